This design comes from an exercise in tuning for a short achievable clock period and few clock cycles on the open sky130 flow, not from production work.
Function was checked by simulation only, so behaviour that the tests miss may differ from the original.
Runs are listed by start time; runs that overlapped did not see each other's results, and the first one shown may already differ from the original design.
The series may have gaps, and a smaller design here may also do less where the tests do not look.

## run.sh

```bash
#!/bin/bash
# synth_recipe.tcl (not shown) runs the flow's synth.tcl, then flattens the netlist and writes it again
# the make line also repeats each setting of config.mk as NAME=value (left out here)
make -C /OpenROAD-flow-scripts/flow DESIGN_CONFIG=/design/flow/config.mk WORK_HOME=/design/flow/orfs CLKGATE_MAP_FILE= SYNTH_SCRIPT=/design/flow/synth_recipe.tcl finish
```

## config.mk

```make
export PLATFORM = sky130hd
export DESIGN_NAME = RV32I
export DESIGN_NICKNAME = RV32I
export VERILOG_FILES = /design/flow/design.v
export SDC_FILE = /design/flow/constraint.sdc
export NUM_CORES = 4
export LEC_CHECK = 0
export CAP_MARGIN = 20
export CORE_MARGIN = 2
export CORE_UTILIZATION = 40
export SLEW_MARGIN = 20
```

## constraint.sdc

```tcl
create_clock -name core_clock -period 8.0 [get_ports {CLK}]
set_input_delay 1.6000 -clock core_clock [delete_from_list [all_inputs] [get_ports {CLK}]]
set_output_delay 1.6000 -clock core_clock [all_outputs]
set_load 0.01 [all_outputs]
```

## design.v

```verilog
module m_regfile (CLK, w_rs1, w_rs2, w_rdata1, w_rdata2, w_we, rd, w_wdata);
    input  wire        CLK;
    input  wire [ 4:0] w_rs1, w_rs2;
    output wire [31:0] w_rdata1, w_rdata2;
    input  wire        w_we;
    input  wire [ 4:0] rd;
    input  wire [31:0] w_wdata;
    reg [31:0] mem [0:31];
    assign w_rdata1 = (w_rs1 == 0) ? 0 : mem[w_rs1];
    assign w_rdata2 = (w_rs2 == 0) ? 0 : mem[w_rs2];
    always @(posedge CLK) begin
        if(w_we) begin
            if(rd!=0) mem[rd] <= w_wdata;
        end
    end
endmodule
module m_imm_gen(w_inst, r_imm);
    input  wire [31:0]  w_inst;
    output reg  [31:0]  r_imm;
    wire [6:0] opcode = w_inst[6:0];
    wire [31:0] imm_I = { {21{w_inst[31]}}, w_inst[30:25], w_inst[24:20] };
    wire [31:0] imm_S = { {21{w_inst[31]}}, w_inst[30:25], w_inst[11:8], w_inst[7] };
    wire [31:0] imm_B = { {20{w_inst[31]}}, w_inst[7],w_inst[30:25] ,w_inst[11:8], 1'b0 };
    wire [31:0] imm_U = { w_inst[31:12], 12'b0 };
    wire [31:0] imm_J = { {12{w_inst[31]}}, w_inst[19:12], w_inst[20], w_inst[30:25], w_inst[24:21], 1'b0 };
    wire [31:0] imm_C = { 27'b0, w_inst[19:15] };
    always @(*) begin
        case (opcode)
            7'h13 : r_imm = imm_I;
            7'h23 : r_imm = imm_S;
            7'h03 : r_imm = imm_I;
            7'h37 : r_imm = imm_U;
            7'h63 : r_imm = imm_B;
            7'h17 : r_imm = imm_U;
            7'h6F : r_imm = imm_J;
            7'h67 : r_imm = imm_I;
            7'h73 : r_imm = imm_C;
            default          : r_imm = 0;
        endcase
    end
endmodule
module m_alu_i (w_in1, w_in2, w_funct3, w_funct7, r_rslt);
    input wire [31:0]   w_in1, w_in2;
    input wire  [2:0]   w_funct3;
    input wire  [6:0]   w_funct7;
    output reg [31:0]   r_rslt;
    wire signed [31:0] w_sin1 = w_in1;
    wire signed [31:0] w_sin2 = w_in2;
    wire [4:0] w_shamt = w_in2[4:0];
    always@(*) begin
        case (w_funct3)
            3'h0 : r_rslt = (w_funct7) ? w_in1 - w_in2 : w_in1 + w_in2;
            3'h1 : r_rslt = w_in1 << w_shamt;
            3'h2 : r_rslt = {31'b0, w_sin1 < w_sin2};
            3'h3 : r_rslt = {31'b0, w_in1 < w_in2};
            3'h4 : r_rslt = w_in1 ^ w_in2;
            3'h5 : begin
                                if(w_funct7[5]) r_rslt = w_sin1 >>> w_shamt;
                                else            r_rslt = w_in1   >> w_shamt;
                            end
            3'h6 : r_rslt = w_in1 | w_in2;
            3'h7 : r_rslt = w_in1 & w_in2;
            default        : begin
                r_rslt = 0;
            end
        endcase
    end
endmodule
module m_alu_b(w_in1, w_in2, w_funct3, r_rslt);
    input wire [31:0]  w_in1, w_in2;
    input wire  [2:0]  w_funct3;
    output reg         r_rslt;
    wire signed [31:0] w_sin1 = w_in1;
    wire signed [31:0] w_sin2 = w_in2;
    always@(*) begin
        case(w_funct3)
            3'h0 : r_rslt = w_in1 == w_in2;
            3'h1 : r_rslt = w_in1 != w_in2;
            3'h4 : r_rslt = w_sin1 < w_sin2;
            3'h5 : r_rslt = w_sin1 >= w_sin2;
            3'h6 : r_rslt = w_in1 < w_in2;
            3'h7 : r_rslt = w_in1 >= w_in2;
            default        : r_rslt = 0;
        endcase
    end
endmodule
module RV32I (
    input  wire         CLK,           
    input  wire         RST_X,         
    output wire [11:0]  imem_addr,
    input  wire [31:0]  imem_rdata,
    output wire [11:0]  dmem_addr,
    output wire  [3:0]  dmem_we,
    output wire [31:0]  dmem_wdata,
    input  wire [31:0]  dmem_rdata,
    output wire [31:0]  io_addr,
    output wire         io_we,
    output wire [31:0]  io_wdata,
    input  wire [31:0]  io_rdata
  );
    wire        w_stall = 1'b0;        
    wire [31:0] w_data = io_rdata;
    wire [31:0] w_mic_addr, w_mic_wdata;
    wire  [2:0] w_mic_ctrl;
    wire  [1:0] w_mic_req;
    wire        w_mic_mmuwe;
    reg  [31:0] r_pc;  
    reg   [1:0] r_state;  
    reg  [31:0] r_ir;  
    reg   [6:0] r_opcode;  
    reg   [2:0] r_funct3;  
    reg   [6:0] r_funct7;  
    reg   [4:0] r_rd;  
    reg  [31:0] r_imm;  
    reg  [31:0] r_rrs1;  
    reg  [31:0] r_rrs2;  
    reg  [31:0] r_rslt;  
    reg  [31:0] r_dram_data;
    always @(posedge CLK) begin
        r_state <= (!RST_X) ? 0 : (w_stall) ? r_state : (r_state==3) ? 0 : r_state+1;
    end
    wire [31:0] w_mem_rdata;
    wire        w_we = (r_opcode==7'h23 && r_state==2);
    wire [31:0] w_reg_d  = (r_opcode==7'h03) ? w_mem_rdata : r_rslt;
    wire        w_reg_we = (r_opcode==7'h03) ? 1 :
                           (r_opcode==7'h37) ? 1 :
                           (r_opcode==7'h17) ? 1 :
                           (r_opcode==7'h6F) ? 1 :
                           (r_opcode==7'h67) ? 1 :
                           (r_opcode==7'h33) ? 1 :
                           (r_opcode==7'h13) ? 1 : 0;
    assign w_mic_req = (r_state==0)                                ? 2  :
                       (r_state==2 && w_we)                        ? 1 :
                       (r_state==2 && r_opcode==7'h03)  ? 0  : 3;
    wire [31:0] w_ir;
    wire  [6:0] w_op      = w_ir[ 6: 0];
    wire  [4:0] w_rd      = w_ir[11: 7];
    wire  [4:0] w_rs1     = w_ir[19:15];
    wire  [4:0] w_rs2     = w_ir[24:20];
    wire  [2:0] w_funct3  = w_ir[14:12];
    wire  [6:0] w_funct7  = w_ir[31:25];
    wire [11:0] w_funct12 = w_ir[31:20];
    wire [31:0] w_imm;
    wire [31:0] w_rrs1, w_rrs2;
    m_imm_gen imm_gen0(w_ir, w_imm);
    wire w_reg_w = (w_reg_we && r_state==0 && !w_stall);  
    m_regfile regs(CLK, w_rs1, w_rs2, w_rrs1, w_rrs2, w_reg_w, r_rd, w_reg_d);
    reg  [31:0] r_mic_addr;
    always @(posedge CLK) begin
        if(r_state == 1) begin
            r_ir       <= w_ir;
            r_opcode   <= w_op;
            r_rd       <= w_rd;
            r_funct3   <= w_funct3;
            r_funct7   <= w_funct7;
            r_imm      <= w_imm;
            r_rrs1     <= w_rrs1;
            r_rrs2     <= w_rrs2;
        end
    end
    always @(posedge CLK) begin
        if(!RST_X)
            r_mic_addr <= 0;
        else if(r_state == 1)
            r_mic_addr <= w_rrs1 + w_imm;
    end
    wire [31:0] w_alu_i_rslt;  
    wire        w_alu_b_rslt;  
    wire  [6:0] w_alu_fn7 = (r_opcode==7'h13) ? 
                            ((r_funct3==3'h0) ? 0 : r_funct7 & 7'h20) : r_funct7;
    wire [31:0] w_in2 = (r_opcode==7'h13) ? r_imm : r_rrs2;
    m_alu_i ALU_I (r_rrs1, w_in2, r_funct3, w_alu_fn7, w_alu_i_rslt);
    m_alu_b ALU_B (r_rrs1, w_in2, r_funct3, w_alu_b_rslt);
    reg  [31:0] r_jmp_pc;
    reg         r_tkn;
    always @(posedge CLK) begin
        if(r_state == 2) begin
           case(r_opcode)  
               7'h37 : r_rslt <= r_imm;
               7'h17 : r_rslt <= r_pc + r_imm;
               7'h6F : r_rslt <= r_pc + 4;
               7'h67 : r_rslt <= r_pc + 4;
               7'h33 : r_rslt <= w_alu_i_rslt;
               7'h13 : r_rslt <= w_alu_i_rslt;
               7'h63 : r_rslt <= 0;
               7'h03 : r_rslt <= 0;
               7'h23 : r_rslt <= 0;
               7'h0F : r_rslt <= 0;
               default : begin
                   r_rslt <= 0;
               end
           endcase
            r_jmp_pc <= (r_opcode==7'h67) ? r_rrs1+r_imm : r_pc+r_imm;
            r_tkn    <= (r_opcode==7'h6F || r_opcode==7'h67) ? 1 :
                        (r_opcode==7'h63) ? w_alu_b_rslt : 0;
        end
    end
    always@(posedge CLK) begin
        r_dram_data <= w_data;
    end
    assign  w_mic_addr  = r_mic_addr;
    assign  w_mic_wdata = r_rrs2;
    assign  w_mic_ctrl  = r_funct3;
    wire [31:0] w_lcm_data;  
    wire [31:0] w_mic_insn_addr = r_pc;
    wire [31:0] w_mic_insn_data;
    assign  w_ir = w_mic_insn_data;
    reg  [2:0] r_ctrl;
    reg  [1:0] r_addr2;
    wire [31:0] w_wdata_t, w_odata1, w_odata2;
    always@(posedge CLK) begin
        r_addr2 <= w_mic_addr;
        r_ctrl  <= w_mic_ctrl;
    end
    assign w_wdata_t =  (w_mic_ctrl[1:0]==0) ? {4{w_mic_wdata[ 7:0]}} :
                        (w_mic_ctrl[1:0]==1) ? {2{w_mic_wdata[15:0]}} :
                        w_mic_wdata;
    assign w_mic_insn_data  = w_odata1;
    wire [31:0] w_odata2_t   = w_odata2;
    wire [31:0] w_odata2_t2  = w_odata2_t >> {r_addr2[1:0], 3'b0};
    wire [31:0] w_odata2_lb  = {{24{w_odata2_t2[7]}}, w_odata2_t2[7:0]};
    wire [31:0] w_odata2_lbu = {24'h0, w_odata2_t2[7:0]};
    wire [31:0] w_odata2_lh  = {{16{w_odata2_t2[15]}}, w_odata2_t2[15:0]};
    wire [31:0] w_odata2_lhu = {16'h0, w_odata2_t2[15:0]};
    assign w_lcm_data = (r_ctrl[2:0]==3'b000) ? w_odata2_lb :
                        (r_ctrl[2:0]==3'b100) ? w_odata2_lbu:
                        (r_ctrl[2:0]==3'b001) ? w_odata2_lh :
                        (r_ctrl[2:0]==3'b101) ? w_odata2_lhu: w_odata2_t2;
    wire  [3:0] w_we_sb = (4'b0001 << w_mic_addr[1:0]);
    wire  [3:0] w_we_sh = (4'b0011 << {w_mic_addr[1], 1'b0});
    wire  [3:0] w_we_sw = 4'b1111;
    wire  [3:0] w_mic_lcmwe =   (!(w_we && w_mic_addr[31:28]==4'h1 && !w_stall))   ? 0 :
                                (w_mic_ctrl[1:0]==2)                            ? w_we_sw :
                                (w_mic_ctrl[1:0]==1)                            ? w_we_sh : w_we_sb;
    assign imem_addr  = w_mic_insn_addr[14-1:2];
    assign w_odata1   = imem_rdata;
    assign dmem_addr  = w_mic_addr[14-1:2];
    assign dmem_we    = w_mic_lcmwe;
    assign dmem_wdata = w_wdata_t;
    assign w_odata2   = dmem_rdata;
    assign io_addr  = w_mic_addr;
    assign io_we    = w_mic_mmuwe;
    assign io_wdata = w_mic_wdata;
    assign w_mic_mmuwe  = w_we && (w_mic_addr[31:28]!=4'h1);
    assign w_mem_rdata  = (w_mic_addr[31:28]==4'h1) ? w_lcm_data : r_dram_data;
    always @(posedge CLK) begin
        r_pc <= (!RST_X) ? {4'h1, 28'h0000000}
                         : (r_state!=3 || w_stall) ? r_pc : (r_tkn) ? r_jmp_pc : r_pc+4;
    end
endmodule
```

==> results of run 1 <==
## metrics by stage
step | cells | hold slack (ns)
finish | 8297 | 0.5062
global placement | 8039 | 0.4873
detailed placement | 8042 | 0.4898
floorplan | 5558 | 0.3462
global route | 8296 | 0.5117
CTS | 8293 | 0.5013
## worst paths after layout
kind,depth (start not counted),end,slack (ns),start
hold reg to reg,2,r_mic_addr[26],0.51,r_mic_addr[26]
setup / recovery,17,r_rslt[29],1.58,r_opcode[6]
setup reg to reg,17,r_rslt[29],1.58,r_opcode[6]
hold / removal,2,r_mic_addr[26],0.51,r_mic_addr[26]
## cells by family after synthesis
| group | after synthesis | share of synthesized area (%) |
|---|---|---|
| flip-flops | 1310 | 51.88 |
| multiplexers | 877 | 21.51 |
| other | 1 | 0.005079 |
| buffers and inverters | 552 | 3.067 |
| AO/OA/AOI/OAI | 1311 | 11.41 |
| XOR/XNOR | 140 | 1.661 |
| AND/OR/NAND/NOR | 1144 | 7.171 |
| adder cells (fa/ha/maj) | 192 | 3.294 |
## worst min-delay path, stage by stage (launching register included)
cell     delay, ns
dfxtp_1       0.32
nand3_1       0.08
o31ai_1       0.06
## registers in the layout, summed over array words and instances (netlist names)
signal and flops:
r_state 2, r_addr2 2, r_mic_addr 32, r_imm 32, r_dram_data 32, r_jmp_pc 32
r_tkn 1, r_funct3 3, r_opcode 7, r_rd 5, r_rrs1 32, r_funct7 7
r_rrs2 32, r_pc 32, r_ctrl 3, regs.mem 1024, r_rslt 32
## per-layer routing
| metal | up-vias | part of all wire (%) | global-route usage (%) |
|---|---|---|---|
| li1 | 22410 | - | - |
| met1 | 27460 | 38 | 39.03 |
| met2 | 3183 | 46 | 47.66 |
| met3 | 717 | 9.0 | 5.885 |
| met4 | 4 | 7.5 | 19.56 |
| met5 | - | 0.0079 | 0 |
## cell usage in the layout (no fill, tap or decap), types with 68 or more instances in the layout
cell	instances
clkbuf_16	142
edfxtp_1	1207
nor3_1	85
nand3_1	101
ha_1	185
nand2_1	312
a21oi_1	345
mux2i_1	257
nor2_1	350
dfxtp_1	103
inv_1	128
clkdlybuf4s50_1	212
buf_4	206
nor2b_1	83
xnor2_1	87
o21ai_0	294
mux4_2	561
a21o_1	68
o221ai_1	86
## cell type report
class	count	area, um2
Fill cell	16270	98810
Sequential cell	1310	38310
Multi-Input combinational cell	3696	33960
Timing Repair Buffer	436	3970
Clock buffer	171	3672
Tap cell	2464	3083
Clock inverter	80	953.4
Inverter	137	518.0
Antenna cell	3	7.507
==> run notes, run 1 <==
outcome no timing/DRC/antenna violations; vias per cell 6.480; first-pass GRT wire length 402.1 mm; Mapped Area 73840 um2; Final WS setup 1.579 ns; Max Clk Rate 155.7 MHz; biggest area consumer among synthesized cells edfxtp_1; Layout area overhead 14.40%; Synth Flop Type edfxtp_1; area share of the largest cell type after synthesis 49.09%; total number of vias 53.77k; final net count 6011; setup tns final 0 ns; dominant cell by count in the synthesized netlist edfxtp_1; Die X 433.7 um; DIE HEIGHT 433.7 um; pre-CTS setup slack 0.9888 ns; Worst setup SP type flip-flop; postcts setup bufs 0; CTS Buffer Depth 3; post-synthesis sequential area ratio 51.88%; CP cell instances and3b_1 -> nand2_4 -> mux2_2 -> inv_1 -> ha_1 -> inv_1 -> o31ai_1 -> a21oi_1 -> a2111oi_0 -> or2_2 -> a211oi_1 -> o41ai_1 -> o211ai_1 -> xnor2_1 -> o221ai_1 -> buf_4 -> nand3_1; Core Area 183300 um2; CTS buffer count 140; CTS H-tree depth 4; Worst EP required 8.50 ns; Final Hold Viols 0; CTS resizes 0; cell count after synthesis 5527; DRC viols 0; die footprint 188100 um2; worst path arrival time 6.93 ns; crit path max fanout 26; Post-synth EDFFs 1207; worst slew pin tran 1.280 ns; RSZ-0062 raised after global routing no; Final Cell Area 84470 um2; Final Cycle Share 80.27%; Avg Cell Area, Syn 13.36 um2; Final Wtd Congestion 1.012; top post-synthesis cells by count 1207 x edfxtp_1, 561 x mux4_2, 386 x nor2_1; antenna violations before repair 6; Slew headroom 13.80%; CTS tree built; count of cell types in the netlist 100; crit-path max cell delay 1.09 ns; vias in the first global route 51.60k; # clock sinks 1310; Bufs and invs on worst path 3; dpl hpwl 199.8 mm; Crit path top cell by count inv_1; FP Rows 157; Critical Path End Type flip-flop; maxcap violations 0; post-synthesis register bit count 1310; Root Buffer Master clkbuf_16; drt first pass iters 7; fin util 46.09%; GRT Overall Usage 30.52%; grt ovf 0; Hold Path Class flip-flop to flip-flop; Antenna Nets Post-Route 0; CP Class flip-flop to flip-flop; port buffer count 222; WL final 290.4 mm; Final Setup Violations 0; Tmin final 6.421 ns; largest net degree at the start of global routing 97; Pins Over Slew Limit 0; Worst path slowest cell a2111oi_0; Post-synth ARST share 0%; Area contributors post-synth edfxtp_1 49%, mux4_2 17%, mux2i_1 3.5%; layout cells sized above 1 20.10%; DRT iter0 DRCs 7554; yosys warns 5; Clk Latency, worst-skew pair 0.81 ns; Starting Density 40.29%; Reg clk slew, reported paths 0.06 ns; placed cell areas 79730 um2; CP delay by family, top compound AO/OA/AOI/OAI gates; hold buffers post-CTS 0; Routed WL per cell 34.99 um; IO Pins 223; clock skew 0.04477 ns
Testbench counts, summed over its fixed seeds: cycles 3,415,692.
Power of run 1 is not shown: the default activity estimate is doubtful for this run.
==> run 2: changes to the inputs <==
==> design.v (replaced) <==
module RV32I (
    input  wire         CLK,
    input  wire         RST_X,
    output wire [11:0]  imem_addr,
    input  wire [31:0]  imem_rdata,
    output wire [11:0]  dmem_addr,
    output wire  [3:0]  dmem_we,
    output wire [31:0]  dmem_wdata,
    input  wire [31:0]  dmem_rdata,
    output wire [31:0]  io_addr,
    output wire         io_we,
    output wire [31:0]  io_wdata,
    input  wire [31:0]  io_rdata
  );
    localparam NB = 8;
    wire        mp;           
    wire [31:0] redirect;
    wire        stall_d;      
    reg         bv   [0:NB-1];
    reg  [31:0] btag [0:NB-1];
    reg  [31:0] btgt [0:NB-1];
    reg   [1:0] bctr [0:NB-1];
    reg   [2:0] brr;
    reg  [31:0] pc_f;
    reg  [NB-1:0] bh;
    reg  [31:0] b_tgt;
    reg   [1:0] b_ctr;
    reg   [2:0] b_idx;
    integer i;
    always @(*) begin
        b_tgt = 32'h0; b_ctr = 2'b0; b_idx = 3'd0;
        for (i = 0; i < NB; i = i + 1) begin
            bh[i] = bv[i] && (btag[i] == pc_f);
            if (bh[i]) begin
                b_tgt = b_tgt | btgt[i];
                b_ctr = b_ctr | bctr[i];
                b_idx = b_idx | i[2:0];
            end
        end
    end
    wire        b_hit = |bh;
    wire        pt_f  = b_hit && b_ctr[1];
    wire [31:0] pc4_f = pc_f + 32'd4;
    wire [31:0] pn_f  = pt_f ? b_tgt : pc4_f;
    assign imem_addr = pc_f[13:2];
    reg         v_i;
    reg  [31:0] pc_i, pn_i;
    reg         pt_i, hit_i;
    reg   [2:0] idx_i;
    reg   [1:0] q;
    reg  [31:0] q0_ins, q0_pc, q0_pn, q1_ins, q1_pc, q1_pn;
    reg         q0_pt, q0_hit, q1_pt, q1_hit;
    reg   [2:0] q0_idx, q1_idx;
    reg         v_d;
    reg  [31:0] ir_d, pc_d, pn_d;
    reg         pt_d, hit_d;
    reg   [2:0] idx_d;
    wire        dacc  = !v_d || !stall_d;
    wire        q_ne  = (q != 2'd0);
    wire        pop   = dacc && q_ne;
    wire        push  = v_i && !(dacc && !q_ne);
    wire  [1:0] q_nx  = q - {1'b0, pop} + {1'b0, push};
    wire        iss   = !q_nx[1];
    always @(posedge CLK) begin
        if (!RST_X) begin
            pc_f <= 32'h10000000;
            v_i  <= 1'b0;
            q    <= 2'd0;
            v_d  <= 1'b0;
        end else if (mp) begin
            pc_f <= redirect;
            v_i  <= 1'b0;
            q    <= 2'd0;
            v_d  <= 1'b0;
        end else begin
            if (iss) pc_f <= pn_f;
            v_i <= iss;
            q   <= q_nx;
            if (dacc) v_d <= q_ne || v_i;
        end
    end
    always @(posedge CLK) begin
        pc_i  <= pc_f;
        pn_i  <= pn_f;
        pt_i  <= pt_f;
        hit_i <= b_hit;
        idx_i <= b_idx;
        if (pop) begin
            q0_ins <= q1_ins; q0_pc <= q1_pc; q0_pn <= q1_pn;
            q0_pt  <= q1_pt;  q0_hit <= q1_hit; q0_idx <= q1_idx;
        end
        if (push) begin
            if ((q == 2'd0) || (q == 2'd1 && pop)) begin
                q0_ins <= imem_rdata; q0_pc <= pc_i; q0_pn <= pn_i;
                q0_pt  <= pt_i; q0_hit <= hit_i; q0_idx <= idx_i;
            end else begin
                q1_ins <= imem_rdata; q1_pc <= pc_i; q1_pn <= pn_i;
                q1_pt  <= pt_i; q1_hit <= hit_i; q1_idx <= idx_i;
            end
        end
        if (dacc) begin
            if (q_ne) begin
                ir_d <= q0_ins; pc_d <= q0_pc; pn_d <= q0_pn;
                pt_d <= q0_pt; hit_d <= q0_hit; idx_d <= q0_idx;
            end else begin
                ir_d <= imem_rdata; pc_d <= pc_i; pn_d <= pn_i;
                pt_d <= pt_i; hit_d <= hit_i; idx_d <= idx_i;
            end
        end
    end
    wire  [6:0] op  = ir_d[6:0];
    wire  [4:0] rd  = ir_d[11:7];
    wire  [2:0] f3  = ir_d[14:12];
    wire  [4:0] rs1 = ir_d[19:15];
    wire  [4:0] rs2 = ir_d[24:20];
    wire  [6:0] f7  = ir_d[31:25];
    wire is_lui   = (op == 7'h37);
    wire is_auipc = (op == 7'h17);
    wire is_jal   = (op == 7'h6F);
    wire is_jalr  = (op == 7'h67);
    wire is_br    = (op == 7'h63);
    wire is_ld    = (op == 7'h03);
    wire is_st    = (op == 7'h23);
    wire is_opi   = (op == 7'h13);
    wire is_op    = (op == 7'h33);
    wire [31:0] imm_I = {{21{ir_d[31]}}, ir_d[30:20]};
    wire [31:0] imm_S = {{21{ir_d[31]}}, ir_d[30:25], ir_d[11:7]};
    wire [31:0] imm_B = {{20{ir_d[31]}}, ir_d[7], ir_d[30:25], ir_d[11:8], 1'b0};
    wire [31:0] imm_U = {ir_d[31:12], 12'b0};
    wire [31:0] imm_J = {{12{ir_d[31]}}, ir_d[19:12], ir_d[20], ir_d[30:21], 1'b0};
    wire [31:0] imm   = is_st ? imm_S : is_br ? imm_B : is_jal ? imm_J :
                        (is_lui || is_auipc) ? imm_U : imm_I;
    wire use1 = is_jalr || is_br || is_ld || is_st || is_opi || is_op;
    wire use2 = is_br || is_st || is_op;
    wire wen  = (is_lui || is_auipc || is_jal || is_jalr || is_op || is_opi || is_ld) && (rd != 5'd0);
    wire sp   = is_lui || is_auipc || is_jal;       
    wire uimm = is_opi || is_ld || is_st || is_jalr;
    wire [31:0] pc4_d = pc_d + 32'd4;
    wire [31:0] tgt_d = pc_d + imm;
    wire [31:0] spv   = is_lui ? imm_U : is_auipc ? tgt_d : pc4_d;
    wire        tok_d = (pn_d == tgt_d);
    wire [6:0] fn7   = is_opi ? ((f3 == 3'd0) ? 7'd0 : (f7 & 7'h20)) : f7;
    wire       alu_r = is_op || is_opi;
    wire c_add  = !alu_r || (f3 == 3'd0 && fn7 == 7'd0);
    wire c_sub  = alu_r && f3 == 3'd0 && fn7 != 7'd0;
    wire c_sll  = alu_r && f3 == 3'd1;
    wire c_slt  = alu_r && f3 == 3'd2;
    wire c_sltu = alu_r && f3 == 3'd3;
    wire c_xor  = alu_r && f3 == 3'd4;
    wire c_srl  = alu_r && f3 == 3'd5 && !fn7[5];
    wire c_sra  = alu_r && f3 == 3'd5 && fn7[5];
    wire c_or   = alu_r && f3 == 3'd6;
    wire c_and  = alu_r && f3 == 3'd7;
    reg  [31:0] rf [1:31];
    reg         v_e, wen_e, ld_e, st_e, br_e, jal_e, jalr_e, pt_e, tok_e, hit_e;
    reg   [4:0] rd_e;
    reg   [2:0] f3_e, idx_e;
    reg  [31:0] opA, opB, opS, tgt_e, pc4_e, pc_e;
    reg         e_add, e_sub, e_sll, e_slt, e_sltu, e_xor, e_srl, e_sra, e_or, e_and;
    reg         wen_m, ld_m;
    reg   [4:0] rd_m;
    reg   [2:0] f3_m;
    reg  [31:0] val_m;
    reg         wen_m2, ld_m2, io_m2;
    reg   [4:0] rd_m2;
    reg   [2:0] f3_m2;
    reg   [1:0] a_m2;
    reg  [31:0] val_m2, iod_m2;
    reg         wen_w;
    reg   [4:0] rd_w;
    reg  [31:0] val_w;
    wire [31:0] res_e;
    wire hE1 = wen_e  && rd_e  == rs1;
    wire hM1 = wen_m  && rd_m  == rs1;
    wire h21 = wen_m2 && rd_m2 == rs1;
    wire hW1 = wen_w  && rd_w  == rs1;
    wire hE2 = wen_e  && rd_e  == rs2;
    wire hM2 = wen_m  && rd_m  == rs2;
    wire h22 = wen_m2 && rd_m2 == rs2;
    wire hW2 = wen_w  && rd_w  == rs2;
    wire st1 = use1 && (hE1 ? ld_e : hM1 ? ld_m : h21 ? ld_m2 : 1'b0);
    wire st2 = use2 && (hE2 ? ld_e : hM2 ? ld_m : h22 ? ld_m2 : 1'b0);
    assign stall_d = st1 || st2;
    wire [31:0] rf1 = (rs1 == 5'd0) ? 32'h0 : rf[rs1];
    wire [31:0] rf2 = (rs2 == 5'd0) ? 32'h0 : rf[rs2];
    wire [31:0] e1  = hM1 ? val_m : h21 ? val_m2 : hW1 ? val_w : rf1;
    wire [31:0] e2  = hM2 ? val_m : h22 ? val_m2 : hW2 ? val_w : rf2;
    wire [31:0] a_early = sp ? spv : e1;
    wire        a_fe    = !sp && hE1;
    wire [31:0] b_early = uimm ? imm : sp ? 32'h0 : e2;
    wire        b_fe    = !uimm && !sp && hE2;
    wire go_e = v_d && !stall_d && !mp;
    always @(posedge CLK) begin
        if (!RST_X) begin
            v_e <= 1'b0; wen_e <= 1'b0; ld_e <= 1'b0; st_e <= 1'b0;
            br_e <= 1'b0; jal_e <= 1'b0; jalr_e <= 1'b0;
        end else begin
            v_e    <= go_e;
            wen_e  <= go_e && wen;
            ld_e   <= go_e && is_ld;
            st_e   <= go_e && is_st;
            br_e   <= go_e && is_br;
            jal_e  <= go_e && is_jal;
            jalr_e <= go_e && is_jalr;
        end
    end
    always @(posedge CLK) begin
        rd_e  <= rd;
        f3_e  <= f3;
        pt_e  <= pt_d;
        tok_e <= tok_d;
        hit_e <= hit_d;
        idx_e <= idx_d;
        tgt_e <= tgt_d;
        pc4_e <= pc4_d;
        pc_e  <= pc_d;
        opA   <= a_fe ? res_e : a_early;
        opB   <= b_fe ? res_e : b_early;
        opS   <= hE2 ? res_e : e2;
        e_add <= c_add; e_sub <= c_sub; e_sll <= c_sll; e_slt <= c_slt; e_sltu <= c_sltu;
        e_xor <= c_xor; e_srl <= c_srl; e_sra <= c_sra; e_or <= c_or; e_and <= c_and;
    end
    wire [31:0] sum  = opA + opB;
    wire [32:0] dif  = {1'b0, opA} - {1'b0, opB};
    wire        ltu  = dif[32];
    wire        lts  = (opA[31] ^ opB[31]) ? opA[31] : dif[31];
    wire        eq   = (opA == opB);
    wire [31:0] sll  = opA << opB[4:0];
    wire [31:0] srl  = opA >> opB[4:0];
    wire signed [31:0] sopA = opA;
    wire [31:0] sra  = sopA >>> opB[4:0];
    assign res_e = ({32{e_add}}  & sum)
                 | ({32{e_sub}}  & dif[31:0])
                 | ({32{e_sll}}  & sll)
                 | ({32{e_slt}}  & {31'b0, lts})
                 | ({32{e_sltu}} & {31'b0, ltu})
                 | ({32{e_xor}}  & (opA ^ opB))
                 | ({32{e_srl}}  & srl)
                 | ({32{e_sra}}  & sra)
                 | ({32{e_or}}   & (opA | opB))
                 | ({32{e_and}}  & (opA & opB));
    reg cond;
    always @(*) begin
        case (f3_e)
            3'd0: cond = eq;
            3'd1: cond = !eq;
            3'd4: cond = lts;
            3'd5: cond = !lts;
            3'd6: cond = ltu;
            3'd7: cond = !ltu;
            default: cond = 1'b0;
        endcase
    end
    wire ok_tk = pt_e && tok_e;
    assign mp = v_e && (jalr_e || (br_e ? (cond ? !ok_tk : pt_e) : jal_e ? !ok_tk : pt_e));
    assign redirect = jalr_e ? sum : ((br_e && cond) || jal_e) ? tgt_e : pc4_e;
    reg         u_v, u_tk, u_hit;
    reg   [2:0] u_idx;
    reg  [31:0] u_pc, u_tgt;
    always @(posedge CLK) begin
        if (!RST_X) u_v <= 1'b0;
        else        u_v <= br_e || jal_e;
        u_tk  <= (br_e && cond) || jal_e;
        u_hit <= hit_e;
        u_idx <= idx_e;
        u_pc  <= pc_e;
        u_tgt <= tgt_e;
    end
    wire u_match = u_hit && bv[u_idx] && (btag[u_idx] == u_pc);
    integer j;
    always @(posedge CLK) begin
        if (!RST_X) begin
            for (j = 0; j < NB; j = j + 1) bv[j] <= 1'b0;
            brr <= 3'd0;
        end else if (u_v) begin
            if (u_match) begin
                if (u_tk) begin
                    if (bctr[u_idx] != 2'd3) bctr[u_idx] <= bctr[u_idx] + 2'd1;
                end else begin
                    if (bctr[u_idx] != 2'd0) bctr[u_idx] <= bctr[u_idx] - 2'd1;
                end
            end else if (u_tk) begin
                bv[brr]   <= 1'b1;
                btag[brr] <= u_pc;
                btgt[brr] <= u_tgt;
                bctr[brr] <= 2'd2;
                brr       <= brr + 3'd1;
            end
        end
    end
    wire        loc_e = (sum[31:28] == 4'h1);
    wire  [3:0] we_sb = 4'b0001 << sum[1:0];
    wire  [3:0] we_sh = 4'b0011 << {sum[1], 1'b0};
    wire  [3:0] we_b  = (f3_e[1:0] == 2'd2) ? 4'b1111 : (f3_e[1:0] == 2'd1) ? we_sh : we_sb;
    reg   [3:0] m_we;
    reg         m_iowe;
    reg  [31:0] m_wd, m_iowd;
    always @(posedge CLK) begin
        if (!RST_X) begin
            wen_m <= 1'b0; ld_m <= 1'b0; m_we <= 4'b0; m_iowe <= 1'b0;
        end else begin
            wen_m  <= wen_e;
            ld_m   <= ld_e;
            m_we   <= (st_e && loc_e) ? we_b : 4'b0;
            m_iowe <= st_e && !loc_e;
        end
        rd_m   <= rd_e;
        f3_m   <= f3_e;
        val_m  <= jalr_e ? pc4_e : res_e;
        m_wd   <= (f3_e[1:0] == 2'd0) ? {4{opS[7:0]}} : (f3_e[1:0] == 2'd1) ? {2{opS[15:0]}} : opS;
        m_iowd <= opS;
    end
    assign dmem_addr  = val_m[13:2];
    assign dmem_we    = m_we;
    assign dmem_wdata = m_wd;
    assign io_addr    = val_m;
    assign io_we      = m_iowe;
    assign io_wdata   = m_iowd;
    always @(posedge CLK) begin
        if (!RST_X) begin
            wen_m2 <= 1'b0; ld_m2 <= 1'b0;
        end else begin
            wen_m2 <= wen_m;
            ld_m2  <= ld_m;
        end
        rd_m2  <= rd_m;
        f3_m2  <= f3_m;
        a_m2   <= val_m[1:0];
        io_m2  <= (val_m[31:28] != 4'h1);
        val_m2 <= val_m;
        iod_m2 <= io_rdata;
    end
    wire [31:0] t2  = dmem_rdata >> {a_m2, 3'b0};
    wire [31:0] lcm = (f3_m2 == 3'b000) ? {{24{t2[7]}}, t2[7:0]} :
                      (f3_m2 == 3'b100) ? {24'h0, t2[7:0]} :
                      (f3_m2 == 3'b001) ? {{16{t2[15]}}, t2[15:0]} :
                      (f3_m2 == 3'b101) ? {16'h0, t2[15:0]} : t2;
    wire [31:0] ldv = io_m2 ? iod_m2 : lcm;
    always @(posedge CLK) begin
        if (!RST_X) wen_w <= 1'b0;
        else        wen_w <= wen_m2;
        rd_w  <= rd_m2;
        val_w <= ld_m2 ? ldv : val_m2;
    end
    always @(posedge CLK) begin
        if (wen_w) rf[rd_w] <= val_w;
    end
endmodule
--- a/config.mk
+++ b/config.mk
@@ -5,7 +5,9 @@
 export SDC_FILE = /design/flow/constraint.sdc
 export NUM_CORES = 4
 export LEC_CHECK = 0
+export ABC_CLOCK_PERIOD_IN_PS = 2500
 export CAP_MARGIN = 20
 export CORE_MARGIN = 2
 export CORE_UTILIZATION = 40
+export SETUP_SLACK_MARGIN = 5
 export SLEW_MARGIN = 20
==> run 2 against run 1 <==
  * Core utilization up 7.2 points
  * Count of clock-buffer cells in the layout rose by 189
  * Die area is 54% higher
  * Sequential cell count increased by 1146
  * Wire length rose by 74%
  * Worst setup slack gained 1.7 ns
  * Highest routed layer unchanged
==> run notes, run 2 <==
grt ovf 0 (unchanged); drt first pass iters 8 (was 7); crit-path max cell delay 0.60 ns (was 1.09 ns); CP Class flip-flop to flip-flop (unchanged); commonest non-fill, non-tap cell in the layout edfxtp_1 (unchanged); DIE HEIGHT 538.0 um (was 433.7 um); largest reg by FF count rf (was regs.mem); cell count after synthesis 8235 (was 5527); Final WS setup 3.282 ns (was 1.579 ns); first-pass GRT wire length 677.3 mm (was 402.1 mm); layout cells sized above 1 39.09% (was 20.10%); Core Area 284500 um2 (was 183300 um2); Reg2Reg Depth 20 (was 17); area share of the largest cell type after synthesis 45.34% (was 49.09%); Final Wtd Congestion 0.9971 (was 1.012); WL final 505.6 mm (was 290.4 mm); maxcap violations 0 (unchanged); setup tns final 0 ns (unchanged); die footprint 289400 um2 (was 188100 um2); Tmin final 4.718 ns (was 6.421 ns); largest net degree at the start of global routing 73 (was 97); CTS tree built (unchanged); crit path max fanout 10 (was 26); GRT Overall Usage 33.61% (was 30.52%); post-synthesis sequential area ratio 58.22% (was 51.88%); port buffer count 222 (unchanged); # clock sinks 2456 (was 1310); CTS buffer count 273 (was 140); vias in the first global route 82.29k (was 51.60k); Antenna Nets Post-Route 0 (unchanged); hold buffers post-CTS 0 (unchanged); yosys warns 1 (was 5); Final Cell Area 151600 um2 (was 84470 um2); worst slew pin tran 1.319 ns (was 1.280 ns); R2R Setup Slk 3.28 ns (was 1.58 ns); Worst EP required 8.81 ns (was 8.50 ns); Fill cells 22.64k (was 16.27k); Slew headroom 11.28% (was 13.80%); Final Hold Viols 0 (unchanged); worst path arrival time 5.52 ns (was 6.93 ns); vias per cell 6.486 (was 6.480); Synth Flop Type edfxtp_1 (unchanged); CP Launch Point opA[2] (was r_opcode[6]); total number of vias 86.66k (was 53.77k); Max Clk Rate 211.9 MHz (was 155.7 MHz); post-synthesis register bit count 2456 (was 1310); FF-to-FF Start opA[2] (was r_opcode[6]); dominant cell by count in the synthesized netlist edfxtp_1 (unchanged); Worst path slowest cell or4_4 (was a2111oi_0); top post-synthesis cells by count 1722 x edfxtp_1, 734 x dfxtp_1, 651 x mux4_2 (was 1207 x edfxtp_1, 561 x mux4_2, 386 x nor2_1); Mapped Area 114100 um2 (was 73840 um2); CTS H-tree depth 5 (was 4); Layout area overhead 32.95% (was 14.40%); biggest area consumer among synthesized cells edfxtp_1 (unchanged); largest registers rf: 992 flops, btag: 256 flops, btgt: 256 flops; Clk Latency, worst-skew pair 0.94 ns (was 0.81 ns); Area contributors post-synth edfxtp_1 45%, dfxtp_1 13%, mux4_2 13% (was edfxtp_1 49%, mux4_2 17%, mux2i_1 3.5%); CP cell instances inv_1 -> ha_4 -> nand2b_4 -> o311ai_4 -> a211o_1 -> a21oi_2 -> a311o_2 -> a211oi_4 -> a2111oi_4 -> nor2_2 -> o31ai_2 -> fa_2 -> inv_4 -> o2bb2ai_4 -> nand3_2 -> o31ai_4 -> or3_4 -> o211a_4 -> or4_4 -> nor3_4 (was and3b_1 -> nand2_4 -> mux2_2 -> inv_1 -> ha_1 -> inv_1 -> o31ai_1 -> a21oi_1 -> a2111oi_0 -> or2_2 -> a211oi_1 -> o41ai_1 -> o211ai_1 -> xnor2_1 -> o221ai_1 -> buf_4 -> nand3_1); IO Pins 223 (unchanged); Post-synth ARST share 0% (unchanged); count of cell types in the netlist 93 (was 100); Worst setup SP type flip-flop (unchanged); Post-synth EDFFs 1722 (was 1207); Reg clk slew, reported paths 0.06 ns (about the same); clock skew 0.08723 ns (was 0.04477 ns); pre-CTS setup slack 1.917 ns (was 0.9888 ns); DRC viols 0 (unchanged); max reg flops 992 (was 1024); Reg-to-Reg End jalr_e (was r_rslt[29]); CTS Buffer Depth 4 (was 3); Routed WL per cell 37.84 um (was 34.99 um); Root Buffer Master clkbuf_16 (unchanged); antenna violations before repair 60 (was 6); Final Setup Violations 0 (unchanged); Worst Setup EP jalr_e (was r_rslt[29]); fin util 53.31% (was 46.09%); Pins Over Slew Limit 0 (unchanged); Avg Cell Area, Syn 13.85 um2 (was 13.36 um2); FP Rows 196 (was 157); Hold Path Class flip-flop to flip-flop (unchanged); outcome no timing/DRC/antenna violations (unchanged); Starting Density 40.10% (was 40.29%); dpl hpwl 290.4 mm (was 199.8 mm); placed cell areas 121100 um2 (was 79730 um2); Final Cycle Share 58.98% (was 80.27%); Die X 538.0 um (was 433.7 um); RSZ-0062 raised after global routing yes (was no); Critical Path End Type flip-flop (unchanged); most frequent cells in the layout 1722 x edfxtp_1, 651 x mux4_2, 602 x dfxtp_1 (was 1207 x edfxtp_1, 561 x mux4_2, 350 x nor2_1); DRT iter0 DRCs 13.84k (was 7554); final net count 9587 (was 6011)
==> run 2: changes by cell type after synthesis, moves of 90 or more <==
cell / change
a211oi_1: +162
a21oi_1: +178
a22oi_1: +115
buf_2: +141
dfxtp_1: +631
edfxtp_1: +515
mux2_2: +105
mux2i_1: +129
mux4_2: +90
nor2_1: +253
xor2_1: +237
==> run 2: what timing repair did <==
action                     in CTS  in global routing
setup buffers                 599                220
pin swaps                     264                251
gates resized for setup      2198                570
setup endpoints to repair    1259               1349
cloned                        183                 21
==> run 2: worst min path at each step <==
stage               endpoint  depth (start not counted)     start  slack [ns]
finish              u_pc[19]                          0  pc_e[19]        0.32
global route        u_pc[20]                          0  pc_e[20]        0.32
CTS                 u_pc[19]                          0  pc_e[19]        0.32
detailed placement  u_idx[2]                          0  idx_e[2]        0.31
global placement    u_idx[2]                          0  idx_e[2]        0.31
floorplan           u_idx[0]                          0  idx_e[0]        0.31
==> run 2: logic make-up after synthesis <==
family,after synthesis,share of synthesized area [%]
fa+ha+maj,137,1.529
mux,1199,17.84
buf+inv,784,2.916
xor+xnor,473,3.755
compound gates,1671,9.563
flops,2456,58.22
simple gates,1515,6.177
==> run 2: area by class of cell <==
class                           instances  area [um2]  share of cell area, %
Multi-Input combinational cell       5039       52360                  34.53
Timing Repair inverter                  1       8.758               0.005776
Timing Repair Buffer                 1409       17950                  11.83
Sequential cell                      2456       66760                  44.03
Clock inverter                        135        1490                 0.9827
Antenna cell                           28       70.07                0.04621
Clock buffer                          360        7607                  5.017
Inverter                              172       688.2                 0.4538
Tap cell                             3762        4707                  3.104
==> run 2: layer usage <==
metal | wire length, um | global-route usage, %
met1 | 178500 | 42.48
met2 | 223300 | 51.23
met3 | 59030 | 8.469
met4 | 44630 | 22.28
met5 | 109 | 0
==> run 2: critical path: cells and delay by family, from the launching register on <==
kind | cells | cell delay, ns
adder cells (fa/ha/maj) | 2 | 0.59
buffers and inverters | 2 | 0.16
flip-flops | 1 | 0.39
AND/OR/NAND/NOR | 6 | 1.44
AO/OA/AOI/OAI | 10 | 2.03
==> run 2: metrics by stage <==
| step | std cells | hold WS (ns) |
|---|---|---|
| finish | 13360 | 0.3159 |
| global route | 13340 | 0.3243 |
| CTS | 13090 | 0.3175 |
| detailed placement | 11820 | 0.3120 |
| global placement | 11820 | 0.3110 |
| floorplan | 8235 | 0.3095 |
Testbench counts for the RTL of run 2, summed over its fixed seeds: cycles 995,852.
Power of run 2 is not shown: the default activity estimate is doubtful for this run.
==> run 3: changes to the inputs <==
==> design.v (replaced) <==
module RV32I (
    input  wire         CLK,
    input  wire         RST_X,
    output wire [11:0]  imem_addr,
    input  wire [31:0]  imem_rdata,
    output wire [11:0]  dmem_addr,
    output wire  [3:0]  dmem_we,
    output wire [31:0]  dmem_wdata,
    input  wire [31:0]  dmem_rdata,
    output wire [31:0]  io_addr,
    output wire         io_we,
    output wire [31:0]  io_wdata,
    input  wire [31:0]  io_rdata
  );
    localparam NB = 8;
    wire        mp;           
    reg         mp_q;         
    wire [31:0] redirect;
    wire        stall_d;      
    reg         bv   [0:NB-1];
    reg  [11:0] btag [0:NB-1];
    reg  [11:0] btgt [0:NB-1];
    reg   [1:0] bctr [0:NB-1];
    reg   [2:0] brr;
    reg  [31:0] pc_f;
    reg  [NB-1:0] bh;
    reg  [11:0] b_tgt;
    reg   [1:0] b_ctr;
    reg   [2:0] b_idx;
    integer i;
    always @(*) begin
        b_tgt = 12'h0; b_ctr = 2'b0; b_idx = 3'd0;
        for (i = 0; i < NB; i = i + 1) begin
            bh[i] = bv[i] && (btag[i] == pc_f[13:2]);
            if (bh[i]) begin
                b_tgt = b_tgt | btgt[i];
                b_ctr = b_ctr | bctr[i];
                b_idx = b_idx | i[2:0];
            end
        end
    end
    wire        b_hit = |bh;
    wire        pt_f  = b_hit && b_ctr[1];
    wire [31:0] pn_f  = pt_f ? {pc_f[31:14], b_tgt, 2'b00} : pc_f + 32'd4;
    assign imem_addr = pc_f[13:2];
    reg         v_i;
    reg  [31:0] pc_i;
    reg  [11:0] pn_i;
    reg         pt_i, hit_i;
    reg   [2:0] idx_i;
    reg   [1:0] q;
    reg  [31:0] q0_ins, q0_pc, q1_ins, q1_pc;
    reg  [11:0] q0_pn, q1_pn;
    reg         q0_pt, q0_hit, q1_pt, q1_hit;
    reg   [2:0] q0_idx, q1_idx;
    reg         v_d;
    reg  [31:0] ir_d, pc_d;
    reg  [11:0] pn_d;
    reg         pt_d, hit_d;
    reg   [2:0] idx_d;
    wire        vi    = v_i && !mp_q;
    wire        vd    = v_d && !mp_q;
    wire  [1:0] qe    = mp_q ? 2'd0 : q;
    wire        dacc  = !vd || !stall_d;
    wire        q_ne  = (qe != 2'd0);
    wire        pop   = dacc && q_ne;
    wire        push  = vi && !(dacc && !q_ne);
    wire  [1:0] q_nx  = qe - {1'b0, pop} + {1'b0, push};
    wire        iss   = (qe == 2'd0) || (qe == 2'd1 && !vi);
    always @(posedge CLK) begin
        if (!RST_X) begin
            pc_f <= 32'h10000000;
            v_i  <= 1'b0;
            q    <= 2'd0;
            v_d  <= 1'b0;
            mp_q <= 1'b0;
        end else begin
            if (mp)       pc_f <= redirect;
            else if (iss) pc_f <= pn_f;
            v_i  <= iss;
            q    <= q_nx;
            if (dacc) v_d <= q_ne || vi;
            mp_q <= mp;
        end
    end
    always @(posedge CLK) begin
        pc_i  <= pc_f;
        pn_i  <= b_tgt;
        pt_i  <= pt_f;
        hit_i <= b_hit;
        idx_i <= b_idx;
        if (pop) begin
            q0_ins <= q1_ins; q0_pc <= q1_pc; q0_pn <= q1_pn;
            q0_pt  <= q1_pt;  q0_hit <= q1_hit; q0_idx <= q1_idx;
        end
        if (push) begin
            if (!q_ne || (qe == 2'd1 && pop)) begin
                q0_ins <= imem_rdata; q0_pc <= pc_i; q0_pn <= pn_i;
                q0_pt  <= pt_i; q0_hit <= hit_i; q0_idx <= idx_i;
            end else begin
                q1_ins <= imem_rdata; q1_pc <= pc_i; q1_pn <= pn_i;
                q1_pt  <= pt_i; q1_hit <= hit_i; q1_idx <= idx_i;
            end
        end
        if (dacc) begin
            if (q_ne) begin
                ir_d <= q0_ins; pc_d <= q0_pc; pn_d <= q0_pn;
                pt_d <= q0_pt; hit_d <= q0_hit; idx_d <= q0_idx;
            end else begin
                ir_d <= imem_rdata; pc_d <= pc_i; pn_d <= pn_i;
                pt_d <= pt_i; hit_d <= hit_i; idx_d <= idx_i;
            end
        end
    end
    wire  [6:0] op  = ir_d[6:0];
    wire  [4:0] rd  = ir_d[11:7];
    wire  [2:0] f3  = ir_d[14:12];
    wire  [4:0] rs1 = ir_d[19:15];
    wire  [4:0] rs2 = ir_d[24:20];
    wire  [6:0] f7  = ir_d[31:25];
    wire is_lui   = (op == 7'h37);
    wire is_auipc = (op == 7'h17);
    wire is_jal   = (op == 7'h6F);
    wire is_jalr  = (op == 7'h67);
    wire is_br    = (op == 7'h63);
    wire is_ld    = (op == 7'h03);
    wire is_st    = (op == 7'h23);
    wire is_opi   = (op == 7'h13);
    wire is_op    = (op == 7'h33);
    wire [31:0] imm_I = {{21{ir_d[31]}}, ir_d[30:20]};
    wire [31:0] imm_S = {{21{ir_d[31]}}, ir_d[30:25], ir_d[11:7]};
    wire [31:0] imm_B = {{20{ir_d[31]}}, ir_d[7], ir_d[30:25], ir_d[11:8], 1'b0};
    wire [31:0] imm_U = {ir_d[31:12], 12'b0};
    wire [31:0] imm_J = {{12{ir_d[31]}}, ir_d[19:12], ir_d[20], ir_d[30:21], 1'b0};
    wire [31:0] imm   = is_st ? imm_S : is_br ? imm_B : is_jal ? imm_J :
                        (is_lui || is_auipc) ? imm_U : imm_I;
    wire use1 = is_jalr || is_br || is_ld || is_st || is_opi || is_op;
    wire use2 = is_br || is_st || is_op;
    wire wen  = (is_lui || is_auipc || is_jal || is_jalr || is_op || is_opi || is_ld) && (rd != 5'd0);
    wire sp   = is_lui || is_auipc || is_jal;       
    wire uimm = is_opi || is_ld || is_st || is_jalr || is_lui || is_auipc;
    wire [31:0] pc4_d = pc_d + 32'd4;
    wire [31:0] spv   = is_lui ? 32'h0 : is_auipc ? pc_d : pc4_d;
    wire [31:0] timm  = ir_d[2] ? imm_J : imm_B;
    wire [14:0] tlo_d = {1'b0, pc_d[13:0]} + {1'b0, timm[13:0]};
    wire        skp   = is_br && (imm_B == 32'd8);
    wire [6:0] fn7   = is_opi ? ((f3 == 3'd0) ? 7'd0 : (f7 & 7'h20)) : f7;
    wire       alu_r = is_op || is_opi;
    wire c_add  = !alu_r || (f3 == 3'd0 && fn7 == 7'd0);
    wire c_sub  = alu_r && f3 == 3'd0 && fn7 != 7'd0;
    wire c_sll  = alu_r && f3 == 3'd1;
    wire c_slt  = alu_r && f3 == 3'd2;
    wire c_sltu = alu_r && f3 == 3'd3;
    wire c_xor  = alu_r && f3 == 3'd4;
    wire c_srl  = alu_r && f3 == 3'd5 && !fn7[5];
    wire c_sra  = alu_r && f3 == 3'd5 && fn7[5];
    wire c_or   = alu_r && f3 == 3'd6;
    wire c_and  = alu_r && f3 == 3'd7;
    reg  [31:0] rf [1:31];
    reg         v_e, wen_e0, ld_e0, st_e0, br_e0, jal_e0, jalr_e0;
    reg         pt_e, skp_e, kil;
    reg  [11:0] pn_e;
    reg  [17:0] pch_e, tih_e;
    reg  [13:0] tlo_e;
    reg         tc_e, tz_e, to_e;
    reg         b_eq, b_ne, b_lt, b_ge, b_ltu, b_geu;
    reg         hit_e;
    reg   [4:0] rd_e;
    reg   [2:0] f3_e, idx_e;
    reg  [31:0] opA, opB, opS, pc4_e;
    reg  [11:0] pcw_e;
    reg         e_add, e_sub, e_sll, e_slt, e_sltu, e_xor, e_srl, e_sra, e_or, e_and;
    wire ev     = !mp_q && !kil;      
    wire wen_e  = wen_e0  && ev;
    wire ld_e   = ld_e0   && ev;
    wire st_e   = st_e0   && ev;
    wire br_e   = br_e0   && ev;
    wire jal_e  = jal_e0  && ev;
    reg         wen_m, ld_m;
    reg   [4:0] rd_m;
    reg   [2:0] f3_m;
    reg  [31:0] val_m;
    reg         wen_m2, ld_m2;
    reg   [4:0] rd_m2;
    reg  [31:0] val_m2, iod_m2;
    reg         wen_w;
    reg   [4:0] rd_w;
    reg  [31:0] val_w;
    wire [31:0] res_e;
    wire [31:0] ldv;
    wire hE1 = wen_e  && rd_e  == rs1;
    wire hM1 = wen_m  && rd_m  == rs1;
    wire h21 = wen_m2 && rd_m2 == rs1;
    wire hW1 = wen_w  && rd_w  == rs1;
    wire hE2 = wen_e  && rd_e  == rs2;
    wire hM2 = wen_m  && rd_m  == rs2;
    wire h22 = wen_m2 && rd_m2 == rs2;
    wire hW2 = wen_w  && rd_w  == rs2;
    wire st1 = use1 && (hE1 ? ld_e : hM1 ? ld_m : 1'b0);
    wire st2 = use2 && (hE2 ? ld_e : hM2 ? ld_m : 1'b0);
    assign stall_d = st1 || st2;
    wire [31:0] rf1 = (rs1 == 5'd0) ? 32'h0 : rf[rs1];
    wire [31:0] rf2 = (rs2 == 5'd0) ? 32'h0 : rf[rs2];
    wire [31:0] e1  = (h21 && !hM1) ? val_m2 : hM1 ? val_m : hW1 ? val_w : rf1;
    wire [31:0] e2  = (h22 && !hM2) ? val_m2 : hM2 ? val_m : hW2 ? val_w : rf2;
    wire        l1  = h21 && !hM1 && ld_m2;    
    wire        l2  = h22 && !hM2 && ld_m2;
    wire [31:0] a_early = sp ? spv : e1;
    wire        a_fe    = !sp && hE1;
    wire [31:0] b_early = uimm ? imm : sp ? 32'h0 : e2;
    wire        b_fe    = !uimm && !sp && hE2;
    wire go_e = vd && !stall_d;
    always @(posedge CLK) begin
        if (!RST_X) begin
            v_e <= 1'b0; wen_e0 <= 1'b0; ld_e0 <= 1'b0; st_e0 <= 1'b0;
            br_e0 <= 1'b0; jal_e0 <= 1'b0; jalr_e0 <= 1'b0;
            pt_e <= 1'b0; skp_e <= 1'b0;
        end else begin
            v_e     <= go_e;
            wen_e0  <= go_e && wen;
            ld_e0   <= go_e && is_ld;
            st_e0   <= go_e && is_st;
            br_e0   <= go_e && is_br;
            jal_e0  <= go_e && is_jal;
            jalr_e0 <= go_e && is_jalr;
            pt_e    <= go_e && pt_d;
            skp_e   <= go_e && skp;
        end
    end
    always @(posedge CLK) begin
        rd_e  <= rd;
        f3_e  <= f3;
        hit_e <= hit_d;
        idx_e <= idx_d;
        tlo_e <= tlo_d[13:0];
        tc_e  <= tlo_d[14];
        tih_e <= timm[31:14];
        tz_e  <= (timm[31:14] == 18'h0);
        to_e  <= (timm[31:14] == 18'h3ffff);
        pch_e <= pc_d[31:14];
        pn_e  <= pn_d;
        pc4_e <= pc4_d;
        pcw_e <= pc_d[13:2];
        b_eq  <= (f3 == 3'd0);
        b_ne  <= (f3 == 3'd1);
        b_lt  <= (f3 == 3'd4);
        b_ge  <= (f3 == 3'd5);
        b_ltu <= (f3 == 3'd6);
        b_geu <= (f3 == 3'd7);
        opA   <= a_fe ? res_e : (!sp && l1) ? ldv : a_early;
        opB   <= b_fe ? res_e : (!uimm && !sp && l2) ? ldv : b_early;
        opS   <= hE2 ? res_e : l2 ? ldv : e2;
        e_add <= c_add; e_sub <= c_sub; e_sll <= c_sll; e_slt <= c_slt; e_sltu <= c_sltu;
        e_xor <= c_xor; e_srl <= c_srl; e_sra <= c_sra; e_or <= c_or; e_and <= c_and;
    end
    wire [31:0] sum  = opA + opB;
    wire [31:0] dif  = opA - opB;
    reg  [30:0] ceq, clt;
    integer k, s;
    always @(*) begin
        ceq = ~(opA[30:0] ^ opB[30:0]);
        clt = ~opA[30:0] & opB[30:0];
        for (s = 1; s < 32; s = s * 2) begin
            for (k = 0; k + s < 31; k = k + 2 * s) begin
                clt[k] = clt[k + s] | (ceq[k + s] & clt[k]);
                ceq[k] = ceq[k + s] & ceq[k];
            end
        end
    end
    wire        eq31 = ~(opA[31] ^ opB[31]);
    wire        eq   = eq31 & ceq[0];
    wire        ltu  = (~opA[31] & opB[31]) | (eq31 & clt[0]);
    wire        lts  = (opA[31] & ~opB[31]) | (eq31 & clt[0]);
    wire signed [31:0] sopA = opA;
    wire [31:0] sll  = opA << opB[4:0];
    wire [31:0] srl  = opA >> opB[4:0];
    wire [31:0] sra  = sopA >>> opB[4:0];
    assign res_e = ({32{e_add}}  & sum)
                 | ({32{e_sub}}  & dif)
                 | ({32{e_sll}}  & sll)
                 | ({32{e_slt}}  & {31'b0, lts})
                 | ({32{e_sltu}} & {31'b0, ltu})
                 | ({32{e_xor}}  & (opA ^ opB))
                 | ({32{e_srl}}  & srl)
                 | ({32{e_sra}}  & sra)
                 | ({32{e_or}}   & (opA | opB))
                 | ({32{e_and}}  & (opA & opB));
    wire cond = (b_eq & eq) | (b_ne & ~eq) | (b_lt & lts) | (b_ge & ~lts) |
                (b_ltu & ltu) | (b_geu & ~ltu);
    wire [31:0] tgt_e = {pch_e + tih_e + {17'h0, tc_e}, tlo_e};
    wire        hi_ok = (tz_e && !tc_e) || (to_e && tc_e);
    wire        ok_e  = pt_e && hi_ok && (tlo_e[13:2] == pn_e) && (tlo_e[1:0] == 2'b00);
    wire mpx_e = jalr_e0 || (jal_e0 && !ok_e) || (!br_e0 && !jal_e0 && pt_e);
    wire mpa_e = br_e0 && pt_e;
    wire mpb_e = br_e0 && (skp_e ? pt_e : !ok_e);
    assign mp = !mp_q && (kil ? pt_e : (mpx_e || (cond ? mpb_e : mpa_e)));
    assign redirect = kil ? pc4_e : jalr_e0 ? sum : ((br_e0 && cond) || jal_e0) ? tgt_e : pc4_e;
    always @(posedge CLK) begin
        if (!RST_X)                                        kil <= 1'b0;
        else if (!mp_q && !kil && skp_e && cond && !pt_e)  kil <= 1'b1;
        else if (v_e)                                      kil <= 1'b0;
    end
    reg         u_v, u_tk, u_hit;
    reg   [2:0] u_idx;
    reg  [11:0] u_pc, u_tgt;
    always @(posedge CLK) begin
        if (!RST_X) u_v <= 1'b0;
        else        u_v <= (br_e && !skp_e) || jal_e;
        u_tk  <= (br_e0 && cond) || jal_e0;
        u_hit <= hit_e;
        u_idx <= idx_e;
        u_pc  <= pcw_e;
        u_tgt <= tgt_e[13:2];
    end
    wire u_match = u_hit && bv[u_idx] && (btag[u_idx] == u_pc);
    integer j;
    always @(posedge CLK) begin
        if (!RST_X) begin
            for (j = 0; j < NB; j = j + 1) bv[j] <= 1'b0;
            brr <= 3'd0;
        end else if (u_v) begin
            if (u_match) begin
                if (u_tk) begin
                    if (bctr[u_idx] != 2'd3) bctr[u_idx] <= bctr[u_idx] + 2'd1;
                end else begin
                    if (bctr[u_idx] != 2'd0) bctr[u_idx] <= bctr[u_idx] - 2'd1;
                end
            end else if (u_tk) begin
                bv[brr]   <= 1'b1;
                btag[brr] <= u_pc;
                btgt[brr] <= u_tgt;
                bctr[brr] <= 2'd2;
                brr       <= brr + 3'd1;
            end
        end
    end
    wire        loc_e = (sum[31:28] == 4'h1);
    wire  [3:0] we_sb = 4'b0001 << sum[1:0];
    wire  [3:0] we_sh = 4'b0011 << {sum[1], 1'b0};
    wire  [3:0] we_b  = (f3_e[1:0] == 2'd2) ? 4'b1111 : (f3_e[1:0] == 2'd1) ? we_sh : we_sb;
    reg   [3:0] m_we;
    reg         m_iowe;
    reg  [31:0] m_wd, m_iowd;
    always @(posedge CLK) begin
        if (!RST_X) begin
            wen_m <= 1'b0; ld_m <= 1'b0; m_we <= 4'b0; m_iowe <= 1'b0;
        end else begin
            wen_m  <= wen_e;
            ld_m   <= ld_e;
            m_we   <= (st_e && loc_e) ? we_b : 4'b0;
            m_iowe <= st_e && !loc_e;
        end
        rd_m   <= rd_e;
        f3_m   <= f3_e;
        val_m  <= jalr_e0 ? pc4_e : res_e;
        m_wd   <= (f3_e[1:0] == 2'd0) ? {4{opS[7:0]}} : (f3_e[1:0] == 2'd1) ? {2{opS[15:0]}} : opS;
        m_iowd <= opS;
    end
    assign dmem_addr  = val_m[13:2];
    assign dmem_we    = m_we;
    assign dmem_wdata = m_wd;
    assign io_addr    = val_m;
    assign io_we      = m_iowe;
    assign io_wdata   = m_iowd;
    wire [1:0] am    = val_m[1:0];
    wire       io_mn = (val_m[31:28] != 4'h1);
    wire       lb_m  = (f3_m[1:0] == 2'b00);
    wire       lh_m  = (f3_m[1:0] == 2'b01);
    reg  [3:0] s0, s1, sg;
    reg        s1e, sw, shs, sio;
    always @(posedge CLK) begin
        if (!RST_X) begin
            wen_m2 <= 1'b0; ld_m2 <= 1'b0;
        end else begin
            wen_m2 <= wen_m;
            ld_m2  <= ld_m;
        end
        rd_m2  <= rd_m;
        val_m2 <= val_m;
        iod_m2 <= io_rdata;
        sio    <= io_mn;
        s0     <= io_mn ? 4'b0 : (4'b0001 << am);
        s1     <= (io_mn || lb_m) ? 4'b0 : (4'b0010 << am);
        sg     <= (io_mn || f3_m[2]) ? 4'b0 : lb_m ? (4'b0001 << am) : lh_m ? (4'b0010 << am) : 4'b0;
        s1e    <= !io_mn && lb_m;
        sw     <= !io_mn && !lb_m && !lh_m;
        shs    <= !io_mn && (lb_m || lh_m);
    end
    wire [31:0] rdd  = dmem_rdata;
    wire        sgn  = |(sg & {rdd[31], rdd[23], rdd[15], rdd[7]});
    wire  [7:0] lb0  = ({8{s0[0]}} & rdd[7:0]) | ({8{s0[1]}} & rdd[15:8]) |
                       ({8{s0[2]}} & rdd[23:16]) | ({8{s0[3]}} & rdd[31:24]) |
                       ({8{sio}} & iod_m2[7:0]);
    wire  [7:0] lb1  = ({8{s1[1]}} & rdd[15:8]) | ({8{s1[3]}} & rdd[31:24]) |
                       ({8{s1e & sgn}}) | ({8{sio}} & iod_m2[15:8]);
    wire [15:0] lhi  = ({16{sw}} & rdd[31:16]) | ({16{shs & sgn}}) | ({16{sio}} & iod_m2[31:16]);
    assign ldv = {lhi, lb1, lb0};
    always @(posedge CLK) begin
        if (!RST_X) wen_w <= 1'b0;
        else        wen_w <= wen_m2;
        rd_w  <= rd_m2;
        val_w <= ld_m2 ? ldv : val_m2;
    end
    always @(posedge CLK) begin
        if (wen_w) rf[rd_w] <= val_w;
    end
endmodule
--- a/config.mk
+++ b/config.mk
@@ -5,9 +5,9 @@
 export SDC_FILE = /design/flow/constraint.sdc
 export NUM_CORES = 4
 export LEC_CHECK = 0
-export ABC_CLOCK_PERIOD_IN_PS = 2500
+export ABC_CLOCK_PERIOD_IN_PS = 1200
 export CAP_MARGIN = 20
 export CORE_MARGIN = 2
-export CORE_UTILIZATION = 40
+export CORE_UTILIZATION = 55
 export SETUP_SLACK_MARGIN = 5
 export SLEW_MARGIN = 20
==> run 3 against run 2 <==
  * Clock skew is 0.047 ns lower
  * Sequential share of layout area fell by 0.31 points
  * Still clean on timing, DRC and antenna
  * Synthesized cell count is 13% lower
  * First-iteration DRC count down 12%
==> run notes, run 3 <==
RSZ-0062 raised after global routing yes (unchanged); FP Rows 154 (was 196); Layout area overhead 28.95% (was 32.95%); Final Wtd Congestion 1.032 (was 0.9971); Critical Path End Type flip-flop (unchanged); Root Buffer Master clkbuf_16 (unchanged); dpl hpwl 235.2 mm (was 290.4 mm); Worst EP required 8.77 ns (was 8.81 ns); vias per cell 7.014 (was 6.486); Fill cells 11.64k (was 22.64k); layout cells sized above 1 39.29% (was 39.09%); Slew headroom 14.34% (was 11.28%); largest registers rf: 992 flops, btag: 96 flops, btgt: 96 flops (was rf: 992 flops, btag: 256 flops, btgt: 256 flops); IO Pins 223 (unchanged); CTS buffer count 206 (was 273); dominant cell by count in the synthesized netlist edfxtp_1 (unchanged); # clock sinks 2037 (was 2456); Final Cycle Share 45.84% (was 58.98%); clock skew 0.04024 ns (was 0.08723 ns); most frequent cells in the layout 1362 x edfxtp_1, 634 x mux4_2, 578 x buf_4 (was 1722 x edfxtp_1, 651 x mux4_2, 602 x dfxtp_1); Hold Path Class flip-flop to flip-flop (unchanged); Mapped Area 97240 um2 (was 114100 um2); total number of vias 74.42k (was 86.66k); largest reg by FF count rf (unchanged); Post-synth EDFFs 1362 (was 1722); CP Class flip-flop to flip-flop (unchanged); Core Area 175900 um2 (was 284500 um2); Max Clk Rate 272.7 MHz (was 211.9 MHz); wire length on met2 179.4 mm (was 223.3 mm); outcome no timing/DRC/antenna violations (unchanged); worst path arrival time 4.44 ns (was 5.52 ns); final net count 8358 (was 9587); largest net degree at the start of global routing 70 (was 73); grt ovf 0 (unchanged); maxcap violations 0 (unchanged); Bufs and invs on worst path 4 (was 2); Post-synth ARST share 0% (unchanged); Starting Density 55.28% (was 40.10%); max reg flops 992 (unchanged); Avg Cell Area, Syn 13.50 um2 (was 13.85 um2); DRC viols 0 (unchanged); DRT met1 WL 137.6 mm (was 178.5 mm); Worst path slowest cell dfxtp_1 (was or4_4); CTS Buffer Depth 3 (was 4); CTS H-tree depth 4 (was 5); CTS tree built (unchanged); count of cell types in the netlist 104 (was 93); top post-synthesis cells by count 1362 x edfxtp_1, 675 x dfxtp_1, 634 x mux4_2 (was 1722 x edfxtp_1, 734 x dfxtp_1, 651 x mux4_2); Crit path top cell by count a21boi_4; DRT iter0 DRCs 12.18k (was 13.84k); drt first pass iters 8 (unchanged); DIE HEIGHT 424.5 um (was 538.0 um); placed cell areas 102400 um2 (was 121100 um2); die footprint 180200 um2 (was 289400 um2); crit path max fanout 17 (was 10); first-pass GRT wire length 540.6 mm (was 677.3 mm); worst slew pin tran 1.285 ns (was 1.319 ns); DR top layer met5 (unchanged); fin util 71.28% (was 53.31%); setup tns final 0 ns (unchanged); commonest non-fill, non-tap cell in the layout edfxtp_1 (unchanged); cell count after synthesis 7201 (was 8235); Tmin final 3.667 ns (was 4.718 ns); CP cell instances inv_1 -> ha_4 -> nor4b_4 -> buf_4 -> a21boi_4 -> o41ai_4 -> a31oi_4 -> mux2i_4 -> buf_6 -> a21boi_4 -> buf_12 -> o211ai_1 -> a21o_1 -> a31oi_1 (was inv_1 -> ha_4 -> nand2b_4 -> o311ai_4 -> a211o_1 -> a21oi_2 -> a311o_2 -> a211oi_4 -> a2111oi_4 -> nor2_2 -> o31ai_2 -> fa_2 -> inv_4 -> o2bb2ai_4 -> nand3_2 -> o31ai_4 -> or3_4 -> o211a_4 -> or4_4 -> nor3_4); Die X 424.5 um (was 538.0 um); R2R Setup Slk 4.33 ns (was 3.28 ns); CP delay by family, top compound AO/OA/AOI/OAI gates (unchanged); antenna violations before repair 26 (was 60); area share of the largest cell type after synthesis 42.06% (was 45.34%); biggest area consumer among synthesized cells edfxtp_1 (unchanged); Pins Over Slew Limit 0 (unchanged); post-synthesis register bit count 2037 (was 2456); Clk Latency, worst-skew pair 0.90 ns (was 0.94 ns); Worst setup SP type flip-flop (unchanged); Area contributors post-synth edfxtp_1 42%, mux4_2 15%, dfxtp_1 14% (was edfxtp_1 45%, dfxtp_1 13%, mux4_2 13%); WL final 394.5 mm (was 505.6 mm); hold buffers post-CTS 0 (unchanged); crit-path max cell delay 0.52 ns (was 0.60 ns); Final Cell Area 125400 um2 (was 151600 um2); Final Hold Viols 0 (unchanged); Final Setup Violations 0 (unchanged); met3 wire len 45.31 mm (was 59.03 mm); Reg clk slew, reported paths 0.07 ns (was 0.06 ns); post-synthesis sequential area ratio 55.96% (was 58.22%); port buffer count 222 (unchanged); vias in the first global route 70.78k (was 82.29k); Routed WL per cell 37.18 um (was 37.84 um); Synth Flop Type edfxtp_1 (unchanged); Antenna Nets Post-Route 0 (unchanged); GRT Overall Usage 42.54% (was 33.61%); yosys warns 1 (unchanged)
## run 3: kinds of logic (layout without fill, tap and decap cells)
family	Yosys count	after routing	synth area share, %
xor gates and xnor gates	266	266	2.396
adders and majority gates	168	168	2.200
muxes	1053	1053	19.19
other	0	8	0
buffers and inverters	696	1739	3.060
AOI/OAI and AO/OA	1495	1497	10.11
and+or+nand+nor	1486	1502	7.086
DFF	2037	2037	55.96
## run 3: path summary, 6_finish.rpt
path             from  endpoint  depth (start not counted)
max           opB[24]   pc_f[5]                         14
min reg2reg  idx_e[0]  u_idx[0]                          0
min          idx_e[0]  u_idx[0]                          0
max reg2reg   opB[24]   pc_f[5]                         14
## run 3: cell type report
type	instances	area [um2]	share of cell area, %
Antenna cell	8	20.02	0.01597
Clock buffer	270	5807	4.631
Clock inverter	108	1315	1.049
Inverter	154	661.9	0.5279
Multi-Input combinational cell	4486	46320	36.94
Sequential cell	2037	54820	43.72
Tap cell	2340	2928	2.335
Timing Repair Buffer	1203	13480	10.75
Timing Repair inverter	4	40.04	0.03193
## run 3: what timing repair did
action / in CTS / in global routing
gates cloned: 84 / 20
resized for setup: 1789 / 520
pin swaps: 270 / 250
endpoints found under the setup margin: 837 / 715
setup buffers: 509 / 213
## run 3: stage by stage
| stage | cells | hold WS (ns) | setup WS, ns |
|---|---|---|---|
| detailed placement | 9395 | 0.3121 | 2.736 |
| CTS | 10370 | 0.3265 | 4.391 |
| finish | 10610 | 0.3296 | 4.333 |
| global route | 10600 | 0.3372 | 4.317 |
| floorplan | 7201 | 0.3089 | 4.468 |
| global placement | 9395 | 0.3113 | 2.433 |
## run 3: routing by layer
metal	track usage [%]	vias up
li1	-	29930
met1	54.01	37650
met2	65.57	5471
met3	10.24	1344
met4	27.70	14
met5	0	-
Testbench counts for the RTL of run 3, summed over its fixed seeds: cycles 933,141.
Power of run 3 is not shown: the default activity estimate is doubtful for this run.
==> run 4: changes to the inputs <==
--- a/design.v
+++ b/design.v
@@ -15,7 +15,8 @@
     localparam NB = 8;
     wire        mp;           
     reg         mp_q;         
-    wire [31:0] redirect;
+    wire [31:0] nT, nF;       
+    wire        cond;
     wire        stall_d;      
     reg         bv   [0:NB-1];
     reg  [11:0] btag [0:NB-1];
@@ -27,11 +28,13 @@
     reg  [11:0] b_tgt;
     reg   [1:0] b_ctr;
     reg   [2:0] b_idx;
+    reg  [NB-1:0] bc1;
     integer i;
     always @(*) begin
         b_tgt = 12'h0; b_ctr = 2'b0; b_idx = 3'd0;
         for (i = 0; i < NB; i = i + 1) begin
             bh[i] = bv[i] && (btag[i] == pc_f[13:2]);
+            bc1[i] = bctr[i][1];
             if (bh[i]) begin
                 b_tgt = b_tgt | btgt[i];
                 b_ctr = b_ctr | bctr[i];
@@ -40,9 +43,10 @@
         end
     end
     wire        b_hit = |bh;
-    wire        pt_f  = b_hit && b_ctr[1];
+    wire        pt_f  = |(bh & bc1);
     wire [31:0] pn_f  = pt_f ? {pc_f[31:14], b_tgt, 2'b00} : pc_f + 32'd4;
-    assign imem_addr = pc_f[13:2];
+    reg  [11:0] ia_n;
+    assign imem_addr = ~ia_n;
     reg         v_i;
     reg  [31:0] pc_i;
     reg  [11:0] pn_i;
@@ -70,13 +74,14 @@
     always @(posedge CLK) begin
         if (!RST_X) begin
             pc_f <= 32'h10000000;
+            ia_n <= 12'hfff;
             v_i  <= 1'b0;
             q    <= 2'd0;
             v_d  <= 1'b0;
             mp_q <= 1'b0;
         end else begin
-            if (mp)       pc_f <= redirect;
-            else if (iss) pc_f <= pn_f;
+            pc_f <= cond ? nT : nF;
+            ia_n <= ~(cond ? nT[13:2] : nF[13:2]);
             v_i  <= iss;
             q    <= q_nx;
             if (dacc) v_d <= q_ne || vi;
@@ -179,7 +184,9 @@
     reg         wen_m, ld_m;
     reg   [4:0] rd_m;
     reg   [2:0] f3_m;
-    reg  [31:0] val_m;
+    reg  [31:0] val_m;        
+    reg  [31:0] lnk_m;
+    reg         jl_m;
     reg         wen_m2, ld_m2;
     reg   [4:0] rd_m2;
     reg  [31:0] val_m2, iod_m2;
@@ -188,19 +195,44 @@
     reg  [31:0] val_w;
     wire [31:0] res_e;
     wire [31:0] ldv;
-    wire hE1 = wen_e  && rd_e  == rs1;
-    wire hM1 = wen_m  && rd_m  == rs1;
-    wire h21 = wen_m2 && rd_m2 == rs1;
-    wire hW1 = wen_w  && rd_w  == rs1;
-    wire hE2 = wen_e  && rd_e  == rs2;
-    wire hM2 = wen_m  && rd_m  == rs2;
-    wire h22 = wen_m2 && rd_m2 == rs2;
-    wire hW2 = wen_w  && rd_w  == rs2;
+    wire [31:0] nx_ins = q_ne ? q0_ins : imem_rdata;
+    wire  [4:0] nrs1   = nx_ins[19:15];
+    wire  [4:0] nrs2   = nx_ins[24:20];
+    reg         mE1, mM1, m21, mW1, mE2, mM2, m22, mW2;
+    reg  [31:0] oh1, oh2;
+    always @(posedge CLK) begin
+        if (dacc) begin
+            mE1 <= (nrs1 == rd);   mM1 <= (nrs1 == rd_e);
+            m21 <= (nrs1 == rd_m); mW1 <= (nrs1 == rd_m2);
+            mE2 <= (nrs2 == rd);   mM2 <= (nrs2 == rd_e);
+            m22 <= (nrs2 == rd_m); mW2 <= (nrs2 == rd_m2);
+            oh1 <= 32'd1 << nrs1;
+            oh2 <= 32'd1 << nrs2;
+        end else begin
+            mE1 <= 1'b0; mM1 <= mE1; m21 <= mM1; mW1 <= m21;
+            mE2 <= 1'b0; mM2 <= mE2; m22 <= mM2; mW2 <= m22;
+        end
+    end
+    wire hE1 = wen_e  && mE1;
+    wire hM1 = wen_m  && mM1;
+    wire h21 = wen_m2 && m21;
+    wire hW1 = wen_w  && mW1;
+    wire hE2 = wen_e  && mE2;
+    wire hM2 = wen_m  && mM2;
+    wire h22 = wen_m2 && m22;
+    wire hW2 = wen_w  && mW2;
     wire st1 = use1 && (hE1 ? ld_e : hM1 ? ld_m : 1'b0);
     wire st2 = use2 && (hE2 ? ld_e : hM2 ? ld_m : 1'b0);
     assign stall_d = st1 || st2;
-    wire [31:0] rf1 = (rs1 == 5'd0) ? 32'h0 : rf[rs1];
-    wire [31:0] rf2 = (rs2 == 5'd0) ? 32'h0 : rf[rs2];
+    reg  [31:0] rf1, rf2;
+    integer r;
+    always @(*) begin
+        rf1 = 32'h0; rf2 = 32'h0;
+        for (r = 1; r < 32; r = r + 1) begin
+            rf1 = rf1 | ({32{oh1[r]}} & rf[r]);
+            rf2 = rf2 | ({32{oh2[r]}} & rf[r]);
+        end
+    end
     wire [31:0] e1  = (h21 && !hM1) ? val_m2 : hM1 ? val_m : hW1 ? val_w : rf1;
     wire [31:0] e2  = (h22 && !hM2) ? val_m2 : hM2 ? val_m : hW2 ? val_w : rf2;
     wire        l1  = h21 && !hM1 && ld_m2;    
@@ -285,7 +317,7 @@
                  | ({32{e_sra}}  & sra)
                  | ({32{e_or}}   & (opA | opB))
                  | ({32{e_and}}  & (opA & opB));
-    wire cond = (b_eq & eq) | (b_ne & ~eq) | (b_lt & lts) | (b_ge & ~lts) |
+    assign cond = (b_eq & eq) | (b_ne & ~eq) | (b_lt & lts) | (b_ge & ~lts) |
                 (b_ltu & ltu) | (b_geu & ~ltu);
     wire [31:0] tgt_e = {pch_e + tih_e + {17'h0, tc_e}, tlo_e};
     wire        hi_ok = (tz_e && !tc_e) || (to_e && tc_e);
@@ -294,7 +326,15 @@
     wire mpa_e = br_e0 && pt_e;
     wire mpb_e = br_e0 && (skp_e ? pt_e : !ok_e);
     assign mp = !mp_q && (kil ? pt_e : (mpx_e || (cond ? mpb_e : mpa_e)));
-    assign redirect = kil ? pc4_e : jalr_e0 ? sum : ((br_e0 && cond) || jal_e0) ? tgt_e : pc4_e;
+    wire        mx  = !mp_q && (kil ? pt_e : mpx_e);
+    wire        mT  = !mp_q && !kil && mpb_e;
+    wire        mF  = !mp_q && !kil && mpa_e;
+    wire [31:0] rx  = kil ? pc4_e : jalr_e0 ? sum : jal_e0 ? tgt_e : pc4_e;
+    wire [31:0] nrm = iss ? pn_f : pc_f;
+    wire [31:0] rT  = mx ? rx : tgt_e;
+    wire [31:0] rF  = mx ? rx : pc4_e;
+    assign nT = (mx || mT) ? rT : nrm;
+    assign nF = (mx || mF) ? rF : nrm;
     always @(posedge CLK) begin
         if (!RST_X)                                        kil <= 1'b0;
         else if (!mp_q && !kil && skp_e && cond && !pt_e)  kil <= 1'b1;
@@ -312,7 +352,7 @@
         u_pc  <= pcw_e;
         u_tgt <= tgt_e[13:2];
     end
-    wire u_match = u_hit && bv[u_idx] && (btag[u_idx] == u_pc);
+    wire u_match = u_hit;
     integer j;
     always @(posedge CLK) begin
         if (!RST_X) begin
@@ -352,14 +392,21 @@
         end
         rd_m   <= rd_e;
         f3_m   <= f3_e;
-        val_m  <= jalr_e0 ? pc4_e : res_e;
+        val_m  <= res_e;
+        lnk_m  <= pc4_e;
+        jl_m   <= jalr_e0;
         m_wd   <= (f3_e[1:0] == 2'd0) ? {4{opS[7:0]}} : (f3_e[1:0] == 2'd1) ? {2{opS[15:0]}} : opS;
         m_iowd <= opS;
     end
-    assign dmem_addr  = val_m[13:2];
+    reg  [31:0] ma;
+    always @(posedge CLK) begin
+        if (!RST_X) ma <= 32'h0;
+        else        ma <= sum;
+    end
+    assign dmem_addr  = ma[13:2];
     assign dmem_we    = m_we;
     assign dmem_wdata = m_wd;
-    assign io_addr    = val_m;
+    assign io_addr    = ma;
     assign io_we      = m_iowe;
     assign io_wdata   = m_iowd;
     wire [1:0] am    = val_m[1:0];
@@ -376,7 +423,7 @@
             ld_m2  <= ld_m;
         end
         rd_m2  <= rd_m;
-        val_m2 <= val_m;
+        val_m2 <= jl_m ? lnk_m : val_m;
         iod_m2 <= io_rdata;
         sio    <= io_mn;
         s0     <= io_mn ? 4'b0 : (4'b0001 << am);
--- a/config.mk
+++ b/config.mk
@@ -8,6 +8,6 @@
 export ABC_CLOCK_PERIOD_IN_PS = 1200
 export CAP_MARGIN = 20
 export CORE_MARGIN = 2
-export CORE_UTILIZATION = 55
+export CORE_UTILIZATION = 50
 export SETUP_SLACK_MARGIN = 5
 export SLEW_MARGIN = 20
==> run 4 against run 3 <==
  * Still clean on timing, DRC and antenna
  * Sequential share of layout area up 5.3 points
  * Clock skew up 0.045 ns
  * First-iteration DRC count up 28%
  * Worst setup slack better by 0.0056 ns
  * Via count up 11%
  * Non-clock buffer count down 277
  * Register-to-register slack about the same
  * Critical endpoint is now opB[10]
  * Largest cell class unchanged
==> run notes, run 4 <==
Synth Flop Type edfxtp_1 (unchanged); WL final 460.2 mm (was 394.5 mm); Starting Density 50.32% (was 55.28%); top post-synthesis cells by count 1424 x edfxtp_1, 750 x dfxtp_1, 586 x nor2_1 (was 1362 x edfxtp_1, 675 x dfxtp_1, 634 x mux4_2); RSZ-0062 raised after global routing yes (unchanged); worst path arrival time 4.42 ns (was 4.44 ns); Post-synth ARST share 0% (unchanged); Worst EP required 8.76 ns (was 8.77 ns); Final Hold Viols 0 (unchanged); fin util 62.38% (was 71.28%); Hold Path Depth 0 (unchanged); commonest non-fill, non-tap cell in the layout edfxtp_1 (unchanged); final net count 8720 (was 8358); CTS tree built (unchanged); Core Area 190000 um2 (was 175900 um2); R2R Setup Slk 4.34 ns (was 4.33 ns); Max Clk Rate 273.1 MHz (was 272.7 MHz); largest net degree at the start of global routing 67 (was 70); Slew headroom 21.13% (was 14.34%); cell count after synthesis 7825 (was 7201); crit path max fanout 5 (was 17); dpl hpwl 276.9 mm (was 235.2 mm); DIE HEIGHT 441.3 um (was 424.5 um); largest registers rf: 992 flops, btag: 96 flops, btgt: 96 flops (unchanged); Reg2Reg Depth 14 (unchanged); first-pass GRT wire length 614.4 mm (was 540.6 mm); die footprint 194700 um2 (was 180200 um2); Post-synth EDFFs 1424 (was 1362); layout cells sized above 1 25.83% (was 39.29%); worst slew pin tran 1.180 ns (was 1.285 ns); setup tns final 0 ns (unchanged); Root Buffer Master clkbuf_16 (unchanged); vias per cell 7.413 (was 7.014); GRT Overall Usage 45.30% (was 42.54%); Reg clk slew, reported paths 0.07 ns (about the same); largest reg by FF count rf (unchanged); max reg flops 992 (unchanged); Tmin final 3.662 ns (was 3.667 ns); CTS H-tree depth 4 (unchanged); Fill cells 14.72k (was 11.64k); Final Wtd Congestion 1.061 (was 1.032); Avg Cell Area, Syn 12.22 um2 (was 13.50 um2); CP Class flip-flop to flip-flop (unchanged); compound-cell area share of the yosys netlist 18.35% (was 10.11%); CTS buffer count 216 (was 206); Antenna Nets Post-Route 0 (unchanged); dominant cell by count in the synthesized netlist edfxtp_1 (unchanged); Critical Path End Type flip-flop (unchanged); post-synthesis xor/xnor area fraction 2.364% (was 2.396%); Final Setup Violations 0 (unchanged); Routed WL per cell 41.18 um (was 37.18 um); largest family of logic cells by synthesized area compound AO/OA/AOI/OAI gates (was multiplexers); FP Rows 160 (was 154); total number of vias 82.86k (was 74.42k); Synth Area in Simple Gates 8.841% (was 7.086%); Final Cycle Share 45.77% (was 45.84%); DRT iter0 DRCs 15.63k (was 12.18k); antenna violations before repair 47 (was 26); Worst setup SP type flip-flop (unchanged); Area contributors post-synth edfxtp_1 45%, dfxtp_1 16%, a221oi_1 4.2% (was edfxtp_1 42%, mux4_2 15%, dfxtp_1 14%); Hold Path Class flip-flop to flip-flop (unchanged); Reg-to-Reg End opB[10] (was pc_f[5]); drt first pass iters 15 (was 8); Layout area overhead 23.96% (was 28.95%); mux cell area share after synthesis 4.645% (was 19.19%); Clk Latency, worst-skew pair 0.89 ns (was 0.90 ns); most frequent cells in the layout 1424 x edfxtp_1, 647 x dfxtp_1, 508 x nor2_1 (was 1362 x edfxtp_1, 634 x mux4_2, 578 x buf_4); grt ovf 0 (unchanged); Post-Synth Adder-Cell Area 2.238% (was 2.200%); IO Pins 223 (unchanged); DRC viols 0 (unchanged); biggest area consumer among synthesized cells edfxtp_1 (unchanged); Mapped Area 95600 um2 (was 97240 um2); # clock sinks 2174 (was 2037); count of cell types in the netlist 107 (was 104); clock skew 0.08506 ns (was 0.04024 ns); Hold Path End u_pc[8] (was u_idx[0]); Hold Path Origin pcw_e[8] (was idx_e[0]); vias in the first global route 76.59k (was 70.78k); FF-to-FF Start opA[0] (was opB[24]); area share of the largest cell type after synthesis 44.73% (was 42.06%); Pins Over Slew Limit 0 (unchanged); outcome no timing/DRC/antenna violations (unchanged); port buffer count 222 (unchanged); maxcap violations 0 (unchanged); post-synthesis sequential area ratio 60.44% (was 55.96%); yosys warns 1 (unchanged); Die X 441.3 um (was 424.5 um); post-synthesis register bit count 2174 (was 2037); CTS Buffer Depth 3 (unchanged)
-- run 4: changes by cell type in the layout (fill, tap and decap cells not counted), moves of 62 or more --
cell      change
a22o_1      +354
a22oi_1     +229
a211oi_1     -66
edfxtp_1     +62
buf_6        -95
buf_4       -105
mux2i_1     -100
nand4_1     +166
nand2_1      +89
nor2_1      +107
buf_16       -68
dfxtp_1     +110
a221oi_1    +366
mux4_2      -574
-- run 4: metrics by stage --
stage	cell area, um2	setup WS [ns]	cells	hold WS, ns
after floorplan	96470	4.309	7825	0.3096
after global placement	101700	2.716	10270	0.3099
after detailed placement	101800	2.666	10280	0.3128
after CTS	115400	4.511	11010	0.3295
after global routing	118500	4.398	11160	0.3305
final	118500	4.338	11180	0.3265
-- run 4: worst max-delay path, stage by stage, from the launching register on --
cell	delay (ns)
dfxtp_4	0.45
inv_4	0.06
ha_4	0.16
fa_2	0.36
o21ba_4	0.22
o2111a_2	0.29
o31ai_4	0.36
buf_6	0.16
a21o_1	0.14
a21oi_4	0.08
a221o_1	0.34
nand2_2	0.15
nand3_4	0.17
a21o_1	0.30
a22o_4	0.30
-- run 4: area by class of cell --
type                       count  area [um2]  area share [%]
tap                         2511        3142           2.651
clock buffer                 275        5974           5.042
multi-input combinational   4933       40120           33.86
inverter                     200       852.1          0.7190
timing repair inverter         3       26.28         0.02217
clock inverter               131        1366           1.153
sequential                  2174       58030           48.97
timing repair buffer         926        8927           7.533
antenna                       24       60.06         0.05068
-- run 4: metal layers --
| metal | GRT usage [%] | share of wire (%) | up-vias |
|---|---|---|---|
| met3 | 18.48 | 15 | 2639 |
| met1 | 54.78 | 33 | 39960 |
| li1 | - | - | 32040 |
| met4 | 32.92 | 9.8 | 38 |
| met5 | 0.1222 | 0.088 | - |
| met2 | 65.21 | 41 | 8187 |
-- run 4: worst max path at each step --
stage | slack, ns | start | cells after the start | to
2_1_floorplan | 4.31 | ir_d[0] | 10 | q1_hit
3_3_place_gp | 2.72 | dmem_rdata[31] | 8 | opB[31]
4_1_cts | 4.51 | opA[0] | 14 | m_we[2]
6_report | 4.34 | opA[0] | 14 | opB[10]
3_5_place_dp | 2.67 | dmem_rdata[31] | 9 | opB[7]
5_1_grt | 4.40 | opA[29] | 13 | pc_f[16]
-- run 4: timing repair --
item	CTS	global route
pin swaps	194	204
buffers inserted	307	125
gates resized for setup	1339	407
setup endpoints to repair	674	332
hold endpoints to repair	0	0
hold buffers	0	0
cloned	25	13
-- run 4: kinds of logic (layout without fill, tap and decap cells) --
| family | after synthesis | after routing |
|---|---|---|
| AOI/OAI and AO/OA | 2365 | 2366 |
| DFF | 2174 | 2174 |
| and+or+nand+nor | 1777 | 1790 |
| buffers and inverters | 732 | 1535 |
| muxes | 351 | 351 |
| xor gates and xnor gates | 258 | 258 |
| adders and majority gates | 168 | 168 |
| other | 0 | 24 |
Testbench counts for the RTL of run 4, summed over its fixed seeds: cycles 933,141.
Power of run 4 is not shown: the default activity estimate is doubtful for this run.

## separate check: timing with driven ports
Ports are ideal in the flow. The routed layouts listed here were re-timed in OpenROAD. Step 1, drivers: a clkbuf_16 drives CLK and a buf_2 each remaining input, both assumed. Step 2 moves the port delays by t, midway between the first and last clock arrival at a register: inputs arrive t later, outputs are due t later. That takes back most of the time a late clock gives input paths. Slacks: ideal ports / drivers / drivers and shift; pairs: ideal ports / drivers.
run | t, ns | setup WS [ns] | hold WS [ns]
run 1 | 0.868 | 1.579 / 1.579 / 0.816 | 0.506 / 0.506 / 0.506
run 2 | 1.006 | 3.282 / 3.282 / 3.200 | 0.316 / 0.316 / 0.316
run 3 | 0.964 | 4.333 / 4.333 / 3.731 | 0.330 / 0.330 / 0.330
run 4 | 0.936 | 4.338 / 4.338 / 3.716 | 0.327 / 0.327 / 0.327
After both steps setup and hold are still met in every run listed. The setup slack of run 1, which loses most, moves by 0.000 ns with the drivers and by -0.763 ns with both steps.
